From an optimization exercise on the open Yosys and OpenROAD flow, aimed at small area; shortcuts taken in it are not production practice.
RTL that was checked went through simulation tests only; none was proved equivalent to the original.
The runs stand in the order in which they began. Some may have run side by side, so a run need not build on the results above it, and the first need not be the original design.
Some runs may be left out. An edit can pass the tests and still lose a function that they never use.
Only the layout flow was run in runs 4, 5 and 9; the RTL was not checked for function there.
No driver is modelled on the clock port, so clocking that relies on it looks cheaper here than on a real chip.

<file path="design.v">
module Mono_Pong(input clk, input rst, input start, input stop, input push_1, input push_2, 
					output [13:0] disp_score, output reg LED_r, output reg LED_g, 
					output reg [9:0] LED, output [6:0] disp_level, output [1:0] blue,
					output [3:0] zybo_LED);
	reg [7:0] score;	 
	reg dir;			 
	wire tick;			 
	reg [3:0] level;	 
	wire push;			 
	clock_generator gen(clk,rst,level,dir,push_1,push_2,tick,push);
	hex_to_sev_seg 	sev_seg_LSB(score[3:0],disp_score[6:0]);
	hex_to_sev_seg 	sev_seg_MSB(score[7:4],disp_score[13:7]);
	hex_to_sev_seg 	sev_seg_level(level[3:0],disp_level[6:0]);
	assign blue[1] = push_2;		 
	assign blue[0] = push_1;		 
	assign zybo_LED[3] = stop;		 
	assign zybo_LED[2] = start;		 
	assign zybo_LED[1] = push;		 
	assign zybo_LED[0] = push;		 
	always @(posedge clk)
		begin
			if(rst)
				begin
					LED_r <= 1'b1;
					LED_g <= 1'b0;
					score <= 8'd0;
					dir <= 1'b0;
					level <= 4'b0;
					LED <= 10'b0;
				end
			else if(tick)
			begin
			if(level==4'd0) 
				begin
					if(start==1'b1)
						begin
							LED_r <= 1'b0;
							LED_g <= 1'b1;
							level <= 4'd1;
							LED <= 10'b0000010000;
							score <= 8'd0;
							dir <= 1'b0;
						end
					else
						begin
							LED <= 10'b0000000000;
							LED_r <= 1'b1;
							LED_g <= 1'b0;
						end
				end
			else
				begin
					if(stop==1'b1)
						begin
							level <= 4'd0;
						end
					else
						begin
							if(dir==1'b0)
								begin
									LED <= LED<<1;
									if(LED == 10'b0100000000)
										dir <= 1'b1;
									if(LED == 10'b0000000001)
										begin
											if(push == 1'b1)
												begin
													if(score[3:0]==4'b1001)
														begin
 															score[7:4] <= score[7:4]+4'b1;
															score[3:0] <= 4'b0;
															if(level != 4'b1111)
																level <= level+4'b1;
														end
													else
														score <= score+8'b1;
												end
											else
												level <= 4'b0;
										end
								end
							if(dir==1'b1)
								begin
									LED <= LED>>1;
									if(LED == 10'b0000000010)
										dir <= 1'b0;
									if(LED == 10'b1000000000)
										begin
											if(push == 1'b1)
												score <= score+8'b1;
											else
												level <= 4'b0;
										end
								end	
						end
				end
			end
		end
endmodule
module clock_generator(input ck, input rst, input [3:0] level, input drctn, input push_a, input push_b,
						output tick, output reg push);
	localparam [30:0] TOT_LEVEL1 = 31'd400;
	localparam [30:0] TOT_STEP   = 31'd25;
	reg clck;				 
	reg [30:0] tot;			 
	reg [30:0] count;		 
	reg [3:0] push_count;	 
	reg [3:0] prev_level;	 
	reg check_cont_push;	 
	wire [3:0] next_push_count = (push_count==4'd9) ? 4'd1 : push_count+4'd1;
	assign tick = (level == prev_level) && (count >= tot) && (clck == 1'b0);
	always @(posedge ck)
		begin
			if(rst)
				begin
					tot <= 31'd0;
					count <= 31'd0;
					clck <= 1'b0;
					push <= 1'b0;
					prev_level <= 4'd0;
					push_count <= 4'd0;
					check_cont_push <= 1'b0;
				end
			else if(level != prev_level)
				begin
					prev_level <= level;
					if(level == 4'd0)
						begin
							tot <= 31'd0;
						end
					else
						begin	
							if(level == 4'd1)
								begin
									tot <= TOT_LEVEL1;	
									push_count <= 4'd5;		 
									check_cont_push <= 1'b0;
									push <= 1'd0;
								end
							else	
								tot <= tot-TOT_STEP;
						end
				end
			else
				begin
					if(count>=tot)
						begin
							clck <= ~clck;
							count <= 31'd0;
							push <= 1'b0;
							if(clck==0)
								begin
									push_count <= next_push_count;
									if(next_push_count!=4'd1)
										check_cont_push <= (next_push_count == 4'd9) &&
											(((drctn==1'b0) && (push_a==1'b1)) || ((drctn==1'b1) && (push_b==1'b1)));
								end
						end
					else
						begin
							count <= count+31'd1;
							if((push_count==4'd1) && (check_cont_push==1'b0) && (((drctn==1'b1) && 
										(push_a==1'b1)) || ((drctn==1'b0) && (push_b==1'b1))))
								push <= 1'b1;
						end
				end
		end
endmodule
module hex_to_sev_seg(input [3:0] out, output [6:0] disp); 
	assign disp[0] = (~out[2] & ~out[0]) | (~out[3] & out[1]) | (~out[3] & out[2] & out[0]) 
						| (out[2] & out[1])	| (out[3] & ~out[2] & ~out[1]) | (out[3] & ~out[0]);
	assign disp[1] = (out[0] & (out[3] ^ out[1])) | (~out[2] & ~out[0]) | (~out[2] & ~out[3])
						| (~out[3] & ~out[1] & ~out[0]);
    assign disp[2] = ~(out[3] | out[1]) | (~(out[3] & out[1]) & out[0]) | (out[3] ^ out[2]);
    assign disp[3] = (~out[3] & ~out[2] & ~out[0]) | (~out[2] & out[1] & out[0])
						| (out[2] & ~out[1] & out[0]) | (out[2] & out[1] & ~out[0]) 
						| (out[3] & ~out[1] & ~out[0]);
    assign disp[4] = (~out[0] & (~out[2] | out[1])) | (out[3] & (out[1] | out[2]));     
    assign disp[5] = (~out[3] & out[2] & ~out[1])  | (~out[1] & ~out[0])  | (out[2] & ~out[0])
						| (out[3] & ~out[2])  | (out[3] & out[1]);
    assign disp[6] = (~out[2] & out[1])  | (out[1] & ~out[0])  | (out[3] & ~out[2])  
						| (out[3] &out[0])	| (~out[3] & out[2] & ~out[1]);
endmodule
</file>
<file path="run.sh">
#!/bin/bash
# synth_recipe.tcl (not shown) runs the flow's synth.tcl, then flattens the netlist and writes it again
# the make line also repeats each setting of config.mk as NAME=value (left out here)
make -C /OpenROAD-flow-scripts/flow DESIGN_CONFIG=/design/flow/config.mk WORK_HOME=/design/flow/orfs CLKGATE_MAP_FILE= SYNTH_SCRIPT=/design/flow/synth_recipe.tcl finish
</file>
<file path="config.mk">
export PLATFORM = sky130hd
export DESIGN_NAME = Mono_Pong
export DESIGN_NICKNAME = Mono_Pong
export VERILOG_FILES = /design/flow/design.v
export SDC_FILE = /design/flow/constraint.sdc
export NUM_CORES = 4
export LEC_CHECK = 0
export CAP_MARGIN = 20
export CORE_MARGIN = 2
export CORE_UTILIZATION = 40
export SLEW_MARGIN = 20
</file>
<file path="constraint.sdc">
create_clock -name core_clock -period 10.0 [get_ports {clk}]
set_input_delay 2.0000 -clock core_clock [delete_from_list [all_inputs] [get_ports {clk}]]
set_output_delay 2.0000 -clock core_clock [all_outputs]
set_load 0.01 [all_outputs]
</file>
==> run notes, run 1 <==
- The worst clock skew is 11.0 ps.
- The peak per-stage delay on the critical path is 640 ps.
- The type of the worst setup path is input pin to primary output.
- The number of max-slew violations in the final report is 0.
- The maximum clock path buffer count is 2.
- The distinct cell type count after synthesis is 70.
- The clock buffer count from CTS is 9.
- The total area of multi-input combinational cells is 0.00425 mm^2.
- The congestion estimate from routability-driven global placement came to 0.859.
- The via count of the first global-routing pass is 5640.
- The clock reaches the later pin of the worst-skew pair after 360 ps.
- The worst hold path endpoint is gen.tot[26]$_SDFFE_PP0N_.
- The number of clock sinks seen by CTS is 98.
- The total instance count after detailed placement is 1059.
- The number of buffers and inverters on the critical path is 2.
- The run finished with no timing, DRC or antenna violations.
- The number of warnings printed during yosys synthesis is 2.
- The number of antenna violations at the first check in global routing is 0.
- Entering global routing, the biggest net connects 67 pins.
- After clock tree synthesis, the setup repair step added 0 buffers.
- Summed over all failing endpoints, the final setup total negative slack is 0 ps.
- The diode insertion count for antenna repair is 0.
- The shortest period the worst path allows is 5240 ps.
- Data arrives at the worst endpoint at 3240 ps.
- The die covers 0.0175 mm^2.
- The post-detailed-routing wire length is 16.7 mm.
- The floorplan die width is 132 um.
- The kind of start point of the critical path is an input pin.
- The timing-limited maximum frequency is 191 MHz.
- The final-report hold violation count is 0.
- 45 I/O pins were placed.
- The initial standard-cell utilization of the core is 0.412.
- The most numerous cell in the Yosys netlist is nor2_1.
- After clock tree synthesis, the repair step resized 0 gates.
- The fraction of registers with async set/reset is 0.
- STA classifies the critical path endpoint as a primary output.
- Dividing the synthesized area by the synthesized cell count gives 7.87 um^2.
- The share of synthesized area in the top cell type comes to 0.297.
- The cell repeated most along the worst path is clkdlybuf4s50_1.
- The worst register-to-register path begins at level[0]$_SDFFE_PP0P_.
- The number of DRC violations after detailed-routing iteration 0 is 447.
- The reg2reg setup slack is 6330 ps.
- The endpoint required time on the critical path is 8000 ps.
- The count of max-cap constraint violations is 0.
- The cell at the root of the clock tree is clkbuf_16.
- The number of cells in the finished layout apart from fillers is 1075.
- The number of H-tree levels is 3.
- The source of the worst hold timing path is gen.tot[26]$_SDFFE_PP0N_.
- Summing all flip-flop and latch instances after layout gives 0.00196 mm^2.
- The biggest area consumer among synthesized cells is dfxtp_1.
- The endpoint identified for the worst register-to-register timing path is gen.tot[10]$_SDFFE_PP0N_.
- The share of synthesized area occupied by flip-flops and latches is 0.297.
- In the global route stage, overall resource usage came out at 0.196.
- The layout net count is 927.
- Of all nets on the critical path, the largest fanout is 6.
- The routed via count divided by cell count is 5.64.
- Counting the fill cells in the layout gives 1640.
- In this run the tightest slew margin relative to its limit is 0.276.
- The layout overhead on the synthesized area is 12.8%.
- Of the cells placed in the final design, the portion with a size suffix greater than 1 is 0.0547.
- The register bit total from synthesis is 98.
- The die boundary height is 132 um.
- The count of antenna-violating nets left after detailed routing is 0.
- After clock tree synthesis, the clock-pin slew on the worst setup and hold paths is 70 ps.
- The HPWL after detailed placement is 11.8 mm.
- The floorplan has 46 rows.
- In this run the tool buffered the top-level ports with 44 buffer cells.
- Setup violations remaining at the end of the flow were counted as 0.
- Setup repair after global routing left no endpoint under its margin.
- For the pin with the worst max-slew slack, the measured transition is 1090 ps.
- The core utilization of the finished layout is 0.465.
- The CTS tree is done.
- The count of unresolved DRC violations after routing is 0.
- In this run, synthesis inferred 0 flip-flops with an integrated enable.
- Dividing the final minimum period by the clock period gives 0.524.
- The count of mapped cells out of synthesis is 838.
- The total via count after detailed routing is 6062.
- The cell area after synthesis is 0.00660 mm^2.
- Ranked by instance count, the synthesized netlist is headed by 106 x nor2_1, 98 x dfxtp_1, 67 x ha_1, 64 x a21oi_1, 56 x nand2_1.
- The path class of the lowest-slack min-delay path is flip-flop to flip-flop.
- The cell with the largest stage delay on the worst path is clkdlybuf4s50_1.
- The wire length of the first global-routing pass is 28.7 mm.
- Buffers inserted to repair hold after CTS numbered 0.
- Sorting the synthesized cells by area gives the leading types as dfxtp_1 30%, ha_1 13%, nor2_1 6.0%.
- The dominant synthesized flop cell is dfxtp_1.
- The worst register-to-register path has a depth of 7.
- The net count after synthesis is 911.
- The cell family contributing the most delay on the critical path is buffers and inverters.
- The length of the first detailed-routing pass in iterations is 5.
- Dividing the detail-routed wire length by the instance count gives 15.6 um.
- The final hold slack is 480 ps.
- The placeable core region is 0.0160 mm^2.
- The total overflow left after global routing is 0.
- The depth of the worst hold-timing path is 2.
- The critical path goes through clkdlybuf4s50_1 > clkdlybuf4s50_1.
## final cells by class
| class | instances | share of cell area |
|---|---|---|
| Multi-Input combinational cell | 643 | 0.571 |
| Sequential cell | 98 | 0.264 |
| Timing Repair Buffer | 50 | 0.0645 |
| Tap cell | 216 | 0.0363 |
| Clock buffer | 11 | 0.0313 |
| Inverter | 52 | 0.0262 |
| Clock inverter | 5 | 0.00740 |
## flip-flops by register name, summed over array words and instances, names as in the netlist
register,cells
gen.count,31
gen.tot,31
LED,10
score,8
gen.prev_level,4
gen.push_count,4
level,4
LED_g,1
LED_r,1
dir,1
gen.check_cont_push,1
gen.clck,1
gen.push,1
## worst max path at each step
stage	start	to	slack [ps]	cells past startpoint
final	stop	zybo_LED[3]	4760	2
after global routing	stop	zybo_LED[3]	4740	2
after CTS	stop	zybo_LED[3]	4770	2
after detailed placement	start	zybo_LED[2]	4770	2
after global placement	stop	zybo_LED[3]	4790	2
after floorplan	push_1	blue[0]	5880	1
## logic make-up (layout without fill, tap and decap cells)
group | after synthesis | count (layout) | synth area share
flip-flops | 98 | 98 | 0.297
AO/OA/AOI/OAI | 194 | 194 | 0.192
XOR/XNOR | 40 | 40 | 0.0531
buffers and inverters | 97 | 118 | 0.0597
multiplexers | 14 | 14 | 0.0218
adder cells (fa/ha/maj) | 67 | 67 | 0.127
AND/OR/NAND/NOR | 328 | 328 | 0.249
## per-stage QoR
| stage | instance area [um^2] | setup slack, ps |
|---|---|---|
| 5_1_grt | 7440 | 4740 |
| 3_5_place_dp | 7150 | 4770 |
| 2_1_floorplan | 6600 | 5880 |
| 3_3_place_gp | 7150 | 4790 |
| 4_1_cts | 7440 | 4770 |
| 6_report | 7440 | 4760 |
## cells in the final DEF, fill, tap and decap left out, drive strengths merged, types with 4 or more instances in the layout
master         instances
or4                    8
a31o                   7
or3                    9
a22oi                  5
and3                  12
nand4                 20
a21oi                 64
mux2i                 11
a221oi                 6
a211oi                 9
nor4                  16
dfxtp                 98
o32ai                  4
nand3b                 5
clkinv                 5
nand3                 44
clkbuf                11
xnor2                 27
and4                   5
nor2                 106
nand2b                 7
o211ai                 4
o21ai                 39
o31ai                  8
xor2                  13
buf                    7
a311oi                10
clkdlybuf4s50         43
nor3                  27
inv                   49
nand2                 56
ha                    67
a31oi                  6
o22ai                  5
## per-layer routing
metal,GRT usage,vias to the layer above,wire [um]
met1,0.288,2836,8410
met3,0.0341,25,808
met5,0,-,0
met4,0.0568,0,309
met2,0.294,136,7190
li1,-,3065,-
Power of run 1 is not shown: the default activity estimate is doubtful for this run.
==> inputs of run 2 (changes only) <==
==> design.v (replaced) <==
module Mono_Pong(input clk, input rst, input start, input stop, input push_1, input push_2,
					output [13:0] disp_score, output LED_r, output LED_g,
					output [9:0] LED, output [6:0] disp_level, output [1:0] blue,
					output [3:0] zybo_LED);
	reg [7:0] score;	 
	reg [3:0] level;	 
	reg [3:0] pos;		 
	reg       dir;		 
	reg       on;		 
	reg       clck;		 
	reg [3:0] m;		 
	reg [4:0] p;		 
	reg       push;		 
	reg       cc;		 
	localparam [4:0] P0 = 5'd0, PM1 = 5'd16, P24 = 5'd20, P25 = 5'd9;
	wire [4:0] p_step = {p[3:0], ~(p[4] ^ p[2])};
	wire half = (m == 4'd0) & (p == P25);
	wire tick = half & ~clck;
	wire at_end = (pos == 4'd0) | (pos == 4'd9);
	wire running = (level != 4'd0);
	wire bcd = ~dir;
	wire low_wrap = (score[3:0] == 4'd15) | (bcd & (score[3:0] == 4'd9));
	wire [7:0] score_inc = low_wrap ? {score[7:4] + 4'd1, 4'd0} : {score[7:4], score[3:0] + 4'd1};
	reg [7:0] score_n;
	reg [3:0] level_n;
	reg [3:0] pos_n;
	reg dir_n, on_n;
	always @* begin
		score_n = score; level_n = level; pos_n = pos; dir_n = dir; on_n = on;
		if (!running) begin
			if (start) begin
				on_n = 1'b1; level_n = 4'd1; pos_n = 4'd4; score_n = 8'd0; dir_n = 1'b0;
			end else
				on_n = 1'b0;
		end else if (stop)
			level_n = 4'd0;
		else begin
			if (!dir) begin
				pos_n = pos + 4'd1;
				if (pos == 4'd8) dir_n = 1'b1;
			end else begin
				pos_n = pos - 4'd1;
				if (pos == 4'd1) dir_n = 1'b0;
			end
			if ((!dir && pos == 4'd0) || (dir && pos == 4'd9)) begin
				if (push) begin
					score_n = score_inc;
					if (bcd && score[3:0] == 4'd9 && level != 4'd15)
						level_n = level + 4'd1;
				end else
					level_n = 4'd0;
			end
		end
	end
	always @(posedge clk) begin
		if (rst) begin
			score <= 8'd0;
			level <= 4'd0;
			on <= 1'b0;
			clck <= 1'b0;
			m <= 4'd0;
			p <= P25;
			push <= 1'b0;
		end else if (half) begin
			clck <= ~clck;
			push <= 1'b0;
			m <= level;
			p <= running ? P0 : P25;
			if (tick) begin
				score <= score_n;
				level <= level_n;
				pos <= pos_n;
				dir <= dir_n;
				on <= on_n;
				m <= level_n;
				if (level_n != level)
					p <= (level_n != 4'd0) ? PM1 : P24;
				else
					p <= (level_n != 4'd0) ? P0 : P25;
				if (!(pos_n == 4'd0 || pos_n == 4'd9))
					cc <= dir ? push_2 : push_1;
			end
		end else begin
			if (p == P24 && m != 4'd0) begin
				m <= m + 4'd1;
				p <= P0;
			end else
				p <= p_step;
			if (running && at_end && !cc && (dir ? push_1 : push_2))
				push <= 1'b1;
		end
	end
	assign LED_g = on;
	assign LED_r = ~on;
	genvar i;
	generate for (i = 0; i < 10; i = i + 1) begin : g_led
		assign LED[i] = on & (pos == i);
	end endgenerate
	assign blue = {push_2, push_1};
	assign zybo_LED = {stop, start, push, push};
	hex_to_sev_seg sev_seg_LSB(score[3:0], disp_score[6:0]);
	hex_to_sev_seg sev_seg_MSB(score[7:4], disp_score[13:7]);
	hex_to_sev_seg sev_seg_level(level, disp_level);
endmodule
module hex_to_sev_seg(input [3:0] out, output [6:0] disp);
	assign disp[0] = (~out[2] & ~out[0]) | (~out[3] & out[1]) | (~out[3] & out[2] & out[0])
						| (out[2] & out[1])	| (out[3] & ~out[2] & ~out[1]) | (out[3] & ~out[0]);
	assign disp[1] = (out[0] & (out[3] ^ out[1])) | (~out[2] & ~out[0]) | (~out[2] & ~out[3])
						| (~out[3] & ~out[1] & ~out[0]);
	assign disp[2] = ~(out[3] | out[1]) | (~(out[3] & out[1]) & out[0]) | (out[3] ^ out[2]);
	assign disp[3] = (~out[3] & ~out[2] & ~out[0]) | (~out[2] & out[1] & out[0])
						| (out[2] & ~out[1] & out[0]) | (out[2] & out[1] & ~out[0])
						| (out[3] & ~out[1] & ~out[0]);
	assign disp[4] = (~out[0] & (~out[2] | out[1])) | (out[3] & (out[1] | out[2]));
	assign disp[5] = (~out[3] & out[2] & ~out[1])  | (~out[1] & ~out[0])  | (out[2] & ~out[0])
						| (out[3] & ~out[2])  | (out[3] & out[1]);
	assign disp[6] = (~out[2] & out[1])  | (out[1] & ~out[0])  | (out[3] & ~out[2])
						| (out[3] &out[0])	| (~out[3] & out[2] & ~out[1]);
endmodule
--- a/config.mk
+++ b/config.mk
@@ -5,6 +5,7 @@
 export SDC_FILE = /design/flow/constraint.sdc
 export NUM_CORES = 4
 export LEC_CHECK = 0
+export ABC_AREA = 1
 export CAP_MARGIN = 20
 export CORE_MARGIN = 2
 export CORE_UTILIZATION = 40
==> run 2 against run 1 <==
Area after synthesis shrank 57%. Critical path depth did not move. Still clean. Non-clock buffer count fell by 6. Worst setup slack gained 170 ps. Synthesized cell count is 51% lower. Flip-flop and latch count fell by 68. Maximum frequency grew 3.3%. Core utilization is 3.3 points higher. Global-route usage fell by 1.4 points. Clock skew rose by 1.3 ps. Count of clock-buffer cells in the layout fell by 4.
==> run notes, run 2 <==
- The number of buffers and inverters on the critical path came to 2 (unchanged).
- The total via count after detailed routing is 2769 (-54%).
- On the critical path the largest part of the delay comes from buffers and inverters.
- The count of max-cap constraint violations is 0 (unchanged).
- The total instance count after detailed placement is 538 (-49%).
- The top-level port count is 45 (unchanged).
- The length of the first detailed-routing pass in iterations is 4 (-1).
- The number of DRC violations after detailed-routing iteration 0 is 120 (-73%).
- The post-route fraction of the period consumed by the critical path is 0.507 (-0.0169).
- The largest registers in the layout are score (8), p (5).
- The area of the die is 0.00775 mm^2 (-56%).
- The peak per-stage delay on the critical path is 550 ps (-90 ps).
- The reg-to-reg critical path endpoint is cc$_DFFE_PP_.
- The final-layout setup total negative slack is 0 ps (unchanged).
- The reg2reg setup slack is 7320 ps (+990 ps).
- The number of H-tree levels came to 2 (-1).
- STA classifies the critical path startpoint as an input pin.
- The clock buffer count from CTS is 5 (-4).
- The main combinational cell family by area after synthesis is simple AND/OR/NAND/NOR gates.
- score holds more flip-flops than any other register.
- The signal on the critical path passes through clkdlybuf4s50_1 > clkdlybuf4s50_1.
- The worst hold path belongs to the class flip-flop to flip-flop.
- The total number of placement rows is 30 (-35%).
- The share of synthesized area spent on multiplexers came to 0.00354 (-0.0183).
- The timing-limited maximum frequency is 197 MHz (+3.3%).
- The layout net count was 495 (-47%).
- The biggest area contributor in the post-synthesis netlist is ha_1.
- The number of hold-repair buffers added at the cts stage is 0 (unchanged).
- The simple-gate portion of the synthesized area is 0.286 (+0.0374).
- The worst clock skew was 12.3 ps (+1.34 ps).
- The via count of the first global-routing pass is 2494 (-56%).
- The global placement routability congestion was 0.860 (+0.10%).
- The source of the worst hold timing path is p[0]$_SDFF_PP1_.
- Clock tree synthesis selected as its root buffer the cell clkbuf_8.
- The maximum number of pins on one net before global-route repair was 14 (-79%).
- For this design, the slowest cell found on the critical path is clkdlybuf4s50_1.
- The cell repeated most along the worst path is clkdlybuf4s50_1.
- The endpoint required time on the critical path came to 8000 ps (about the same).
- The number of buffers added for setup after CTS is 0 (unchanged).
- The most numerous cell in the Yosys netlist is nand2_1.
- The dominant synthesized flop cell is dfxtp_1.
- The type of the worst setup path is input pin to primary output.
- The distinct cell type count after synthesis was 45 (-36%).
- The net count after synthesis came to 455 (-50%).
- The number of buffers inserted by port buffering came to 44 (unchanged).
- The number of cells in the finished layout apart from fillers is 546 (-49%).
- The clock latency of the later-clocked register in the worst-skew pair was 280 ps (-80 ps).
- The number of antenna violations at the first check in global routing is 0 (unchanged).
- The wire length of the first global-routing pass was 11.3 mm (-61%).
- The floorplan die width was 88.1 um (-34%).
- The diode insertion count for antenna repair is 0 (unchanged).
- The fraction of layout instances using a drive strength above 1 is 0.0800 (+0.0253).
- The fraction of post-synthesis cell area in the top cell type by area came to 0.177 (-0.120).
- The maximum clock path buffer count was 2 (unchanged).
- The cell area after synthesis is 0.00283 mm^2 (-57%).
- The biggest fanout along the worst timing path was 4 (-2).
- The depth of the worst hold-timing path is 2 (unchanged).
- The routed via count divided by cell count is 5.07 (-10%).
- The share of synthesized cell area in full adder, half adder and majority cells is 0.177 (+0.0500).
- The HPWL after detailed placement is 5.28 mm (-55%).
- The worst-case reg-to-reg path depth is 11 (+4).
- In the layout the commonest cells are 82 x nand2_1, 51 x inv_1, 45 x nor2_1.
- After synthesis, the cell types taking the most area are ha_1 18%, dfxtp_1 17%, nand2_1 11%.
- The flow ran to the end and the layout has no timing, DRC or antenna violations.
- The total global-route track usage was 0.183 (-0.0138).
- The shortest period the worst path allows is 5070 ps (-169 ps).
- The area share of xor/xnor cells in the synthesized design is 0.0124 (-0.0407).
- Setup repair after global routing left no endpoint under its margin.
- The final-report hold violation count is 0 (unchanged).
- The category of the worst setup path capture point is a primary output.
- The total of cells resized after clock tree synthesis came to 0 (unchanged).
- The final routed wire length divided by cell count is 12.3 um (-21%).
- The initial standard-cell utilization of the core was 0.414 (+0.00140).
- The slew at the pin closest to its max-slew limit was 542 ps (-545 ps).
- By count the netlist is led by 82 x nand2_1, 51 x inv_1, 45 x nor2_1, 40 x ha_1, 29 x o21ai_0.
- The placeable core region is 0.00683 mm^2 (-57%).
- The post-synthesis compound-gate area fraction is 0.179 (-0.0131).
- The number of warnings printed during yosys synthesis is 1 (-1).
- The layout overhead on the synthesized area is 20.4%.
- The commonest non-fill, non-tap cell in the layout is nand2_1.
- The clock slew seen by the registers of the worst setup and hold paths is 50 ps (-20 ps).
- The remaining global-route overflow was 0 (unchanged).
- The flip-flop count of the largest register, all copies and words added is 8.
- The count of flip-flops with a built-in enable after synthesis is 6 (+6).
- The die boundary height was 88.1 um (-34%).
- The share of synthesized area occupied by flip-flops and latches is 0.234 (-0.0636).
- The reg-to-reg critical path startpoint is level[1]$_SDFFE_PP0P_.
- The core utilization of the finished layout is 0.498 (+0.0328).
- The count of antenna-violating nets left after detailed routing is 0 (unchanged).
- The post-detailed-routing wire length was 6.69 mm (-60%).
- The arrival time at the worst endpoint is 3070 ps (-170 ps).
- The max-slew headroom at the worst pin is 0.636 (+0.360).
- The number of clock sinks seen by CTS is 30 (-69%).
- The number of max-slew violations in the final report is 0 (unchanged).
- TritonCTS built the clock tree.
- The count of unresolved DRC violations after routing came to 0 (unchanged).
- The worst hold path terminates at p[1]$_SDFF_PP0_.
- The count of mapped cells out of synthesis came to 409 (-51%).
- The fraction of registers with async set/reset is 0 (unchanged).
- Tracing the worst setup path back leads to its startpoint at start.
- The register bit total from synthesis came to 30 (-69%).
- The post-synthesis average cell area is 6.91 um^2 (-12%).
- The number of endpoints failing setup at the final stage was 0 (unchanged).
[run 2: area by class of cell]
cell class                      instances  area (um^2)
Timing Repair Buffer                   44          440
Tap cell                               96          120
Multi-Input combinational cell        307         1860
Clock buffer                            7         86.3
Fill cell                             727         3430
Sequential cell                        30          661
Inverter                               61          229
Clock inverter                          1         5.00
[run 2: worst register-to-register path, stage by stage, from the launching register on]
cell and delay, ps:
dfxtp_1 600, inv_1 250, ha_1 280, nand2_2 180
nand2_2 120, inv_1 180, nand3_1 120, o21ai_1 90
o21a_2 170, inv_2 40, or2_1 200, a31oi_1 160
[run 2: layer usage]
layer / global-route usage / part of all wire / vias up
met5: 0 / 0 / -
li1: - / - / 1429
met2: 0.293 / 0.46 / 67
met1: 0.251 / 0.49 / 1267
met4: 0.0551 / 0.011 / 0
met3: 0.0339 / 0.039 / 6
[run 2: how the worst max path moves through the flow]
stage                             end  slack [ps]  depth (start not counted)
after CTS                 zybo_LED[2]        4920                          2
after floorplan               blue[0]        5880                          1
after global placement    zybo_LED[2]        4950                          2
after detailed placement  zybo_LED[2]        4920                          2
after global routing      zybo_LED[2]        4880                          2
final                     zybo_LED[2]        4930                          2
[run 2: cells by family (layout without fill, tap and decap cells)]
logic type | after synthesis | in the layout
simple gates | 179 | 179
compound gates | 83 | 83
xor+xnor | 4 | 4
buf+inv | 72 | 113
mux | 1 | 1
flops | 30 | 30
fa+ha+maj | 40 | 40
[run 2: stage by stage]
step	worst slack, ps	instance area [um^2]	hold slack (ps)
after detailed placement	4920	3310	450
after CTS	4920	3400	458
after floorplan	5880	2830	430
after global routing	4880	3400	471
final	4930	3400	456
after global placement	4950	3310	444
Power of run 2 is not shown: the default activity estimate is doubtful for this run.
==> inputs of run 3 (changes only) <==
==> flow/run.sh (new file) <==
#!/bin/bash
# Own layout flow: the standard synthesis, then the combinational logic between the
# standard synthesis's flip-flops is re-mapped by ABC for area (flip-flops, their names and
# cell types are kept as the standard synthesis made them), then the standard layout.
# Each tool's output goes to a log file of its own in the work folder.
set -euo pipefail
W=$(pwd)
R=$W/orfs/results/${FLOW_PLATFORM}/Mono_Pong/base
LIB=$FLOW_HOME/platforms/${FLOW_PLATFORM}/lib/sky130_fd_sc_hd__tt_025C_1v80.lib
YOSYS=$(command -v yosys || echo "$FLOW_HOME/../tools/install/yosys/bin/yosys")

bash standard.sh synth > "$W/synth.log" 2>&1
cp "$R/1_2_yosys.v" "$W/standard_synth.v"

SEQ=$(grep -oE "sky130_fd_sc_hd__[a-z0-9_]+" "$W/standard_synth.v" | sort -u | grep -E "__(e?df|sdf|dl|conb)" | tr '\n' ' ')
sed -e "s|@LIB@|$LIB|g" -e "s|@SEQ@|$SEQ|g" -e "s|@IN@|$W/standard_synth.v|g" \
    -e "s|@OUT@|$W/resynth.v|g" -e "s|@ABC@|$W/flow/area.abc|g" -e "s|@TOP@|$FLOW_TOP|g" \
    "$W/flow/resynth.ys" > "$W/resynth_run.ys"
"$YOSYS" -s "$W/resynth_run.ys" > "$W/resynth.log" 2>&1

grep -E "sky130_fd_sc_hd__(e?df|sdf|dl)[a-z0-9_]* " "$W/standard_synth.v" | sort > "$W/ff_standard.txt"
grep -E "sky130_fd_sc_hd__(e?df|sdf|dl)[a-z0-9_]* " "$W/resynth.v" | sort > "$W/ff_resynth.txt"
if cmp -s "$W/ff_standard.txt" "$W/ff_resynth.txt"; then
  cp "$W/resynth.v" "$R/1_2_yosys.v"
else
  echo "flip-flops differ after re-mapping; keeping the standard netlist" >> "$W/resynth.log"
fi
touch "$R/1_2_yosys.v"

bash standard.sh finish > "$W/layout.log" 2>&1
==> flow/area.abc (new file) <==
strash
&get -n
&deepsyn -T 60
&put
strash
dch -f
map -a
topo
==> flow/resynth.ys (new file) <==
# re-map the combinational logic of the standard synthesis netlist; flip-flops stay as they are
read_liberty -ignore_miss_func @LIB@
blackbox @SEQ@
read_verilog @IN@
hierarchy -top @TOP@
flatten
rename -hide w:*.*
opt -purge
abc -liberty @LIB@ -dont_use *probe* -dont_use *lpflow* -dont_use *clkbuf* -dont_use *clkinv* -script @ABC@
opt_clean -purge
setundef -zero
splitnets
opt_clean -purge
hilomap -singleton -hicell sky130_fd_sc_hd__conb_1 HI -locell sky130_fd_sc_hd__conb_1 LO
insbuf -buf sky130_fd_sc_hd__buf_1 A X
opt_clean -purge
stat -liberty @LIB@
write_verilog -noattr -nohex -nodec @OUT@
==> standard.sh (new file) <==
#!/bin/bash
# synth_recipe.tcl (not shown) runs the flow's synth.tcl, then flattens the netlist and writes it again
# the make line also repeats each setting of config.mk as NAME=value (left out here)
make -C /OpenROAD-flow-scripts/flow DESIGN_CONFIG=/design/flow/config.mk WORK_HOME=/design/flow/orfs CLKGATE_MAP_FILE= SYNTH_SCRIPT=/design/flow/synth_recipe.tcl "${@:-finish}"
removed: run.sh
==> run 3 against run 2 <==
Clock skew shrank 1.3 ps. Non-clock buffer count is the same. Wire length shrank 30%. Global-route usage is 1.2 points higher.
==> run notes, run 3 <==
- The flow ran to the end and the layout has no timing, DRC or antenna violations.
- The count of max-cap constraint violations was 0 (unchanged).
- The clock slew seen by the registers of the worst setup and hold paths is 70 ps (+20 ps).
- The length of the first detailed-routing pass in iterations is 4 (unchanged).
- The most crowded layer after global routing is met2.
- The shortest period the worst path allows is 5100 ps (+30.4 ps).
- The met3 routing resource usage after global routing is 0.0389 (+0.00496).
- The total number of placement rows is 24 (-20%).
- The routed via count divided by cell count came to 5.06 (-0.30%).
- The source of the worst hold timing path is p[0]$_SDFF_PP1_.
- The flip-flop count of the largest register, all copies and words added is 8 (unchanged).
- The worst clock skew is 11.0 ps (-1.32 ps).
- The number of buffers and inverters on the critical path came to 2 (unchanged).
- The number of DRC violations after detailed-routing iteration 0 was 157 (+31%).
- The type of the worst setup path is input pin to primary output.
- The area of the die is 0.00520 mm^2 (-33%).
- The final hold slack is 443 ps (-13.6 ps).
- The endpoint required time on the critical path is 8000 ps (about the same).
- The worst setup path is launched from an input pin.
- The critical path goes through clkdlybuf4s50_1 > clkdlybuf4s50_1.
- The biggest fanout along the worst timing path is 3 (-1).
- The largest registers in the layout are score (8), p (5).
- The cell at the root of the clock tree is clkbuf_8.
- The count of antenna-violating nets left after detailed routing was 0 (unchanged).
- The depth of the worst hold-timing path is 2 (unchanged).
- TritonCTS built the clock tree.
- The post-detailed-routing wire length was 4.65 mm (-30%).
- The number of warnings printed during yosys synthesis was 1 (unchanged).
- The number of hold-repair buffers added at the cts stage was 0 (unchanged).
- The cell area after synthesis is 0.00186 mm^2 (-34%).
- The max-slew headroom at the worst pin is 0.714 (+0.0781).
- The met2 track utilization from global routing is 0.316 (+0.0233).
- Counting stages on the worst path, the most repeated cell is clkdlybuf4s50_1.
- The floorplan die width is 72.1 um (-18%).
- The maximum number of pins on one net before global-route repair is 11 (-3).
- The final routed wire length divided by cell count was 11.9 um (-3.1%).
- The number of antenna violations at the first check in global routing was 0 (unchanged).
- The HPWL after detailed placement is 3.72 mm (-30%).
- The count of unresolved DRC violations after routing is 0 (unchanged).
- The placeable core region is 0.00441 mm^2 (-35%).
- The number of buffers added for setup after CTS is 0 (unchanged).
- The library cells used most frequently in the layout, excluding fill and tap cells, are 60 x nor2_1, 56 x inv_1, 44 x nand2_1, 44 x clkdlybuf4s50_1.
- The final-layout setup total negative slack is 0 ps (unchanged).
- The timing-limited maximum frequency was 196 MHz (-0.60%).
- The final-report hold violation count is 0 (unchanged).
- The maximum clock path buffer count is 2 (unchanged).
- Broken down by cell family, the worst path's largest delay share belongs to buffers and inverters.
- The net count after synthesis is 300 (-34%).
- The count of mapped cells out of synthesis is 294 (-28%).
- The wire length of the first global-routing pass was 8.17 mm (-27%).
- The reg-to-reg critical path startpoint is pos[0]$_DFFE_PP_.
- The number of endpoints failing setup at the final stage was 0 (unchanged).
- The met1 capacity usage during global routing is 0.263 (+0.0125).
- The total global-route track usage is 0.195 (+0.0123).
- The clock latency of the later-clocked register in the worst-skew pair is 280 ps (about the same).
- Relative to the synthesized area, the layout overhead comes to 31.2%.
- The reg-to-reg critical path endpoint is score[7]$_SDFFE_PP0P_.
- The top-level port count is 45 (unchanged).
- The total instance count after detailed placement is 384 (-29%).
- The commonest non-fill, non-tap cell in the layout is nor2_1.
- The register name with the most flops is score.
- The total of cells resized after clock tree synthesis is 0 (unchanged).
- The category of the worst setup path capture point is a primary output.
- The number of cells in the finished layout apart from fillers came to 392 (-28%).
- The worst hold path endpoint is p[1]$_SDFF_PP0_.
- The clock buffer count from CTS is 5 (unchanged).
- The number of clock sinks seen by CTS came to 30 (unchanged).
- Setup repair after global routing left no endpoint under its margin.
- The arrival time at the worst endpoint is 3100 ps (+30 ps).
- The slew at the pin closest to its max-slew limit is 427 ps (-114 ps).
- The fraction of layout instances using a drive strength above 1 came to 0.0324 (-0.0476).
- The post-synthesis average cell area is 6.31 um^2 (-8.7%).
- The number of max-slew violations in the final report is 0 (unchanged).
- The global placement routability congestion is 0.902 (+4.9%).
- The number of H-tree levels is 2 (unchanged).
- The via count of the first global-routing pass was 1891 (-24%).
- The reg2reg setup slack is 7170 ps (-150 ps).
- The post-route fraction of the period consumed by the critical path came to 0.510 (+0.00304).
- The peak per-stage delay on the critical path was 560 ps (about the same).
- The cell with the largest stage delay on the worst path is clkdlybuf4s50_1.
- The diode insertion count for antenna repair came to 0 (unchanged).
- The initial standard-cell utilization of the core is 0.420 (+0.00662).
- The worst-case reg-to-reg path depth is 17 (+6).
- The remaining global-route overflow was 0 (unchanged).
- The path class of the lowest-slack min-delay path is flip-flop to flip-flop.
- The total via count after detailed routing was 1982 (-28%).
- The number of buffers inserted by port buffering was 44 (unchanged).
- The layout net count is 345 (-30%).
- The die boundary height came to 72.1 um (-18%).
==> run 3: worst max-delay path by stage <==
stage                     startpoint          end  slack [ps]  depth (start not counted)
final                           stop  zybo_LED[3]        4900                          2
after global routing            stop  zybo_LED[3]        4880                          2
after CTS                       stop  zybo_LED[3]        4900                          2
after detailed placement        stop  zybo_LED[3]        4900                          2
after global placement          stop  zybo_LED[3]        4900                          2
after floorplan               push_1      blue[0]        5880                          1
==> run 3: final cells by class <==
type	count	area, um^2
clock inverters	2	12.5
well taps	52	65.1
fillers	483	1980
multi-input cells	202	962
repair buffers	44	440
inverters	56	210
clock buffers	6	82.6
flip-flops and latches	30	661
==> run 3: through the flow <==
step | util | setup slack [ps] | area (um^2)
after floorplan | - | 5880 | 1860
after global placement | 0.530 | 4900 | 2340
after detailed placement | 0.530 | 4900 | 2340
after CTS | 0.551 | 4900 | 2430
after global routing | 0.551 | 4880 | 2430
final | 0.551 | 4900 | 2430
==> run 3: per-layer routing <==
| layer | share of wire | routed length (um) |
|---|---|---|
| met1 | 0.49 | 2300 |
| met2 | 0.45 | 2100 |
| met3 | 0.046 | 215 |
| met4 | 0.0073 | 34 |
| met5 | 0 | 0 |
Power of run 3 is not shown: the default activity estimate is doubtful for this run.
==> inputs of run 4 (changes only) <==
==> design.v (replaced) <==
module Mono_Pong(input clk, input rst, input start, input stop, input push_1, input push_2,
					output [13:0] disp_score, output LED_r, output LED_g,
					output [9:0] LED, output [6:0] disp_level, output [1:0] blue,
					output [3:0] zybo_LED);
	reg [7:0] score;	 
	reg [3:0] level;	 
	reg [3:0] pos;		 
	reg       dir;		 
	reg       on;		 
	reg       clck;		 
	reg [3:0] m;		 
	reg [4:0] p;		 
	reg       push;		 
	reg       cc;		 
	localparam [4:0] P0 = 5'd0, PM1 = 5'd16, P24 = 5'd20, P25 = 5'd9;
	wire running = |level;
	wire half = (m == 4'd0) & (p == P25);
	wire tick = half & ~clck;
	wire at0 = ~pos[3] & ~pos[2] & ~pos[1] & ~pos[0];
	wire at9 = pos[3] & pos[0];
	wire at_end = at0 | at9;
	wire at1 = ~pos[3] & ~pos[2] & ~pos[1] & pos[0];
	wire at8 = pos[3] & ~pos[0];
	wire turn = dir ? at1 : at8;		 
	wire hit_pos = dir ? at9 : at0;		 
	wire btn_end = dir ? push_1 : push_2;	 
	wire btn_next = dir ? push_2 : push_1;	 
	wire bcd = ~dir;
	wire nine = (score[3:0] == 4'd9);
	wire low_wrap = (&score[3:0]) | (bcd & nine);
	wire [7:0] score_inc = low_wrap ? {score[7:4] + 4'd1, 4'd0} : {score[7:4], score[3:0] + 4'd1};
	wire play = running & ~stop;			 
	wire new_game = ~running & start;
	wire hit = play & hit_pos & push;
	wire miss = play & hit_pos & ~push;
	wire up = hit & bcd & nine & ~(&level);
	wire [3:0] level_step = new_game ? 4'd1 : (stop | miss) ? 4'd0 : up ? level + 4'd1 : level;
	wire level_chg = new_game | (running & stop) | miss | up;
	wire [3:0] level_n = rst ? 4'd0 : tick ? level_step : level;
	wire chg = tick & level_chg & ~rst;
	wire reload = rst | half;
	wire run_n = |level_n;
	always @(posedge clk) begin
		level <= level_n;
		if (rst | (tick & new_game))
			score <= 8'd0;
		else if (tick & hit)
			score <= score_inc;
		if (rst)
			on <= 1'b0;
		else if (tick & ~running)
			on <= start;
		if (tick & new_game) begin
			pos <= 4'd4;
			dir <= 1'b0;
		end else if (tick & play) begin
			pos <= dir ? pos - 4'd1 : pos + 4'd1;
			if (turn) dir <= ~dir;
		end
		if (tick & ~turn)
			cc <= btn_next;
		if (reload) begin
			m <= level_n;
			p <= chg ? (run_n ? PM1 : P24) : (run_n ? P0 : P25);
		end else if (p == P24 && m != 4'd0) begin
			m <= m + 4'd1;
			p <= P0;
		end else
			p <= {p[3:0], ~(p[4] ^ p[2])};
		if (rst)
			clck <= 1'b0;
		else if (half)
			clck <= ~clck;
		if (reload)
			push <= 1'b0;
		else if (running & at_end & ~cc & btn_end)
			push <= 1'b1;
	end
	assign LED_g = on;
	assign LED_r = ~on;
	assign LED[0] = on & at0;
	assign LED[1] = on & at1;
	assign LED[2] = on & ~pos[3] & ~pos[2] & pos[1] & ~pos[0];
	assign LED[3] = on & ~pos[3] & ~pos[2] & pos[1] & pos[0];
	assign LED[4] = on & ~pos[3] & pos[2] & ~pos[1] & ~pos[0];
	assign LED[5] = on & ~pos[3] & pos[2] & ~pos[1] & pos[0];
	assign LED[6] = on & ~pos[3] & pos[2] & pos[1] & ~pos[0];
	assign LED[7] = on & ~pos[3] & pos[2] & pos[1] & pos[0];
	assign LED[8] = on & at8;
	assign LED[9] = on & at9;
	assign blue = {push_2, push_1};
	assign zybo_LED = {stop, start, push, push};
	hex_to_sev_seg sev_seg_LSB(score[3:0], disp_score[6:0]);
	hex_to_sev_seg sev_seg_MSB(score[7:4], disp_score[13:7]);
	hex_to_sev_seg sev_seg_level(level, disp_level);
endmodule
module hex_to_sev_seg(input [3:0] out, output [6:0] disp);
	assign disp[0] = (~out[2] & ~out[0]) | (~out[3] & out[1]) | (~out[3] & out[2] & out[0])
						| (out[2] & out[1])	| (out[3] & ~out[2] & ~out[1]) | (out[3] & ~out[0]);
	assign disp[1] = (out[0] & (out[3] ^ out[1])) | (~out[2] & ~out[0]) | (~out[2] & ~out[3])
						| (~out[3] & ~out[1] & ~out[0]);
	assign disp[2] = ~(out[3] | out[1]) | (~(out[3] & out[1]) & out[0]) | (out[3] ^ out[2]);
	assign disp[3] = (~out[3] & ~out[2] & ~out[0]) | (~out[2] & out[1] & out[0])
						| (out[2] & ~out[1] & out[0]) | (out[2] & out[1] & ~out[0])
						| (out[3] & ~out[1] & ~out[0]);
	assign disp[4] = (~out[0] & (~out[2] | out[1])) | (out[3] & (out[1] | out[2]));
	assign disp[5] = (~out[3] & out[2] & ~out[1])  | (~out[1] & ~out[0])  | (out[2] & ~out[0])
						| (out[3] & ~out[2])  | (out[3] & out[1]);
	assign disp[6] = (~out[2] & out[1])  | (out[1] & ~out[0])  | (out[3] & ~out[2])
						| (out[3] &out[0])	| (~out[3] & out[2] & ~out[1]);
endmodule
--- a/flow/run.sh
+++ b/flow/run.sh
@@ -27,4 +27,6 @@
 fi
 touch "$R/1_2_yosys.v"
 
+# ports get the smallest plain buffer instead of the delay buffer buffer_ports picks itself
+export BUFFER_PORTS_ARGS="-buffer_cell sky130_fd_sc_hd__buf_1"
 bash standard.sh finish > "$W/layout.log" 2>&1
--- a/config.mk
+++ b/config.mk
@@ -8,5 +8,5 @@
 export ABC_AREA = 1
 export CAP_MARGIN = 20
 export CORE_MARGIN = 2
-export CORE_UTILIZATION = 40
+export CORE_UTILIZATION = 70
 export SLEW_MARGIN = 20
==> run 4 against run 3 <==
Maximum frequency rose by 20%. Worst setup slack better by 840 ps. Die area fell by 43%. Clock skew fell by 3.1 ps. Hold slack improved by 22 ps. Critical path depth unchanged. Core utilization increased by 28 points. Global-route usage increased by 8.9 points. Sequential share of layout area increased by 4.9 points.
==> run notes, run 4 <==
- The path class of the lowest-slack min-delay path is flip-flop to flip-flop.
- The number of antenna violations at the first check in global routing is 0 (unchanged).
- The HPWL after detailed placement is 3.03 mm (-19%).
- The worst clock skew is 7.84 ps (-3.13 ps).
- The clock slew seen by the registers of the worst setup and hold paths is 90 ps (+20 ps).
- The cell area after placement is 0.00195 mm^2 (-16%).
- The biggest fanout along the worst timing path is 3 (unchanged).
- The maximum number of pins on one net before global-route repair was 11 (unchanged).
- The number of max-slew violations in the final report is 0 (unchanged).
- The peak per-stage delay on the critical path was 160 ps (-400 ps).
- The post-detailed-routing wire length is 4.08 mm (-12%).
- The final design instance area without fill is 0.00203 mm^2 (-17%).
- The total number of placement rows came to 18 (-25%).
- The diode insertion count for antenna repair was 0 (unchanged).
- The clock buffer count from CTS is 5 (unchanged).
- The layout overhead on the synthesized area is 14.5%.
- The number of hold-repair buffers added at the cts stage was 0 (unchanged).
- The die boundary height was 54.3 um (-25%).
- The wire length of the first global-routing pass came to 6.14 mm (-25%).
- The number of buffers added for setup after CTS is 0 (unchanged).
- The count of antenna-violating nets left after detailed routing is 0 (unchanged).
- The initial standard-cell utilization of the core is 0.729 (+0.309).
- The number of endpoints failing setup at the final stage is 0 (unchanged).
- The CTS tree is done.
- The number of fillers in the final layout is 178 (-63%).
- The number of warnings printed during yosys synthesis is 1 (unchanged).
- The final-report hold violation count is 0 (unchanged).
- The cell at the root of the clock tree is clkbuf_4.
- The maximum clock path buffer count is 2 (unchanged).
- The length of the first detailed-routing pass in iterations is 5 (+1).
- The register name with the most flops is score.
- The met3 routing resource usage after global routing is 0.0519 (+0.0130).
- The slew at the pin closest to its max-slew limit is 468 ps (+41.1 ps).
- The flip-flop count of the largest register, all copies and words added is 8 (unchanged).
- The count of unresolved DRC violations after routing is 0 (unchanged).
- The post-route fraction of the period consumed by the critical path is 0.426 (-0.0840).
- The number of buffers inserted by port buffering came to 44 (unchanged).
- The timing-limited maximum frequency is 235 MHz (+20%).
- The total global-route track usage is 0.284 (+0.0895).
- The largest registers in the layout are score (8), p (5).
- Setup repair after global routing left no endpoint under its margin.
- The top-level port count was 45 (unchanged).
- The fraction of layout instances using a drive strength above 1 is 0.0307 (-0.00168).
- The total via count after detailed routing is 1918 (-3.2%).
- The type of the worst setup path is input pin to primary output.
- The cell repeated most along the worst path is buf_1.
- The global placement routability congestion came to 0.873 (-3.1%).
- The run finished with no timing, DRC or antenna violations.
- The max-slew headroom at the worst pin is 0.685 (-0.0287).
- The total area of sequential cells is 651 um^2 (-1.5%).
- The met2 track utilization from global routing is 0.510 (+0.194).
- The slowest stage of the critical path is the buf_1 cell.
- Traced cell by cell, the critical path runs through buf_1 > buf_1.
- The cell area after synthesis is 0.00177 mm^2 (-4.5%).
- The via count of the first global-routing pass was 1555 (-18%).
- The floorplan die width was 54.3 um (-25%).
- The clock latency of the later-clocked register in the worst-skew pair came to 330 ps (+50 ps).
- The area of the die was 0.00295 mm^2 (-43%).
- The met1 capacity usage during global routing is 0.340 (+0.0770).
- The total of cells resized after clock tree synthesis came to 0 (unchanged).
- The number of clock sinks seen by CTS is 30 (unchanged).
- Leaving out fill and tap cells, the most frequent cells in the layout are 67 x nor2_1, 52 x inv_1, 44 x buf_1.
- The shortest period the worst path allows is 4260 ps (-840 ps).
- The total area of multi-input combinational cells was 905 um^2 (-6.0%).
- The commonest non-fill, non-tap cell in the layout is nor2_1.
- The endpoint required time on the critical path is 8000 ps (about the same).
- The post-synthesis average cell area was 6.33 um^2 (+0.33%).
- The arrival time at the worst endpoint is 2260 ps (-840 ps).
- The core utilization of the finished layout is 0.835 (+0.284).
- STA classifies the critical path startpoint as an input pin.
- The remaining global-route overflow is 0 (unchanged).
- The number of H-tree levels was 2 (unchanged).
- The cell family contributing the most delay on the critical path is buffers and inverters.
- The final routed wire length divided by cell count is 11.5 um (-3.4%).
- The count of mapped cells out of synthesis was 280 (-4.8%).
- The number of DRC violations after detailed-routing iteration 0 is 90 (-43%).
- The layout net count is 331 (-4.1%).
- The final-layout setup total negative slack is 0 ps (unchanged).
- The routed via count divided by cell count is 5.39 (+6.6%).
- The placeable core region is 0.00243 mm^2 (-45%).
- STA classifies the critical path endpoint as a primary output.
- The net count after synthesis is 286 (-4.7%).
- The most crowded layer after global routing is met2.
- The number of buffers and inverters on the critical path was 2 (unchanged).
- The count of max-cap constraint violations came to 0 (unchanged).
## run 4: final timing paths
kind	startpoint	endpoint	slack, ps	depth (start not counted)
hold reg to reg	p[0]$_DFF_P_	p[1]$_SDFF_PP0_	460	2
hold / removal	p[0]$_DFF_P_	p[1]$_SDFF_PP0_	460	2
setup reg to reg	m[0]$_DFFE_PP_	m[2]$_DFFE_PP_	7280	13
setup / recovery	stop	zybo_LED[3]	5740	2
## run 4: metal layers
| layer | vias to the layer above | part of all wire | wire [um] |
|---|---|---|---|
| met5 | - | 0 | 0 |
| met4 | 0 | 0.016 | 65 |
| met3 | 7 | 0.058 | 237 |
| met2 | 70 | 0.50 | 2030 |
| met1 | 848 | 0.43 | 1740 |
| li1 | 993 | - | - |
## run 4: worst reg2reg max path, stage by stage (launching register included)
cell and delay (ps):
edfxtp_1 410, nor2_1 150, nand2_1 90, nor2_1 140
inv_1 90, nor2_1 250, nand2_1 140, nor3_1 260
inv_1 100, nor3_1 380, o21ai_0 190, a31oi_1 220
nand2_1 70, o31ai_1 70
## run 4: final cells by class
class / count / area share
multi-input combinational: 192 / 0.445
sequential: 30 / 0.320
inverter: 52 / 0.0961
timing repair buffer: 44 / 0.0813
clock inverter: 3 / 0.0197
clock buffer: 5 / 0.0185
tap: 30 / 0.0185
## run 4: per-stage QoR
stage,hold slack [ps],std cells,setup WS (ps)
after floorplan,423,280,5880
after global placement,435,348,5740
after detailed placement,447,348,5730
after CTS,463,356,5730
after global routing,495,356,5620
final,465,356,5740
Power of run 4 is not shown: the default activity estimate is doubtful for this run.
==> inputs of run 5 (changes only) <==
--- a/config.mk
+++ b/config.mk
@@ -9,4 +9,6 @@
 export CAP_MARGIN = 20
 export CORE_MARGIN = 2
 export CORE_UTILIZATION = 70
+export CTS_BUF_LIST = sky130_fd_sc_hd__clkbuf_4
+export CTS_CLUSTER_SIZE = 30
 export SLEW_MARGIN = 20
==> run 5 against run 4 <==
Still clean. Count of clock-buffer cells in the layout stayed put. Global-route usage stayed put. Wire length is the same. Worst setup slack is the same. Synthesized cell count is the same. First-iteration DRC count did not move. Core utilization unchanged. Register-to-register slack about the same. Sequential share of layout area unchanged. Largest cell class unchanged.
==> run notes, run 5 <==
- The run finished with no timing, DRC or antenna violations.
- The routed via count divided by cell count was 5.39 (unchanged).
- The die boundary height is 54.3 um (unchanged).
- The core utilization of the finished layout was 0.835 (unchanged).
- The reg-to-reg critical path endpoint is m[2]$_DFFE_PP_.
- The total area of sequential cells was 651 um^2 (unchanged).
- The cell at the root of the clock tree is clkbuf_4.
- The number of buffers inserted by port buffering is 44 (unchanged).
- The cell with the largest stage delay on the worst path is buf_1.
- The clock slew seen by the registers of the worst setup and hold paths is 90 ps (about the same).
- The CTS tree is done.
- The number of cells in the finished layout apart from fillers was 356 (unchanged).
- The number of H-tree levels is 2 (unchanged).
- The worst hold path begins at p[0]$_DFF_P_.
- Counting flops per register, the top entry is score.
- The area of the die is 0.00295 mm^2 (unchanged).
- The top-level port count is 45 (unchanged).
- The length of the first detailed-routing pass in iterations is 5 (unchanged).
- The maximum number of pins on one net before global-route repair was 11 (unchanged).
- The arrival time at the worst endpoint was 2260 ps (about the same).
- The via count of the first global-routing pass is 1555 (unchanged).
- The library cells used most frequently in the layout, excluding fill and tap cells, are 67 x nor2_1, 52 x inv_1, 44 x buf_1.
- The startpoint identified for the worst register-to-register timing path is m[0]$_DFFE_PP_.
- The slew at the pin closest to its max-slew limit was 468 ps (unchanged).
- The floorplan die width is 54.3 um (unchanged).
- The count of max-cap constraint violations is 0 (unchanged).
- The largest registers in the layout are score (8), p (5).
- The layout overhead on the synthesized area is 14.5% (unchanged).
- The count of antenna-violating nets left after detailed routing is 0 (unchanged).
- The shortest period the worst path allows came to 4260 ps (unchanged).
- The cell area after synthesis is 0.00177 mm^2 (unchanged).
- The final-report hold violation count is 0 (unchanged).
- The depth of the worst hold-timing path is 2 (unchanged).
- The final routed wire length divided by cell count is 11.5 um (unchanged).
- The number of warnings printed during yosys synthesis was 1 (unchanged).
- The timing-limited maximum frequency is 235 MHz (unchanged).
- The number of fillers in the final layout is 178 (unchanged).
- For hold timing, the worst endpoint is p[1]$_SDFF_PP0_.
- The met3 routing resource usage after global routing is 0.0519 (unchanged).
- The most crowded layer after global routing is met2.
- The number of endpoints failing setup at the final stage came to 0 (unchanged).
- The HPWL after detailed placement came to 3.03 mm (unchanged).
- The worst-case reg-to-reg path depth was 13 (unchanged).
- Grouping stages by cell kind, the critical path spends the most delay in buffers and inverters.
- The diode insertion count for antenna repair is 0 (unchanged).
- The final design instance area without fill is 0.00203 mm^2 (unchanged).
- The wire length of the first global-routing pass is 6.14 mm (unchanged).
- The met2 track utilization from global routing is 0.510 (unchanged).
- The fraction of layout instances using a drive strength above 1 was 0.0307 (unchanged).
- The worst clock skew is 7.84 ps (unchanged).
- The count of unresolved DRC violations after routing is 0 (unchanged).
- The initial standard-cell utilization of the core is 0.729 (unchanged).
- The category of the worst setup path capture point is a primary output.
- The cell area after placement is 0.00195 mm^2 (unchanged).
- The number of DRC violations after detailed-routing iteration 0 came to 90 (unchanged).
- The total area of multi-input combinational cells was 905 um^2 (unchanged).
- Setup repair after global routing left no endpoint under its margin.
- The total via count after detailed routing is 1918 (unchanged).
- The total of cells resized after clock tree synthesis came to 0 (unchanged).
- The number of buffers and inverters on the critical path was 2 (unchanged).
- The total global-route track usage was 0.284 (unchanged).
- The clock buffer count from CTS came to 5 (unchanged).
- The number of buffers added for setup after CTS was 0 (unchanged).
- The path class of the tightest hold or removal check is flip-flop to flip-flop.
- STA classifies the critical path startpoint as an input pin.
- The number of clock sinks seen by CTS is 30 (unchanged).
- Walking the worst path, the cells encountered are buf_1 > buf_1.
- The net count after synthesis is 286 (unchanged).
- The final-layout setup total negative slack came to 0 ps (unchanged).
- The layout net count is 331 (unchanged).
- The flip-flop count of the largest register, all copies and words added is 8 (unchanged).
- The number of antenna violations at the first check in global routing is 0 (unchanged).
- The reg2reg setup slack is 7280 ps (about the same).
- The post-route fraction of the period consumed by the critical path was 0.426 (unchanged).
- The type of the worst setup path is input pin to primary output.
- Leaving out fill and tap cells, the most frequent cell in the layout is nor2_1.
- The max-slew headroom at the worst pin came to 0.685 (unchanged).
- The number of max-slew violations in the final report is 0 (unchanged).
- The biggest fanout along the worst timing path is 3 (unchanged).
- The global placement routability congestion is 0.873 (unchanged).
- The cell depth of the worst setup path was 2 (unchanged).
- The post-detailed-routing wire length is 4.08 mm (unchanged).
- The peak per-stage delay on the critical path is 160 ps (about the same).
- The remaining global-route overflow is 0 (unchanged).
- The total number of placement rows was 18 (unchanged).
- The placeable core region was 0.00243 mm^2 (unchanged).
- The total instance count after detailed placement is 348 (unchanged).
- The post-synthesis average cell area is 6.33 um^2 (unchanged).
- The number of hold-repair buffers added at the cts stage is 0 (unchanged).
- The clock latency of the later-clocked register in the worst-skew pair is 330 ps (about the same).
- The met1 capacity usage during global routing is 0.340 (unchanged).
- The maximum clock path buffer count is 2 (unchanged).
- The count of mapped cells out of synthesis is 280 (unchanged).
- The endpoint required time on the critical path is 8000 ps (about the same).
- The cell that appears most often on the critical path is buf_1.
-- run 5: layer usage --
layer / wire (um) / part of all wire / vias up
li1: - / - / 993
met1: 1740 / 0.43 / 848
met2: 2030 / 0.50 / 70
met3: 237 / 0.058 / 7
met4: 65 / 0.016 / 0
met5: 0 / 0 / -
-- run 5: final cells by class --
cell class                      count  area share
Clock buffer                        5      0.0185
Clock inverter                      3      0.0197
Inverter                           52      0.0961
Multi-Input combinational cell    192       0.445
Sequential cell                    30       0.320
Tap cell                           30      0.0185
Timing Repair Buffer               44      0.0813
-- run 5: stage by stage --
| stage | setup WS [ps] | hold slack (ps) |
|---|---|---|
| floorplan | 5880 | 423 |
| global placement | 5740 | 435 |
| detailed placement | 5730 | 447 |
| CTS | 5730 | 463 |
| global route | 5620 | 495 |
| finish | 5740 | 465 |
-- run 5: how the worst max path moves through the flow --
| stage | from | endpoint | slack [ps] |
|---|---|---|---|
| 4_1_cts | stop | zybo_LED[3] | 5730 |
| 3_3_place_gp | stop | zybo_LED[3] | 5740 |
| 5_1_grt | score[2]$_SDFFE_PP0P_ | disp_score[0] | 5620 |
| 3_5_place_dp | stop | zybo_LED[3] | 5730 |
| 6_report | stop | zybo_LED[3] | 5740 |
| 2_1_floorplan | push_1 | blue[0] | 5880 |
-- run 5: worst reg2reg max path: stages, from the launching register on --
cell,delay (ps)
edfxtp_1,410
nor2_1,150
nand2_1,90
nor2_1,140
inv_1,90
nor2_1,250
nand2_1,140
nor3_1,260
inv_1,100
nor3_1,380
o21ai_0,190
a31oi_1,220
nand2_1,70
o31ai_1,70
Power of run 5 is not shown: the default activity estimate is doubtful for this run.
==> inputs of run 6 (changes only) <==
--- a/design.v
+++ b/design.v
@@ -6,7 +6,6 @@
 	reg [3:0] level;	 
 	reg [3:0] pos;		 
 	reg       dir;		 
-	reg       on;		 
 	reg       clck;		 
 	reg [3:0] m;		 
 	reg [4:0] p;		 
@@ -16,8 +15,9 @@
 	wire running = |level;
 	wire half = (m == 4'd0) & (p == P25);
 	wire tick = half & ~clck;
+	wire off = pos[3] & pos[1];
 	wire at0 = ~pos[3] & ~pos[2] & ~pos[1] & ~pos[0];
-	wire at9 = pos[3] & pos[0];
+	wire at9 = pos[3] & ~pos[1] & pos[0];
 	wire at_end = at0 | at9;
 	wire at1 = ~pos[3] & ~pos[2] & ~pos[1] & pos[0];
 	wire at8 = pos[3] & ~pos[0];
@@ -46,11 +46,9 @@
 			score <= 8'd0;
 		else if (tick & hit)
 			score <= score_inc;
-		if (rst)
-			on <= 1'b0;
-		else if (tick & ~running)
-			on <= start;
-		if (tick & new_game) begin
+		if (rst | (tick & ~running & ~start))
+			pos <= 4'd15;
+		else if (tick & new_game) begin
 			pos <= 4'd4;
 			dir <= 1'b0;
 		end else if (tick & play) begin
@@ -76,18 +74,18 @@
 		else if (running & at_end & ~cc & btn_end)
 			push <= 1'b1;
 	end
-	assign LED_g = on;
-	assign LED_r = ~on;
-	assign LED[0] = on & at0;
-	assign LED[1] = on & at1;
-	assign LED[2] = on & ~pos[3] & ~pos[2] & pos[1] & ~pos[0];
-	assign LED[3] = on & ~pos[3] & ~pos[2] & pos[1] & pos[0];
-	assign LED[4] = on & ~pos[3] & pos[2] & ~pos[1] & ~pos[0];
-	assign LED[5] = on & ~pos[3] & pos[2] & ~pos[1] & pos[0];
-	assign LED[6] = on & ~pos[3] & pos[2] & pos[1] & ~pos[0];
-	assign LED[7] = on & ~pos[3] & pos[2] & pos[1] & pos[0];
-	assign LED[8] = on & at8;
-	assign LED[9] = on & at9;
+	assign LED_g = ~off;
+	assign LED_r = off;
+	assign LED[0] = at0;
+	assign LED[1] = at1;
+	assign LED[2] = ~pos[3] & ~pos[2] & pos[1] & ~pos[0];
+	assign LED[3] = ~pos[3] & ~pos[2] & pos[1] & pos[0];
+	assign LED[4] = ~pos[3] & pos[2] & ~pos[1] & ~pos[0];
+	assign LED[5] = ~pos[3] & pos[2] & ~pos[1] & pos[0];
+	assign LED[6] = ~pos[3] & pos[2] & pos[1] & ~pos[0];
+	assign LED[7] = ~pos[3] & pos[2] & pos[1] & pos[0];
+	assign LED[8] = at8;
+	assign LED[9] = at9;
 	assign blue = {push_2, push_1};
 	assign zybo_LED = {stop, start, push, push};
 	hex_to_sev_seg sev_seg_LSB(score[3:0], disp_score[6:0]);
--- a/config.mk
+++ b/config.mk
@@ -8,7 +8,8 @@
 export ABC_AREA = 1
 export CAP_MARGIN = 20
 export CORE_MARGIN = 2
-export CORE_UTILIZATION = 70
+export CORE_UTILIZATION = 75
 export CTS_BUF_LIST = sky130_fd_sc_hd__clkbuf_4
+export CTS_CLUSTER_DIAMETER = 100
 export CTS_CLUSTER_SIZE = 30
 export SLEW_MARGIN = 20
==> run 6 against run 5 <==
Area after synthesis down 0.42%. Synthesized cell count up 0.71%. The run now fails in global placement (3_3_place_gp).
==> run notes, run 6 <==
- The flow did not finish.
- The stage where the run came to a stop is global placement (3_3_place_gp).
- The first error in the log reads "[ERROR GPL-0301] Utilization 101.230 % exceeds 100%".
- The number of warnings printed during yosys synthesis came to 1 (unchanged).
- The total number of placement rows was 17 (-1).
- The cell area after synthesis is 0.00177 mm^2 (-0.42%).
- The number of buffers inserted by port buffering is 44 (unchanged).
- The post-synthesis average cell area was 6.26 um^2 (-1.1%).
- The net count after synthesis is 288 (+0.70%).
- The floorplan die width is 52.5 um (-3.3%).
- The die boundary height is 52.5 um (-3.3%).
- The top-level port count was 45 (unchanged).
- The initial standard-cell utilization of the core is 0.798 (+0.0692).
- The count of mapped cells out of synthesis is 282 (+0.71%).
==> inputs of run 7 (changes only) <==
--- a/design.v
+++ b/design.v
@@ -39,6 +39,7 @@
 	wire [3:0] level_n = rst ? 4'd0 : tick ? level_step : level;
 	wire chg = tick & level_chg & ~rst;
 	wire reload = rst | half;
+	wire wrap = (p == P24) & (m != 4'd0);
 	wire run_n = |level_n;
 	always @(posedge clk) begin
 		level <= level_n;
@@ -50,21 +51,19 @@
 			pos <= 4'd15;
 		else if (tick & new_game) begin
 			pos <= 4'd4;
-			dir <= 1'b0;
 		end else if (tick & play) begin
 			pos <= dir ? pos - 4'd1 : pos + 4'd1;
-			if (turn) dir <= ~dir;
 		end
+		dir <= ~(tick & new_game) & (dir ^ (tick & play & turn));
 		if (tick & ~turn)
 			cc <= btn_next;
 		if (reload) begin
 			m <= level_n;
 			p <= chg ? (run_n ? PM1 : P24) : (run_n ? P0 : P25);
-		end else if (p == P24 && m != 4'd0) begin
-			m <= m + 4'd1;
-			p <= P0;
-		end else
-			p <= {p[3:0], ~(p[4] ^ p[2])};
+		end else begin
+			m <= m + {3'd0, wrap};
+			p <= wrap ? P0 : {p[3:0], ~(p[4] ^ p[2])};
+		end
 		if (rst)
 			clck <= 1'b0;
 		else if (half)
==> flow/area.abc (replaced) <==
strash
&get -n
&deepsyn -T 30
&put
strash
dch -f
amap
topo
--- a/config.mk
+++ b/config.mk
@@ -7,9 +7,9 @@
 export LEC_CHECK = 0
 export ABC_AREA = 1
 export CAP_MARGIN = 20
-export CORE_MARGIN = 2
-export CORE_UTILIZATION = 75
+export CORE_AREA = 2.3 2.72 59.8 59.84
 export CTS_BUF_LIST = sky130_fd_sc_hd__clkbuf_4
 export CTS_CLUSTER_DIAMETER = 100
 export CTS_CLUSTER_SIZE = 30
+export DIE_AREA = 0 0 62 62
 export SLEW_MARGIN = 20
==> run 7 against run 6 <==
The run now finishes clean. Area after synthesis shrank 5.5%. Synthesized cell count shrank 9.9%.
==> run notes, run 7 <==
- The floorplan step defined a die boundary enclosing 0.00384 mm^2.
- For the pin with the worst max-slew slack, the measured transition is 596 ps.
- The number of hold buffers added after CTS was 0.
- The cell at the root of the clock tree is clkbuf_4.
- The count of mapped cells out of synthesis was 254 (-9.9%).
- Counting stages on the worst path, the most repeated cell is buf_1.
- For the worst setup path, the data arrival time is 2320 ps.
- The cell area after synthesis is 0.00167 mm^2 (-5.5%).
- In this run the worst path has a maximum fanout of 3.
- The number of buffers inserted by port buffering came to 44 (unchanged).
- CTS built an H-tree with a depth of 2.
- The first detailed-routing pass took 4 iterations.
- For the final routed database, the setup TNS stands at 0 ps.
- The worst setup path startpoint is stop.
- The total number of placement rows is 21 (+4).
- The number of antenna violations at the first check in global routing came to 0.
- The number of clock sinks seen by CTS is 29.
- The commonest non-fill, non-tap cell in the layout is nor2_1.
- The post-synthesis average cell area came to 6.57 um^2 (+4.9%).
- The met2 track utilization from global routing is 0.335.
- The count of nets left with antenna violations once routing finished came out at 0.
- Max-cap violations in this run came to 0.
- For this block, the routed nets add up to 3.86 mm of wire.
- The die boundary height came to 62 um (+18%).
- The number of max-slew violations in the final report is 0.
- Clock-pin slew was measured on the worst setup and hold paths at 90 ps.
- The register with the most flip-flops in the layout has 8 of them.
- In this run, the number of DRC markers left after iteration 0 of detailed routing was 115.
- The CTS tree is done.
- The source of the worst hold timing path is clck$_SDFFE_PP0P_.
- In this run the worst hold path is classified as flip-flop to flip-flop.
- The number of endpoints failing setup at the final stage is 0.
- The repair_antennas step left the layout with diodes totalling 0.
- Derived from the worst setup path, the maximum achievable clock frequency is 231 MHz.
- For met1 alone, demand over resource in global routing was 0.270.
- The first global-routing pass estimated 5.95 mm of wire.
- The number of fillers in the final layout is 329.
- The floorplan die width is 62 um (+18%).
- The worst hold path passes through 2 cells.
- Of the available clock period, the critical path in the final layout requires 0.432.
- Traced cell by cell, the critical path runs through buf_1 > buf_1.
- The clock latency of the later-clocked register in the worst-skew pair is 320 ps.
- Setup repair after global routing left no endpoint under its margin.
- Together, buffers and inverters on the worst path number 2.
- For this run, the slowest stage of the critical path takes 190 ps.
- The number of cells on the worst reg-to-reg path is 14.
- The worst clock skew is 7.21 ps.
- The layout overhead on the synthesized area is 15.0%.
- The library cells used most frequently in the layout, excluding fill and tap cells, are 65 x nor2_1, 44 x buf_1, 35 x inv_1.
- The fraction of layout instances using a drive strength above 1 is 0.0200.
- The initial standard-cell utilization of the core is 0.508 (-0.290).
- Dividing the detail-routed via count by the number of cells gives 5.23.
- The kind of cell adding the most delay to the critical path is buffers and inverters.
- The run finished with no timing, DRC or antenna violations.
- In the global route stage, met3 resource usage came out at 0.0683.
- The placeable core region is 0.00328 mm^2.
- In this run the post-CTS setup repair buffer count came out at 0.
- After global routing, the most crowded layer is met2.
- The max-slew headroom at the worst pin is 0.599.
- The top-level port count was 45 (unchanged).
- The type of the worst setup path is input pin to primary output.
- The number of warnings printed during yosys synthesis is 1 (unchanged).
- The register name with the most flops is score.
- The maximum number of pins on one net before global-route repair is 10.
- In the final layout, the registers with the most flip-flops are score (8), p (5).
- For this run the aggregate overflow at the end of global routing stands at 0.
- The total of cells resized after clock tree synthesis is 0.
- The count of unresolved DRC violations after routing is 0.
- Across every metal layer, demand over resource in global routing totals 0.212.
- The final route contains 1809 vias.
- The longest clock path from root to sink contains 2 buffers.
- The endpoint required time on the critical path is 8000 ps.
- Detailed placement ended at an HPWL of 3.01 mm.
- The via count of the first global-routing pass is 1407.
- Among all stages on the critical path, the largest delay is contributed by buf_1.
- The final-report hold violation count is 0.
- The net count of the finished layout is 305.
- The net count after synthesis is 260 (-9.7%).
- The cell depth of the worst setup path is 2.
- The congestion estimate from routability-driven global placement came to 0.806.
- The final routed wire length divided by cell count is 11.2 um.
- Buffers inserted during clock tree synthesis total 5.
- The smallest clock period supported by the final layout is computed as 4320 ps.
- The kind of start point of the critical path is an input pin.
- In this run the critical register-to-register path is launched from m[0]$_DFF_P_.
- The category of the worst setup path capture point is a primary output.
==> run 7: path summary, 6_finish.rpt <==
kind	end	slack, ps
hold / removal	clck$_SDFFE_PP0P_	470
hold reg to reg	clck$_SDFFE_PP0P_	470
setup reg to reg	score[7]$_SDFFE_PP0P_	6360
setup / recovery	zybo_LED[3]	5680
==> run 7: layout make-up <==
class,instances,area [um^2],share of cell area
multi-input cells,184,923,0.481
flip-flops and latches,29,591,0.308
repair buffers,44,165,0.0861
inverters,35,131,0.0685
well taps,46,57.6,0.0300
clock buffers,5,37.5,0.0196
clock inverters,3,12.5,0.00652
==> run 7: layer usage <==
metal,vias up,share of wire
li1,958,-
met1,804,0.47
met2,43,0.47
met3,4,0.051
met4,0,0.012
met5,-,0
==> run 7: stage by stage <==
step / cell area, um^2 / setup WS (ps) / utilization / std cells / hold WS (ps)
finish: 1920 / 5680 / 0.584 / 346 / 468
global route: 1920 / 5630 / 0.584 / 346 / 511
CTS: 1920 / 5670 / 0.584 / 346 / 476
detailed placement: 1870 / 5670 / 0.569 / 338 / 464
global placement: 1870 / 5670 / 0.569 / 338 / 440
floorplan: 1670 / 5880 / - / 254 / 426
Power of run 7 is not shown: the default activity estimate is doubtful for this run.
==> inputs of run 8 (changes only) <==
--- a/config.mk
+++ b/config.mk
@@ -8,8 +8,8 @@
 export ABC_AREA = 1
 export CAP_MARGIN = 20
 export CORE_AREA = 2.3 2.72 59.8 59.84
-export CTS_BUF_LIST = sky130_fd_sc_hd__clkbuf_4
-export CTS_CLUSTER_DIAMETER = 100
-export CTS_CLUSTER_SIZE = 30
+export CTS_BUF_LIST = sky130_fd_sc_hd__clkbuf_8
+export CTS_CLUSTER_DIAMETER = 300
+export CTS_CLUSTER_SIZE = 50
 export DIE_AREA = 0 0 62 62
 export SLEW_MARGIN = 20
==> run 8 against run 7 <==
Cell count did not move. Critical path depth is the same. Worst setup slack about the same. Non-clock buffer count stayed put. Area after synthesis unchanged. Die area unchanged. Maximum frequency about the same. Register-to-register slack about the same. Via count grew 0.17%.
==> run notes, run 8 <==
- The total via count after detailed routing is 1812 (+0.17%).
- The biggest fanout along the worst timing path was 3 (unchanged).
- The number of hold-repair buffers added at the cts stage is 0 (unchanged).
- The floorplan die width was 62 um (unchanged).
- The number of antenna violations at the first check in global routing is 0 (unchanged).
- The wire length of the first global-routing pass is 5.95 mm (unchanged).
- The final critical-path setup slack is 5680 ps (-0.180 ps).
- The final-layout setup total negative slack was 0 ps (unchanged).
- The maximum clock path buffer count was 2 (unchanged).
- The number of buffers inserted by port buffering is 44 (unchanged).
- The run finished with no timing, DRC or antenna violations.
- The final-report hold violation count is 0 (unchanged).
- The die boundary height is 62 um (unchanged).
- The top-level port count is 45 (unchanged).
- The root buffer cell chosen for the clock tree is clkbuf_8.
- The slew at the pin closest to its max-slew limit is 596 ps (+0.604 ps).
- The count of mapped cells out of synthesis was 254 (unchanged).
- The category of the worst setup path capture point is a primary output.
- The kind of cell adding the most delay to the critical path is buffers and inverters.
- The maximum number of pins on one net before global-route repair is 10 (unchanged).
- The depth of the worst hold-timing path is 2 (unchanged).
- The number of cells in the finished layout apart from fillers is 346 (unchanged).
- The arrival time at the worst endpoint was 2320 ps (about the same).
- The startpoint identified for the worst hold timing path is clck$_SDFFE_PP0P_.
- The timing-limited maximum frequency is 231 MHz (about the same).
- The layout net count is 305 (unchanged).
- The worst-case reg-to-reg path depth was 14 (unchanged).
- The clock latency of the later-clocked register in the worst-skew pair is 270 ps (-50 ps).
- The post-route fraction of the period consumed by the critical path is 0.432 (about the same).
- The fraction of layout instances using a drive strength above 1 is 0.0267 (+0.00667).
- The net count after synthesis came to 260 (unchanged).
- The reg-to-reg critical path startpoint is m[0]$_DFF_P_.
- The cell area after synthesis is 0.00167 mm^2 (unchanged).
- The worst clock skew is 6.48 ps (-0.736 ps).
- The via count of the first global-routing pass is 1410 (+0.21%).
- Setup repair after global routing left no endpoint under its margin.
- The total of cells resized after clock tree synthesis was 0 (unchanged).
- The length of the first detailed-routing pass in iterations is 4 (unchanged).
- The type of the worst setup path is input pin to primary output.
- The number of clock sinks seen by CTS was 29 (unchanged).
- The count of antenna-violating nets left after detailed routing came to 0 (unchanged).
- The placeable core region came to 0.00328 mm^2 (unchanged).
- Counting flops per register, the top entry is score.
- The diode insertion count for antenna repair is 0 (unchanged).
- The signal on the critical path passes through buf_1 > buf_1.
- The HPWL after detailed placement is 3.01 mm (unchanged).
- The area of the die is 0.00384 mm^2 (unchanged).
- The number of endpoints failing setup at the final stage is 0 (unchanged).
- The layout overhead on the synthesized area is 18.1%.
- The endpoint required time on the critical path is 8000 ps (about the same).
- The number of max-slew violations in the final report was 0 (unchanged).
- The worst hold path endpoint is clck$_SDFFE_PP0P_.
- The routed via count divided by cell count is 5.24 (+0.17%).
- The number of buffers added for setup after CTS is 0 (unchanged).
- The count of max-cap constraint violations was 0 (unchanged).
- The shortest period the worst path allows is 4320 ps (+0.180 ps).
- The clock buffer count from CTS is 5 (unchanged).
- The count of unresolved DRC violations after routing is 0 (unchanged).
- The max-slew headroom at the worst pin was 0.599 (about the same).
- The total number of placement rows is 21 (unchanged).
- The library cells used most frequently in the layout, excluding fill and tap cells, are 65 x nor2_1, 44 x buf_1, 35 x inv_1.
- TritonCTS built the clock tree.
- The post-placement setup slack is 5670 ps (unchanged).
- The total global-route track usage is 0.212 (unchanged).
- The worst register-to-register path ends at score[7]$_SDFFE_PP0P_.
- The peak per-stage delay on the critical path is 190 ps (about the same).
- The number of fillers in the final layout was 322 (-2.1%).
- The global placement routability congestion was 0.806 (unchanged).
- The number of H-tree levels came to 2 (unchanged).
- The number of DRC violations after detailed-routing iteration 0 came to 118 (+2.6%).
- The number of warnings printed during yosys synthesis came to 1 (unchanged).
- The initial standard-cell utilization of the core is 0.508 (unchanged).
- Among all stages on the critical path, the largest delay is contributed by buf_1.
- The number of buffers and inverters on the critical path is 2 (unchanged).
- The final routed wire length divided by cell count was 11.1 um (-0.36%).
- The remaining global-route overflow is 0 (unchanged).
- The cell repeated most along the worst path is buf_1.
- The final hold slack was 464 ps (-3.88 ps).
- The post-detailed-routing wire length is 3.84 mm (-0.36%).
- The post-synthesis average cell area is 6.57 um^2 (unchanged).
- The total instance count after detailed placement is 338 (unchanged).
- The flip-flop count of the largest register, all copies and words added is 8 (unchanged).
- In the final layout, the registers with the most flip-flops are score (8), p (5).
- The kind of start point of the critical path is an input pin.
- The reg2reg setup slack is 6360 ps (about the same).
- The clock slew seen by the registers of the worst setup and hold paths is 60 ps (-30 ps).
- The library cell used most frequently in the layout, excluding fill and tap cells, is nor2_1.
- The path class of the lowest-slack min-delay path is flip-flop to flip-flop.
==> run 8: routing by layer <==
metal | track usage | routed length (um) | vias up
met5 | 0 | 0 | -
met4 | 0.0760 | 46 | 0
met3 | 0.0683 | 190 | 4
met2 | 0.335 | 1810 | 48
met1 | 0.270 | 1800 | 794
li1 | - | - | 966
==> run 8: area by class of cell <==
class | count | area, um^2 | area share
tap | 46 | 57.6 | 0.0292
inverter | 35 | 131 | 0.0667
sequential | 29 | 591 | 0.300
clock buffer | 7 | 96.3 | 0.0489
clock inverter | 1 | 5.00 | 0.00254
multi-input combinational | 184 | 923 | 0.469
timing repair buffer | 44 | 165 | 0.0839
==> run 8: worst max-delay path by stage <==
stage / slack, ps / cells after the start / from / end
3_3_place_gp: 5670 / 2 / stop / zybo_LED[3]
4_1_cts: 5670 / 2 / stop / zybo_LED[3]
6_report: 5680 / 2 / stop / zybo_LED[3]
3_5_place_dp: 5670 / 2 / stop / zybo_LED[3]
2_1_floorplan: 5880 / 1 / push_1 / blue[0]
5_1_grt: 5630 / 2 / stop / zybo_LED[3]
==> run 8: per-stage QoR <==
stage               instance area [um^2]  utilization
global route                        1970        0.600
floorplan                           1670            -
finish                              1970        0.600
detailed placement                  1870        0.569
global placement                    1870        0.569
CTS                                 1970        0.600
Power of run 8 is not shown: the default activity estimate is doubtful for this run.
==> inputs of run 9 (changes only) <==
--- a/design.v
+++ b/design.v
@@ -26,15 +26,19 @@
 	wire btn_end = dir ? push_1 : push_2;	 
 	wire btn_next = dir ? push_2 : push_1;	 
 	wire bcd = ~dir;
-	wire nine = (score[3:0] == 4'd9);
-	wire low_wrap = (&score[3:0]) | (bcd & nine);
-	wire [7:0] score_inc = low_wrap ? {score[7:4] + 4'd1, 4'd0} : {score[7:4], score[3:0] + 4'd1};
+	wire nine = (score[3:0] == 4'd8);
+	wire low_wrap = (score[3:0] == 4'd14) | (bcd & nine);
+	wire [3:0] low_step = {score[3:0][2:0], ((score[3:0] == 4'd0) | (score[3:0] == 4'd1) | (score[3:0] == 4'd2) | (score[3:0] == 4'd3) | (score[3:0] == 4'd7) | (score[3:0] == 4'd12) | (score[3:0] == 4'd13) | (score[3:0] == 4'd14))};
+	wire [3:0] high_step = {score[7:4][2:0], ((score[7:4] == 4'd0) | (score[7:4] == 4'd4) | (score[7:4] == 4'd5) | (score[7:4] == 4'd6) | (score[7:4] == 4'd7) | (score[7:4] == 4'd9) | (score[7:4] == 4'd10) | (score[7:4] == 4'd11))};
+	wire [7:0] score_inc = low_wrap ? {high_step, 4'd13} : {score[7:4], low_step};
+	wire [3:0] level_inc = {level[2:0], ((level == 4'd0) | (level == 4'd4) | (level == 4'd5) | (level == 4'd6) | (level == 4'd7) | (level == 4'd9) | (level == 4'd10) | (level == 4'd11))};
+	wire [3:0] m_inc = {m[2:0], ((m == 4'd0) | (m == 4'd4) | (m == 4'd5) | (m == 4'd6) | (m == 4'd7) | (m == 4'd9) | (m == 4'd10) | (m == 4'd11))};
 	wire play = running & ~stop;			 
 	wire new_game = ~running & start;
 	wire hit = play & hit_pos & push;
 	wire miss = play & hit_pos & ~push;
-	wire up = hit & bcd & nine & ~(&level);
-	wire [3:0] level_step = new_game ? 4'd1 : (stop | miss) ? 4'd0 : up ? level + 4'd1 : level;
+	wire up = hit & bcd & nine & (level != 4'd8);
+	wire [3:0] level_step = new_game ? 4'd1 : (stop | miss) ? 4'd0 : up ? level_inc : level;
 	wire level_chg = new_game | (running & stop) | miss | up;
 	wire [3:0] level_n = rst ? 4'd0 : tick ? level_step : level;
 	wire chg = tick & level_chg & ~rst;
@@ -44,7 +48,7 @@
 	always @(posedge clk) begin
 		level <= level_n;
 		if (rst | (tick & new_game))
-			score <= 8'd0;
+			score <= {4'd9, 4'd13};
 		else if (tick & hit)
 			score <= score_inc;
 		if (rst | (tick & ~running & ~start))
@@ -61,7 +65,7 @@
 			m <= level_n;
 			p <= chg ? (run_n ? PM1 : P24) : (run_n ? P0 : P25);
 		end else begin
-			m <= m + {3'd0, wrap};
+			if (wrap) m <= m_inc;
 			p <= wrap ? P0 : {p[3:0], ~(p[4] ^ p[2])};
 		end
 		if (rst)
@@ -87,22 +91,25 @@
 	assign LED[9] = at9;
 	assign blue = {push_2, push_1};
 	assign zybo_LED = {stop, start, push, push};
-	hex_to_sev_seg sev_seg_LSB(score[3:0], disp_score[6:0]);
-	hex_to_sev_seg sev_seg_MSB(score[7:4], disp_score[13:7]);
-	hex_to_sev_seg sev_seg_level(level, disp_level);
+	assign disp_score[6:0] = {((score[3:0] == 4'd0) | (score[3:0] == 4'd1) | (score[3:0] == 4'd2) | (score[3:0] == 4'd4) | (score[3:0] == 4'd5) | (score[3:0] == 4'd6) | (score[3:0] == 4'd7) | (score[3:0] == 4'd8) | (score[3:0] == 4'd9) | (score[3:0] == 4'd12) | (score[3:0] == 4'd14) | (score[3:0] == 4'd15)),
+		((score[3:0] == 4'd0) | (score[3:0] == 4'd1) | (score[3:0] == 4'd2) | (score[3:0] == 4'd3) | (score[3:0] == 4'd4) | (score[3:0] == 4'd5) | (score[3:0] == 4'd8) | (score[3:0] == 4'd9) | (score[3:0] == 4'd13) | (score[3:0] == 4'd14) | (score[3:0] == 4'd15)),
+		((score[3:0] == 4'd0) | (score[3:0] == 4'd1) | (score[3:0] == 4'd3) | (score[3:0] == 4'd4) | (score[3:0] == 4'd5) | (score[3:0] == 4'd6) | (score[3:0] == 4'd7) | (score[3:0] == 4'd13) | (score[3:0] == 4'd14) | (score[3:0] == 4'd15)),
+		((score[3:0] == 4'd1) | (score[3:0] == 4'd2) | (score[3:0] == 4'd3) | (score[3:0] == 4'd4) | (score[3:0] == 4'd5) | (score[3:0] == 4'd6) | (score[3:0] == 4'd7) | (score[3:0] == 4'd12) | (score[3:0] == 4'd13) | (score[3:0] == 4'd15)),
+		((score[3:0] == 4'd0) | (score[3:0] == 4'd1) | (score[3:0] == 4'd2) | (score[3:0] == 4'd4) | (score[3:0] == 4'd5) | (score[3:0] == 4'd7) | (score[3:0] == 4'd8) | (score[3:0] == 4'd9) | (score[3:0] == 4'd10) | (score[3:0] == 4'd11) | (score[3:0] == 4'd12) | (score[3:0] == 4'd13)),
+		((score[3:0] == 4'd0) | (score[3:0] == 4'd4) | (score[3:0] == 4'd6) | (score[3:0] == 4'd7) | (score[3:0] == 4'd8) | (score[3:0] == 4'd9) | (score[3:0] == 4'd10) | (score[3:0] == 4'd11) | (score[3:0] == 4'd12) | (score[3:0] == 4'd13)),
+		((score[3:0] == 4'd0) | (score[3:0] == 4'd2) | (score[3:0] == 4'd3) | (score[3:0] == 4'd4) | (score[3:0] == 4'd5) | (score[3:0] == 4'd6) | (score[3:0] == 4'd8) | (score[3:0] == 4'd10) | (score[3:0] == 4'd12) | (score[3:0] == 4'd13) | (score[3:0] == 4'd14) | (score[3:0] == 4'd15))};
+	assign disp_score[13:7] = {((score[7:4] == 4'd1) | (score[7:4] == 4'd2) | (score[7:4] == 4'd4) | (score[7:4] == 4'd5) | (score[7:4] == 4'd6) | (score[7:4] == 4'd8) | (score[7:4] == 4'd10) | (score[7:4] == 4'd11) | (score[7:4] == 4'd12) | (score[7:4] == 4'd13) | (score[7:4] == 4'd14) | (score[7:4] == 4'd15)),
+		((score[7:4] == 4'd0) | (score[7:4] == 4'd2) | (score[7:4] == 4'd4) | (score[7:4] == 4'd5) | (score[7:4] == 4'd8) | (score[7:4] == 4'd9) | (score[7:4] == 4'd10) | (score[7:4] == 4'd11) | (score[7:4] == 4'd12) | (score[7:4] == 4'd14) | (score[7:4] == 4'd15)),
+		((score[7:4] == 4'd0) | (score[7:4] == 4'd1) | (score[7:4] == 4'd2) | (score[7:4] == 4'd4) | (score[7:4] == 4'd6) | (score[7:4] == 4'd8) | (score[7:4] == 4'd9) | (score[7:4] == 4'd11) | (score[7:4] == 4'd12) | (score[7:4] == 4'd15)),
+		((score[7:4] == 4'd0) | (score[7:4] == 4'd1) | (score[7:4] == 4'd2) | (score[7:4] == 4'd5) | (score[7:4] == 4'd6) | (score[7:4] == 4'd8) | (score[7:4] == 4'd9) | (score[7:4] == 4'd11) | (score[7:4] == 4'd13) | (score[7:4] == 4'd15)),
+		((score[7:4] == 4'd1) | (score[7:4] == 4'd3) | (score[7:4] == 4'd5) | (score[7:4] == 4'd7) | (score[7:4] == 4'd8) | (score[7:4] == 4'd9) | (score[7:4] == 4'd10) | (score[7:4] == 4'd11) | (score[7:4] == 4'd12) | (score[7:4] == 4'd13) | (score[7:4] == 4'd14) | (score[7:4] == 4'd15)),
+		((score[7:4] == 4'd1) | (score[7:4] == 4'd3) | (score[7:4] == 4'd6) | (score[7:4] == 4'd7) | (score[7:4] == 4'd9) | (score[7:4] == 4'd10) | (score[7:4] == 4'd12) | (score[7:4] == 4'd13) | (score[7:4] == 4'd14) | (score[7:4] == 4'd15)),
+		((score[7:4] == 4'd0) | (score[7:4] == 4'd2) | (score[7:4] == 4'd4) | (score[7:4] == 4'd5) | (score[7:4] == 4'd6) | (score[7:4] == 4'd7) | (score[7:4] == 4'd9) | (score[7:4] == 4'd11) | (score[7:4] == 4'd12) | (score[7:4] == 4'd13) | (score[7:4] == 4'd14) | (score[7:4] == 4'd15))};
+	assign disp_level = {((level == 4'd2) | (level == 4'd3) | (level == 4'd4) | (level == 4'd5) | (level == 4'd6) | (level == 4'd7) | (level == 4'd8) | (level == 4'd9) | (level == 4'd10) | (level == 4'd11) | (level == 4'd12) | (level == 4'd14)),
+		((level == 4'd0) | (level == 4'd3) | (level == 4'd5) | (level == 4'd6) | (level == 4'd7) | (level == 4'd8) | (level == 4'd9) | (level == 4'd10) | (level == 4'd11) | (level == 4'd12) | (level == 4'd15)),
+		((level == 4'd0) | (level == 4'd2) | (level == 4'd6) | (level == 4'd7) | (level == 4'd8) | (level == 4'd10) | (level == 4'd11) | (level == 4'd12) | (level == 4'd14) | (level == 4'd15)),
+		((level == 4'd0) | (level == 4'd2) | (level == 4'd3) | (level == 4'd4) | (level == 4'd6) | (level == 4'd7) | (level == 4'd10) | (level == 4'd12) | (level == 4'd14) | (level == 4'd15)),
+		((level == 4'd0) | (level == 4'd1) | (level == 4'd3) | (level == 4'd4) | (level == 4'd5) | (level == 4'd6) | (level == 4'd7) | (level == 4'd9) | (level == 4'd10) | (level == 4'd11) | (level == 4'd13) | (level == 4'd14)),
+		((level == 4'd0) | (level == 4'd1) | (level == 4'd2) | (level == 4'd4) | (level == 4'd5) | (level == 4'd9) | (level == 4'd10) | (level == 4'd11) | (level == 4'd13) | (level == 4'd14)),
+		((level == 4'd0) | (level == 4'd2) | (level == 4'd3) | (level == 4'd4) | (level == 4'd5) | (level == 4'd6) | (level == 4'd8) | (level == 4'd10) | (level == 4'd11) | (level == 4'd12) | (level == 4'd13) | (level == 4'd15))};
 endmodule
-module hex_to_sev_seg(input [3:0] out, output [6:0] disp);
-	assign disp[0] = (~out[2] & ~out[0]) | (~out[3] & out[1]) | (~out[3] & out[2] & out[0])
-						| (out[2] & out[1])	| (out[3] & ~out[2] & ~out[1]) | (out[3] & ~out[0]);
-	assign disp[1] = (out[0] & (out[3] ^ out[1])) | (~out[2] & ~out[0]) | (~out[2] & ~out[3])
-						| (~out[3] & ~out[1] & ~out[0]);
-	assign disp[2] = ~(out[3] | out[1]) | (~(out[3] & out[1]) & out[0]) | (out[3] ^ out[2]);
-	assign disp[3] = (~out[3] & ~out[2] & ~out[0]) | (~out[2] & out[1] & out[0])
-						| (out[2] & ~out[1] & out[0]) | (out[2] & out[1] & ~out[0])
-						| (out[3] & ~out[1] & ~out[0]);
-	assign disp[4] = (~out[0] & (~out[2] | out[1])) | (out[3] & (out[1] | out[2]));
-	assign disp[5] = (~out[3] & out[2] & ~out[1])  | (~out[1] & ~out[0])  | (out[2] & ~out[0])
-						| (out[3] & ~out[2])  | (out[3] & out[1]);
-	assign disp[6] = (~out[2] & out[1])  | (out[1] & ~out[0])  | (out[3] & ~out[2])
-						| (out[3] &out[0])	| (~out[3] & out[2] & ~out[1]);
-endmodule
==> flow/run.sh (replaced) <==
#!/bin/bash
# Own layout flow: the standard synthesis, then the combinational logic between the
# standard synthesis's flip-flops is re-mapped by ABC for area (flip-flops, their names and
# cell types are kept as the standard synthesis made them), then the standard layout
# with plain buf_1 port buffers. The re-mapping is tried with several ABC seeds in two
# rounds (the second starts from the first round's smallest netlist); the smallest is kept.
# Each tool's output goes to a log file of its own in the work folder.
set -euo pipefail
W=$(pwd)
R=$W/orfs/results/${FLOW_PLATFORM}/Mono_Pong/base
LIB=$FLOW_HOME/platforms/${FLOW_PLATFORM}/lib/sky130_fd_sc_hd__tt_025C_1v80.lib
YOSYS=$(command -v yosys || echo "$FLOW_HOME/../tools/install/yosys/bin/yosys")

bash standard.sh synth > "$W/synth.log" 2>&1
cp "$R/1_2_yosys.v" "$W/standard_synth.v"
SEQ=$(grep -oE "sky130_fd_sc_hd__[a-z0-9_]+" "$W/standard_synth.v" | sort -u | grep -E "__(e?df|sdf|dl|conb)" | tr '\n' ' ')
ffs() { grep -E "sky130_fd_sc_hd__(e?df|sdf|dl)[a-z0-9_]* " "$1" | sort; }
ffs "$W/standard_synth.v" > "$W/ff_standard.txt"

resynth() { # input netlist, seed -> resynth_<seed>.v, resynth_<seed>.log
  local in=$1 s=$2
  sed "s|@SEED@|$s|" "$W/flow/area.abc" > "$W/area_$s.abc"
  sed -e "s|@LIB@|$LIB|g" -e "s|@SEQ@|$SEQ|g" -e "s|@IN@|$in|g" \
      -e "s|@OUT@|$W/resynth_$s.v|g" -e "s|@ABC@|$W/area_$s.abc|g" -e "s|@TOP@|$FLOW_TOP|g" \
      "$W/flow/resynth.ys" > "$W/resynth_$s.ys"
  "$YOSYS" -s "$W/resynth_$s.ys" > "$W/resynth_$s.log" 2>&1 || true
}
best="$W/standard_synth.v"; best_area=1e12
pick() { # keep the smallest valid netlist among the given seeds
  for s in "$@"; do
    [[ -s "$W/resynth_$s.v" ]] || continue
    ffs "$W/resynth_$s.v" > "$W/ff_$s.txt"
    cmp -s "$W/ff_standard.txt" "$W/ff_$s.txt" || continue
    a=$(grep -a "Chip area" "$W/resynth_$s.log" | tail -1 | awk '{print $NF}')
    if awk -v a="$a" -v b="$best_area" 'BEGIN{exit !(a<b)}'; then best="$W/resynth_$s.v"; best_area=$a; fi
  done
}
for s in 1 2 3 4; do resynth "$W/standard_synth.v" $s & done; wait
pick 1 2 3 4
cp "$best" "$W/round1.v"
for s in 5 6 7 8; do resynth "$W/round1.v" $s & done; wait
pick 5 6 7 8
echo "kept $best ($best_area um2)" > "$W/resynth_choice.log"
cp "$best" "$W/resynth.v"
cp "$best" "$R/1_2_yosys.v"
touch "$R/1_2_yosys.v"

# ports get the smallest plain buffer instead of the delay buffer buffer_ports picks itself
export BUFFER_PORTS_ARGS="-buffer_cell sky130_fd_sc_hd__buf_1"
bash standard.sh finish > "$W/layout.log" 2>&1
==> flow/area.abc (replaced) <==
strash
&get -n
&deepsyn -T 30 -S @SEED@
&put
strash
dch -f
amap
topo
--- a/config.mk
+++ b/config.mk
@@ -8,8 +8,8 @@
 export ABC_AREA = 1
 export CAP_MARGIN = 20
 export CORE_AREA = 2.3 2.72 59.8 59.84
-export CTS_BUF_LIST = sky130_fd_sc_hd__clkbuf_8
-export CTS_CLUSTER_DIAMETER = 300
-export CTS_CLUSTER_SIZE = 50
+export CTS_BUF_LIST = sky130_fd_sc_hd__clkbuf_4
+export CTS_CLUSTER_DIAMETER = 100
+export CTS_CLUSTER_SIZE = 30
 export DIE_AREA = 0 0 62 62
 export SLEW_MARGIN = 20
==> run 9 against run 8 <==
Still clean on timing, DRC and antenna. Area after synthesis shrank 2.7%. First-iteration DRC count shrank 4.2%. Worst setup slack gained 27 ps. Critical path depth is the same. Global-route usage shrank 0.57 points. Clock skew grew 0.80 ps. Non-clock buffer count is the same. Count of clock-buffer cells in the layout shrank 2.
==> run notes, run 9 <==
- The run finished with no timing, DRC or antenna violations.
- The number of warnings printed during yosys synthesis was 1 (unchanged).
- The routed via count divided by cell count is 5.09 (-2.9%).
- The number of clock sinks seen by CTS came to 29 (unchanged).
- The worst-case reg-to-reg path depth is 16 (+2).
- The length of the first detailed-routing pass in iterations is 4 (unchanged).
- The clock slew seen by the registers of the worst setup and hold paths is 90 ps (+30 ps).
- The floorplan die width was 62 um (unchanged).
- The HPWL after detailed placement is 2.81 mm (-6.6%).
- The peak per-stage delay on the critical path is 170 ps (-20 ps).
- The worst clock skew is 7.27 ps (+0.800 ps).
- Traced cell by cell, the critical path runs through buf_1 > buf_1.
- The area of the die is 0.00384 mm^2 (unchanged).
- The number of buffers inserted by port buffering came to 44 (unchanged).
- The arrival time at the worst endpoint was 2300 ps (-20 ps).
- The register name with the most flops is score.
- The post-route fraction of the period consumed by the critical path is 0.430 (-0.00273).
- The path class of the lowest-slack min-delay path is flip-flop to flip-flop.
- The maximum clock path buffer count was 2 (unchanged).
- The die boundary height is 62 um (unchanged).
- STA classifies the critical path endpoint as a primary output.
- The number of endpoints failing setup at the final stage was 0 (unchanged).
- The top-level port count is 45 (unchanged).
- The cell area after placement came to 0.00182 mm^2 (-2.4%).
- The total number of placement rows was 21 (unchanged).
- The total of cells resized after clock tree synthesis came to 0 (unchanged).
- The cell with the largest stage delay on the worst path is buf_1.
- Setup repair after global routing left no endpoint under its margin.
- Tracing the worst setup path back leads to its startpoint at stop.
- The count of max-cap constraint violations came to 0 (unchanged).
- The count of mapped cells out of synthesis came to 240 (-5.5%).
- The remaining global-route overflow is 0 (unchanged).
- The number of DRC violations after detailed-routing iteration 0 came to 113 (-4.2%).
- The final design instance area without fill came to 0.00190 mm^2 (-3.4%).
- The placeable core region was 0.00328 mm^2 (unchanged).
- The critical path in this run is classified as input pin to primary output.
- The diode insertion count for antenna repair was 0 (unchanged).
- The initial standard-cell utilization of the core is 0.494 (-0.0137).
- The cell depth of the worst setup path is 2 (unchanged).
- The count of antenna-violating nets left after detailed routing is 0 (unchanged).
- The cell at the root of the clock tree is clkbuf_4.
- The largest registers in the layout are score (8), p (5).
- The core utilization of the finished layout is 0.579 (-0.0206).
- The reg2reg setup slack is 6640 ps (+280 ps).
- The number of buffers added for setup after CTS came to 0 (unchanged).
- The global placement routability congestion is 0.825 (+2.4%).
- The final routed wire length divided by cell count is 10.9 um (-1.6%).
- Leaving out fill and tap cells, the most frequent cell in the layout is nor2_1.
- The kind of cell adding the most delay to the critical path is buffers and inverters.
- The count of unresolved DRC violations after routing was 0 (unchanged).
- The reg-to-reg critical path startpoint is m[0]$_DFFE_PP_.
- The max-slew headroom at the worst pin is 0.540 (-0.0593).
- TritonCTS built the clock tree.
- The number of H-tree levels is 2 (unchanged).
- The number of buffers and inverters on the critical path is 2 (unchanged).
- The layout net count is 291 (-4.6%).
- The slew at the pin closest to its max-slew limit was 683 ps (+87.2 ps).
- The post-detailed-routing wire length is 3.63 mm (-5.6%).
- The total via count after detailed routing is 1689 (-6.8%).
- The maximum number of pins on one net before global-route repair came to 12 (+2).
- The depth of the worst hold-timing path is 2 (unchanged).
- The shortest period the worst path allows was 4300 ps (-27.3 ps).
- The via count of the first global-routing pass is 1351 (-4.2%).
- The clock latency of the later-clocked register in the worst-skew pair came to 340 ps (+70 ps).
- Counting stages on the worst path, the most repeated cell is buf_1.
- The clock buffer count from CTS is 5 (unchanged).
- The final-report hold violation count was 0 (unchanged).
- The net count after synthesis is 246 (-5.4%).
- The total instance count after detailed placement is 324 (-4.1%).
- The cell area after synthesis is 0.00162 mm^2 (-2.7%).
- The total global-route track usage is 0.206 (-0.00568).
- The final-layout setup total negative slack was 0 ps (unchanged).
- The biggest fanout along the worst timing path is 3 (unchanged).
- The fraction of layout instances using a drive strength above 1 is 0.0245 (-0.00219).
- In this run the most critical hold path is launched from p[0]$_DFF_P_.
- The flip-flop count of the largest register, all copies and words added was 8 (unchanged).
- The number of hold-repair buffers added at the cts stage is 0 (unchanged).
- The worst setup path is launched from an input pin.
- The endpoint required time on the critical path is 8000 ps (about the same).
- The number of max-slew violations in the final report is 0 (unchanged).
- The number of antenna violations at the first check in global routing is 0 (unchanged).
- The timing-limited maximum frequency is 233 MHz (+0.64%).
- The wire length of the first global-routing pass is 5.72 mm (-3.8%).
- In the layout the commonest cells are 65 x nor2_1, 44 x buf_1, 35 x inv_1.
- The post-synthesis average cell area is 6.76 um^2 (+3.0%).
- The number of cells in the finished layout apart from fillers is 332 (-4.0%).
- The area growth from synthesis to layout is 17.2%.
-- run 9: metal layers --
layer,track usage,wire length [um],vias up
met5,0,0,-
met4,0.109,77,0
met3,0.0435,111,8
met2,0.332,1690,34
met1,0.258,1750,738
li1,-,-,909
-- run 9: metrics by stage --
stage	setup slack [ps]	hold slack (ps)
floorplan	5880	431
global placement	5720	448
detailed placement	5710	447
CTS	5710	460
global route	5660	507
finish	5700	458
-- run 9: final cells by class --
cell class	instances	area [um^2]
clock inverters	3	41.3
repair buffers	44	165
inverters	35	131
flip-flops and latches	29	631
well taps	46	57.6
multi-input cells	170	838
fillers	341	1380
clock buffers	5	37.5
-- run 9: final timing paths --
path | endpoint
worst min register to register | p[1]$_SDFF_PP0_
worst max-delay path | zybo_LED[3]
worst max register to register | m[3]$_DFFE_PP_
worst min-delay path | p[1]$_SDFF_PP0_
Power of run 9 is not shown: the default activity estimate is doubtful for this run.
==> inputs of run 10 (changes only) <==
--- a/design.v
+++ b/design.v
@@ -28,8 +28,10 @@
 	wire bcd = ~dir;
 	wire nine = (score[3:0] == 4'd8);
 	wire low_wrap = (score[3:0] == 4'd14) | (bcd & nine);
-	wire [3:0] low_step = {score[3:0][2:0], ((score[3:0] == 4'd0) | (score[3:0] == 4'd1) | (score[3:0] == 4'd2) | (score[3:0] == 4'd3) | (score[3:0] == 4'd7) | (score[3:0] == 4'd12) | (score[3:0] == 4'd13) | (score[3:0] == 4'd14))};
-	wire [3:0] high_step = {score[7:4][2:0], ((score[7:4] == 4'd0) | (score[7:4] == 4'd4) | (score[7:4] == 4'd5) | (score[7:4] == 4'd6) | (score[7:4] == 4'd7) | (score[7:4] == 4'd9) | (score[7:4] == 4'd10) | (score[7:4] == 4'd11))};
+	wire [3:0] sl = score[3:0];
+	wire [3:0] sh = score[7:4];
+	wire [3:0] low_step = {sl[2:0], ((sl == 4'd0) | (sl == 4'd1) | (sl == 4'd2) | (sl == 4'd3) | (sl == 4'd7) | (sl == 4'd12) | (sl == 4'd13) | (sl == 4'd14))};
+	wire [3:0] high_step = {sh[2:0], ((sh == 4'd0) | (sh == 4'd4) | (sh == 4'd5) | (sh == 4'd6) | (sh == 4'd7) | (sh == 4'd9) | (sh == 4'd10) | (sh == 4'd11))};
 	wire [7:0] score_inc = low_wrap ? {high_step, 4'd13} : {score[7:4], low_step};
 	wire [3:0] level_inc = {level[2:0], ((level == 4'd0) | (level == 4'd4) | (level == 4'd5) | (level == 4'd6) | (level == 4'd7) | (level == 4'd9) | (level == 4'd10) | (level == 4'd11))};
 	wire [3:0] m_inc = {m[2:0], ((m == 4'd0) | (m == 4'd4) | (m == 4'd5) | (m == 4'd6) | (m == 4'd7) | (m == 4'd9) | (m == 4'd10) | (m == 4'd11))};
--- a/flow/run.sh
+++ b/flow/run.sh
@@ -2,8 +2,8 @@
 # Own layout flow: the standard synthesis, then the combinational logic between the
 # standard synthesis's flip-flops is re-mapped by ABC for area (flip-flops, their names and
 # cell types are kept as the standard synthesis made them), then the standard layout
-# with plain buf_1 port buffers. The re-mapping is tried with several ABC seeds in two
-# rounds (the second starts from the first round's smallest netlist); the smallest is kept.
+# with plain buf_1 port buffers. The re-mapping is tried with eight ABC seeds; the smallest
+# netlist is kept.
 # Each tool's output goes to a log file of its own in the work folder.
 set -euo pipefail
 W=$(pwd)
@@ -37,8 +37,7 @@
 }
 for s in 1 2 3 4; do resynth "$W/standard_synth.v" $s & done; wait
 pick 1 2 3 4
-cp "$best" "$W/round1.v"
-for s in 5 6 7 8; do resynth "$W/round1.v" $s & done; wait
+for s in 5 6 7 8; do resynth "$W/standard_synth.v" $s & done; wait
 pick 5 6 7 8
 echo "kept $best ($best_area um2)" > "$W/resynth_choice.log"
 cp "$best" "$W/resynth.v"
==> run 10 against run 9 <==
Critical path type unchanged. Worst setup slack improved by 8.7 ps. First-iteration DRC count decreased by 31%. Highest routed layer unchanged. Maximum frequency increased by 0.20%. Cell count decreased by 3.0%. Register-to-register slack got worse by 220 ps. Still clean. Global-route usage increased by 0.19 points. Count of clock-buffer cells in the layout increased by 2.
==> run notes, run 10 <==
- The flow ran to the end and the layout has no timing, DRC or antenna violations.
- The count of mapped cells out of synthesis is 230 (-4.2%).
- The post-route fraction of the period consumed by the critical path is 0.429 (-0.000875).
- The worst hold path endpoint is p[1]$_SDFF_PP0_.
- Among cell families on the critical path, the largest total delay comes from buffers and inverters.
- The initial standard-cell utilization of the core is 0.487 (-0.00724).
- The number of buffers and inverters on the critical path is 2 (unchanged).
- The final-report hold violation count is 0 (unchanged).
- The wire length of the first global-routing pass is 5.85 mm (+2.3%).
- The flip-flop count of the largest register, all copies and words added was 8 (unchanged).
- STA classifies the critical path startpoint as an input pin.
- In this design, the critical path's most frequently occurring cell is buf_1.
- The die boundary height is 62 um (unchanged).
- The HPWL after detailed placement is 2.87 mm (+2.0%).
- The arrival time at the worst endpoint is 2290 ps (about the same).
- The slew at the pin closest to its max-slew limit is 682 ps (-1.73 ps).
- The count of max-cap constraint violations is 0 (unchanged).
- The clock latency of the later-clocked register in the worst-skew pair is 320 ps (-20 ps).
- The critical path goes through buf_1 > buf_1.
- The fraction of layout instances using a drive strength above 1 is 0.0254 (+0.000887).
- The worst clock skew is 5.71 ps (-1.57 ps).
- The post-synthesis average cell area is 6.95 um^2 (+2.8%).
- The count of antenna-violating nets left after detailed routing is 0 (unchanged).
- The shortest period the worst path allows is 4290 ps (-8.75 ps).
- The post-detailed-routing wire length is 3.70 mm (+2.1%).
- The net count after synthesis is 236 (-4.1%).
- The top-level port count is 45 (unchanged).
- The via count of the first global-routing pass is 1369 (+1.3%).
- The number of fillers in the final layout is 332 (-2.6%).
- The routed via count divided by cell count came to 5.25 (+3.1%).
- The area of the die came to 0.00384 mm^2 (unchanged).
- The total via count after detailed routing is 1689 (unchanged).
- The number of antenna violations at the first check in global routing came to 0 (unchanged).
- The maximum number of pins on one net before global-route repair is 10 (-2).
- The peak per-stage delay on the critical path is 160 ps (about the same).
- The number of hold-repair buffers added at the cts stage is 0 (unchanged).
- The endpoint required time on the critical path came to 8000 ps (about the same).
- The count of unresolved DRC violations after routing is 0 (unchanged).
- The final-layout setup total negative slack is 0 ps (unchanged).
- The clock buffer count from CTS was 5 (unchanged).
- TritonCTS built the clock tree.
- The number of buffers added for setup after CTS was 0 (unchanged).
- The maximum clock path buffer count is 2 (unchanged).
- After global routing, the most crowded layer is met2.
- The timing-limited maximum frequency came to 233 MHz (+0.20%).
- The met1 capacity usage during global routing came to 0.266 (+0.00788).
- The global placement routability congestion is 0.812 (-1.7%).
- The reg2reg setup slack is 6420 ps (-220 ps).
- The worst hold path begins at p[0]$_DFF_P_.
- The commonest non-fill, non-tap cell in the layout is nor2_1.
- The number of clock sinks seen by CTS is 29 (unchanged).
- The length of the first detailed-routing pass in iterations came to 5 (+1).
- The total of cells resized after clock tree synthesis is 0 (unchanged).
- The placeable core region is 0.00328 mm^2 (unchanged).
- The clock slew seen by the registers of the worst setup and hold paths is 80 ps (about the same).
- score holds more flip-flops than any other register.
- The cell area after synthesis is 0.00160 mm^2 (-1.5%).
- The final routed wire length divided by cell count came to 11.5 um (+5.3%).
- The number of max-slew violations in the final report was 0 (unchanged).
- The depth of the worst hold-timing path came to 2 (unchanged).
- The total global-route track usage is 0.208 (+0.00195).
- The number of buffers inserted by port buffering was 44 (unchanged).
- The biggest fanout along the worst timing path came to 3 (unchanged).
- Setup repair after global routing left no endpoint under its margin.
- The number of DRC violations after detailed-routing iteration 0 came to 78 (-31%).
- The number of warnings printed during yosys synthesis is 1 (unchanged).
- The layout net count came to 281 (-3.4%).
- The remaining global-route overflow came to 0 (unchanged).
- The reg-to-reg critical path endpoint is m[0]$_DFFE_PP_.
- The worst setup path is of the input pin to primary output kind.
- The reg-to-reg critical path startpoint is m[0]$_DFFE_PP_.
- The worst setup path is captured at a primary output.
- The total number of placement rows is 21 (unchanged).
- The root buffer cell chosen for the clock tree is clkbuf_4.
- The worst-case reg-to-reg path depth is 16 (unchanged).
- The largest registers in the layout are score (8), p (5).
- The min-delay analysis places its worst path in the category flip-flop to flip-flop.
- The number of endpoints failing setup at the final stage is 0 (unchanged).
- The met3 routing resource usage after global routing is 0.0683 (+0.0248).
- The diode insertion count for antenna repair is 0 (unchanged).
- The layout overhead on the synthesized area is 16.0%.
- The met2 track utilization from global routing is 0.329 (-0.00298).
- The floorplan die width was 62 um (unchanged).
- The max-slew headroom at the worst pin came to 0.541 (+0.00117).
- The number of H-tree levels was 2 (unchanged).
- The top cell types in the final layout, fill and taps aside, are 64 x nor2_1, 44 x buf_1, 33 x inv_1.
- The cell with the largest stage delay on the worst path is buf_1.
-- run 10: final cells by class --
class	count	area (um^2)	area share
Clock inverter	1	3.75	0.00202
Tap cell	46	57.6	0.0310
Sequential cell	29	631	0.340
Clock buffer	7	52.6	0.0283
Multi-Input combinational cell	162	822	0.443
Inverter	33	124	0.0668
Timing Repair Buffer	44	165	0.0890
-- run 10: how the worst max path moves through the flow --
stage / start / to / slack [ps] / cells past startpoint
after global routing: stop / zybo_LED[3] / 5650 / 2
after global placement: stop / zybo_LED[3] / 5710 / 2
after detailed placement: stop / zybo_LED[3] / 5710 / 2
after floorplan: push_1 / blue[0] / 5880 / 1
final: stop / zybo_LED[3] / 5710 / 2
after CTS: stop / zybo_LED[3] / 5710 / 2
-- run 10: metrics by stage --
step	util	hold slack [ps]	cells	area [um^2]	setup slack (ps)
after global placement	0.548	464	314	1800	5710
final	0.565	468	322	1860	5710
after detailed placement	0.548	456	314	1800	5710
after global routing	0.565	486	322	1860	5650
after CTS	0.565	469	322	1860	5710
after floorplan	-	431	230	1600	5880
-- run 10: per-layer routing --
layer,part of all wire,up-vias
li1,-,888
met1,0.47,762
met2,0.47,34
met3,0.044,5
met4,0.011,0
met5,0,-
Power of run 10 is not shown: the default activity estimate is doubtful for this run.
==> inputs of run 11 (changes only) <==
--- a/flow/run.sh
+++ b/flow/run.sh
@@ -2,7 +2,7 @@
 # Own layout flow: the standard synthesis, then the combinational logic between the
 # standard synthesis's flip-flops is re-mapped by ABC for area (flip-flops, their names and
 # cell types are kept as the standard synthesis made them), then the standard layout
-# with plain buf_1 port buffers. The re-mapping is tried with eight ABC seeds; the smallest
+# with plain buf_1 port buffers and a one-buffer clock tree. The re-mapping is tried with eight ABC seeds; the smallest
 # netlist is kept.
 # Each tool's output goes to a log file of its own in the work folder.
 set -euo pipefail
@@ -46,4 +46,7 @@
 
 # ports get the smallest plain buffer instead of the delay buffer buffer_ports picks itself
 export BUFFER_PORTS_ARGS="-buffer_cell sky130_fd_sc_hd__buf_1"
+# after CTS, one clock buffer drives all flip-flops (see post_cts.tcl)
+export POST_CTS_TCL="$W/flow/post_cts.tcl"
+export POST_CTS_ROOT_BUF=sky130_fd_sc_hd__clkbuf_8
 bash standard.sh finish > "$W/layout.log" 2>&1
==> flow/post_cts.tcl (new file) <==
# Run by ORFS's cts step after its clock tree (POST_CTS_TCL): the tree TritonCTS built for this
# small design (a root buffer and four leaf buffers) is replaced by its root buffer alone,
# sized up, driving every flip-flop clock pin. All flip-flops keep a common clock arrival.
# Nothing changes unless the tree is made only of clkbuf cells and flip-flop clock pins.
set block [ord::get_db_block]
set db [ord::get_db]
set port_net [[$block findBTerm clk] getNet]
set root ""
foreach it [$port_net getITerms] {
  set inst [$it getInst]
  if {[string match "sky130_fd_sc_hd__clkbuf_*" [[$inst getMaster] getName]]} { lappend root $inst }
}
if {[llength $root] != 1} {
  puts "post_cts: [llength $root] buffers on the clock port, tree kept"
  return
}
set root_out [[$root findITerm X] getNet]
set bufs {}
set sinks {}
set ok 1
set queue [list $root_out]
while {[llength $queue]} {
  set n [lindex $queue 0]
  set queue [lrange $queue 1 end]
  foreach it [$n getITerms] {
    set inst [$it getInst]
    if {$inst eq $root} continue
    set m [[$inst getMaster] getName]
    set pin [[$it getMTerm] getName]
    if {[string match "sky130_fd_sc_hd__clkbuf_*" $m] && $pin eq "A"} {
      lappend bufs $inst
      lappend queue [[$inst findITerm X] getNet]
    } elseif {[string match "sky130_fd_sc_hd__*df*" $m] && $pin eq "CLK"} {
      lappend sinks $it
    } else {
      puts "post_cts: unexpected clock load $m/$pin, tree kept"
      set ok 0
    }
  }
}
if {!$ok} { return }
puts "post_cts: replacing [llength $bufs] leaf buffers, [llength $sinks] flip-flop clock pins"
foreach it $sinks {
  $it disconnect
  $it connect $root_out
}
foreach b $bufs {
  set n [[$b findITerm X] getNet]
  odb::dbInst_destroy $b
  if {$n ne "NULL" && [llength [$n getITerms]] == 0} { odb::dbNet_destroy $n }
}
$root swapMaster [$db findMaster $::env(POST_CTS_ROOT_BUF)]
detailed_placement
check_placement -verbose
estimate_parasitics -placement
report_clock_skew
==> run 11 against run 10 <==
Synthesized cell count is the same. Area after synthesis unchanged. The run now fails in clock tree synthesis (4_1_cts).
==> run notes, run 11 <==
- The number of buffers inserted by port buffering is 44 (unchanged).
- The cell area after synthesis was 0.00160 mm^2 (unchanged).
- The die boundary height is 62 um (unchanged).
- The cell area after placement is 0.00180 mm^2 (unchanged).
- The number of warnings printed during yosys synthesis was 1 (unchanged).
- The global placement routability congestion is 0.812 (unchanged).
- The initial standard-cell utilization of the core is 0.487 (unchanged).
- The last stage reached is clock tree synthesis (4_1_cts).
- The post-synthesis average cell area is 6.95 um^2 (unchanged).
- The flow did not finish.
- The net count after synthesis is 236 (unchanged).
- The first error in the log reads "Error: cts.tcl, 90 invalid command name ”NULL”".
- The top-level port count came to 45 (unchanged).
- The HPWL after detailed placement was 2.87 mm (unchanged).
- The floorplan die width is 62 um (unchanged).
- The total number of placement rows is 21 (unchanged).
- The count of mapped cells out of synthesis came to 230 (unchanged).
[run 11: worst max-delay path by stage]
stage | slack (ps) | start | end
detailed placement | 5710 | stop | zybo_LED[3]
global placement | 5710 | stop | zybo_LED[3]
floorplan | 5880 | push_1 | blue[0]
[run 11: metrics by stage]
step	worst slack, ps	std cells	utilization
floorplan	5880	230	-
global placement	5710	314	0.548
detailed placement	5710	314	0.548
==> inputs of run 12 (changes only) <==
--- a/flow/run.sh
+++ b/flow/run.sh
@@ -2,8 +2,8 @@
 # Own layout flow: the standard synthesis, then the combinational logic between the
 # standard synthesis's flip-flops is re-mapped by ABC for area (flip-flops, their names and
 # cell types are kept as the standard synthesis made them), then the standard layout
-# with plain buf_1 port buffers and a one-buffer clock tree. The re-mapping is tried with eight ABC seeds; the smallest
-# netlist is kept.
+# with plain buf_1 port buffers and without CTS's dummy clock loads. The re-mapping is tried
+# with twelve ABC seeds; the smallest netlist is kept.
 # Each tool's output goes to a log file of its own in the work folder.
 set -euo pipefail
 W=$(pwd)
@@ -39,6 +39,8 @@
 pick 1 2 3 4
 for s in 5 6 7 8; do resynth "$W/standard_synth.v" $s & done; wait
 pick 5 6 7 8
+for s in 9 10 11 12; do resynth "$W/standard_synth.v" $s & done; wait
+pick 9 10 11 12
 echo "kept $best ($best_area um2)" > "$W/resynth_choice.log"
 cp "$best" "$W/resynth.v"
 cp "$best" "$R/1_2_yosys.v"
@@ -46,7 +48,5 @@
 
 # ports get the smallest plain buffer instead of the delay buffer buffer_ports picks itself
 export BUFFER_PORTS_ARGS="-buffer_cell sky130_fd_sc_hd__buf_1"
-# after CTS, one clock buffer drives all flip-flops (see post_cts.tcl)
-export POST_CTS_TCL="$W/flow/post_cts.tcl"
-export POST_CTS_ROOT_BUF=sky130_fd_sc_hd__clkbuf_8
+export CTS_ARGS="-sink_clustering_enable -repair_clock_nets -sink_clustering_size 30 -sink_clustering_max_diameter 100 -buf_list sky130_fd_sc_hd__clkbuf_4 -dont_use_dummy_load"
 bash standard.sh finish > "$W/layout.log" 2>&1
removed: flow/post_cts.tcl
==> run 12 against run 11 <==
The run now finishes clean. Area after synthesis is the same. Synthesized cell count unchanged.
==> run notes, run 12 <==
- The flow ran to the end and the layout has no timing, DRC or antenna violations.
- The top-level port count is 45 (unchanged).
- In the layout the commonest cells are 64 x nor2_1, 44 x buf_1, 33 x inv_1.
- In this run the tightest slew margin relative to its limit is 0.541.
- At the pin with the least slew margin, the transition time is 682 ps.
- The kind of cell adding the most delay to the critical path is buffers and inverters.
- The register with the most flip-flops in the layout has 8 of them.
- The number of buffers and inverters on the critical path is 2.
- The number of warnings printed during yosys synthesis is 1 (unchanged).
- The post-synthesis average cell area is 6.95 um^2 (unchanged).
- Once the clock tree was built, the resizer swapped 0 gates to a different size.
- The layout overhead on the synthesized area is 14.9%.
- Once the clock tree was built, the setup fixing pass inserted 0 buffers.
- The clock buffer count from CTS is 5.
- Among the stages of the critical path, the cell type that occurs most often is buf_1.
- The detailed router placed 1683 vias in this run.
- The layout has 331 filler cells.
- The final-report hold violation count was 0.
- The count of antenna-violating nets left after detailed routing is 0.
- The floorplan die width is 62 um (unchanged).
- Dividing the detail-routed wire length by the instance count gives 11.6 um.
- The die boundary height is 62 um (unchanged).
- The net count after synthesis is 236 (unchanged).
- Data on the critical path is required at its endpoint by 8000 ps.
- Clock-pin slew was measured on the worst setup and hold paths at 80 ps.
- The pre-antenna-repair detailed-routing pass consisted of 4 iterations.
- The arrival time at the worst endpoint is 2290 ps.
- The count of max-cap constraint violations is 0.
- The category of the worst setup path capture point is a primary output.
- The worst-case reg-to-reg path depth is 16.
- The CTS tree is done.
- The via count of the first global-routing pass is 1365.
- The floorplan step defined a die boundary enclosing 0.00384 mm^2.
- The routed via count divided by cell count is 5.28.
- The path class of the lowest-slack min-delay path is flip-flop to flip-flop.
- At the end of the flow, the number of nets in the layout was 281.
- The cell area after synthesis is 0.00160 mm^2 (unchanged).
- The cell depth of the worst setup path is 2.
- The cell with the largest stage delay on the worst path is buf_1.
- The maximum clock path buffer count is 2.
- The signal on the critical path passes through buf_1 > buf_1.
- The final hold slack is 468 ps.
- The first global-routing pass estimated 5.80 mm of wire.
- The number of DRC violations after detailed-routing iteration 0 is 64.
- The initial standard-cell utilization of the core is 0.487 (unchanged).
- The number of buffers inserted by port buffering came to 44 (unchanged).
- Summed over all layers, the routed wires come to 3.69 mm.
- The fraction of layout instances using a drive strength above 1 is 0.0183.
- The placeable core region is 0.00328 mm^2.
- The shortest period the worst path allows is 4290 ps.
- Setup violations remaining at the end of the flow were counted as 0.
- The depth of the worst hold-timing path is 2.
- For this run, design rule violations remaining after detail routing come to 0.
- The post-route fraction of the period consumed by the critical path is 0.429.
- The kind of start point of the critical path is an input pin.
- The tree is rooted in a clkbuf_4.
- The clock latency of the later-clocked register in the worst-skew pair is 320 ps.
- The total number of placement rows is 21 (unchanged).
- The worst clock skew is 4.55 ps.
- Clock tree synthesis found a total of 29 sinks.
- Leaving out fill and tap cells, the most frequent cell in the layout is nor2_1.
- The number of antenna diodes in the final layout is 0.
- The type of the worst setup path is input pin to primary output.
- The largest registers in the layout are score (8), p (5).
- The number of max-slew violations in the final report is 0.
- For this run, the slowest stage of the critical path takes 160 ps.
- The final-layout setup total negative slack is 0 ps.
- Entering global routing, the biggest net connects 9 pins.
- The count of mapped cells out of synthesis is 230 (unchanged).
- The number of hold-repair buffers added at the cts stage is 0.
- For this run, the total global-route usage over all layers was measured as 0.206.
- The number of antenna violations at the first check in global routing is 0.
- Measured on the finished design, the core utilization comes to 0.559.
- Setup repair after global routing left no endpoint under its margin.
- The biggest fanout along the worst timing path is 3.
- The HPWL after detailed placement is 2.87 mm (unchanged).
- The number of H-tree levels is 2.
- Counting flops per register, the top entry is score.
- The global placement routability congestion is 0.812 (unchanged).
- After global routing the overflow that remains totals 0.
- The timing-limited maximum frequency is 233 MHz.
run 12: cell type report:
class	instances	area, um^2	share of cell area
Timing Repair Buffer	44	165	0.0899
Multi-Input combinational cell	162	822	0.448
Sequential cell	29	631	0.343
Inverter	33	124	0.0674
Clock buffer	5	37.5	0.0204
Tap cell	46	57.6	0.0313
run 12: metrics by stage:
stage | area, um^2 | worst slack, ps | instances
2_1_floorplan | 1600 | 5880 | 230
4_1_cts | 1840 | 5710 | 319
3_3_place_gp | 1800 | 5710 | 314
6_report | 1840 | 5710 | 319
3_5_place_dp | 1800 | 5710 | 314
5_1_grt | 1840 | 5650 | 319
run 12: worst register-to-register path: cells and delay by family (launching register included):
family	cells	cell delay, ps
DFF	1	400
and+or+nand+nor	11	1910
buffers and inverters	2	360
AOI/OAI and AO/OA	3	760
run 12: final timing paths:
| kind | from | to | slack, ps |
|---|---|---|---|
| max | stop | zybo_LED[3] | 5710 |
| min | p[0]$_DFF_P_ | p[1]$_SDFF_PP0_ | 470 |
| max reg2reg | m[0]$_DFFE_PP_ | m[0]$_DFFE_PP_ | 6420 |
| min reg2reg | p[0]$_DFF_P_ | p[1]$_SDFF_PP0_ | 470 |
run 12: routing by layer:
layer	track usage	part of all wire	vias up	wire length, um
met5	0	0	-	0
met4	0.0729	0.011	0	42
met3	0.0683	0.044	5	162
met2	0.326	0.47	34	1750
met1	0.263	0.47	760	1740
li1	-	-	884	-
Power of run 12 is not shown: the default activity estimate is doubtful for this run.
==> inputs of run 13 (changes only) <==
--- a/design.v
+++ b/design.v
@@ -40,9 +40,9 @@
 	wire hit = play & hit_pos & push;
 	wire miss = play & hit_pos & ~push;
 	wire up = hit & bcd & nine & (level != 4'd8);
-	wire [3:0] level_step = new_game ? 4'd1 : (stop | miss) ? 4'd0 : up ? level_inc : level;
 	wire level_chg = new_game | (running & stop) | miss | up;
-	wire [3:0] level_n = rst ? 4'd0 : tick ? level_step : level;
+	wire kill = rst | (tick & running & (stop | miss));
+	wire [3:0] level_n = kill ? 4'd0 : (tick & (new_game | up)) ? level_inc : level;
 	wire chg = tick & level_chg & ~rst;
 	wire reload = rst | half;
 	wire wrap = (p == P24) & (m != 4'd0);
==> run 13 against run 12 <==
Sequential share of layout area rose by 0.38 points. Non-clock buffer count did not move. Critical path type unchanged. Critical path depth did not move. Cell count fell by 0.94%. Maximum frequency rose by 0.17%. Still clean. Worst setup slack improved by 7.2 ps. Count of clock-buffer cells in the layout did not move. Register-to-register slack improved by 330 ps. Largest cell class unchanged. First-iteration DRC count rose by 53%. Area after synthesis fell by 1.3%.
==> run notes, run 13 <==
- The flow ran to the end and the layout has no timing, DRC or antenna violations.
- The post-detailed-routing wire length was 3.67 mm (-0.60%).
- The clock latency of the later-clocked register in the worst-skew pair came to 320 ps (about the same).
- The initial standard-cell utilization of the core is 0.481 (-0.00610).
- The remaining global-route overflow is 0 (unchanged).
- The type of the worst setup path is input pin to primary output.
- The count of antenna-violating nets left after detailed routing is 0 (unchanged).
- The count of max-cap constraint violations is 0 (unchanged).
- The top-level port count is 45 (unchanged).
- The layout net count was 278 (-1.1%).
- The global placement routability congestion was 0.918 (+13%).
- The total of cells resized after clock tree synthesis came to 0 (unchanged).
- The count of mapped cells out of synthesis came to 227 (-1.3%).
- The final-layout setup total negative slack is 0 ps (unchanged).
- The flip-flop count of the largest register, all copies and words added was 8 (unchanged).
- The worst setup path is captured at a primary output.
- In the layout the commonest cells are 58 x nor2_1, 44 x buf_1, 32 x inv_1.
- The fraction of layout instances using a drive strength above 1 is 0.0185 (+0.000204).
- The number of clock sinks seen by CTS came to 29 (unchanged).
- The path with the worst hold slack has its endpoint at pos[3]$_SDFFE_PP1P_.
- The shortest period the worst path allows came to 4280 ps (-7.23 ps).
- The total global-route track usage came to 0.196 (-0.0107).
- The max-slew headroom at the worst pin was 0.515 (-0.0260).
- The path class of the lowest-slack min-delay path is flip-flop to flip-flop.
- The wire length of the first global-routing pass is 5.58 mm (-3.8%).
- The biggest fanout along the worst timing path is 3 (unchanged).
- The number of DRC violations after detailed-routing iteration 0 is 98 (+53%).
- The worst clock skew is 12.1 ps (+7.59 ps).
- The HPWL after detailed placement is 2.89 mm (+0.70%).
- The number of hold-repair buffers added at the cts stage is 0 (unchanged).
- The post-synthesis average cell area is 6.96 um^2 (about the same).
- The kind of cell adding the most delay to the critical path is buffers and inverters.
- The timing-limited maximum frequency was 234 MHz (+0.17%).
- The library cell used most frequently in the layout, excluding fill and tap cells, is nor2_1.
- The length of the first detailed-routing pass in iterations is 4 (unchanged).
- The clock buffer count from CTS is 5 (unchanged).
- The depth of the worst hold-timing path was 1 (-1).
- The area of the die is 0.00384 mm^2 (unchanged).
- The via count of the first global-routing pass is 1306 (-4.3%).
- The cell at the root of the clock tree is clkbuf_4.
- The number of buffers and inverters on the critical path is 2 (unchanged).
- The number of warnings printed during yosys synthesis is 1 (unchanged).
- The final routed wire length divided by cell count is 11.6 um (+0.35%).
- The number of buffers added for setup after CTS is 0 (unchanged).
- The number of antenna violations at the first check in global routing is 0 (unchanged).
- The number of fillers in the final layout is 362 (+9.4%).
- The final-report hold violation count came to 0 (unchanged).
- The maximum clock path buffer count is 2 (unchanged).
- The maximum number of pins on one net before global-route repair came to 9 (unchanged).
- The worst register-to-register path begins at m[0]$_DFFE_PP_.
- The arrival time at the worst endpoint is 2280 ps (about the same).
- The endpoint required time on the critical path came to 8000 ps (about the same).
- The source of the worst hold timing path is pos[3]$_SDFFE_PP1P_.
- The reg-to-reg critical path endpoint is score[0]$_SDFFE_PP1P_.
- The critical path goes through buf_1 > buf_1.
- The placeable core region is 0.00328 mm^2 (unchanged).
- The kind of start point of the critical path is an input pin.
- The reg2reg setup slack is 6750 ps (+330 ps).
- The diode insertion count for antenna repair is 0 (unchanged).
- The number of endpoints failing setup at the final stage is 0 (unchanged).
- The layout overhead on the synthesized area is 15.1%.
- The die boundary height is 62 um (unchanged).
- The total via count after detailed routing is 1653 (-1.8%).
- The number of H-tree levels was 2 (unchanged).
- The net count after synthesis is 233 (-1.3%).
- The cell repeated most along the worst path is buf_1.
- Among all stages on the critical path, the largest delay is contributed by buf_1.
- The register name with the most flops is score.
- The count of unresolved DRC violations after routing is 0 (unchanged).
- The clock slew seen by the registers of the worst setup and hold paths was 70 ps (about the same).
- The number of buffers inserted by port buffering is 44 (unchanged).
- The floorplan die width is 62 um (unchanged).
- The post-route fraction of the period consumed by the critical path is 0.428 (-0.000723).
- The worst-case reg-to-reg path depth was 13 (-3).
- The peak per-stage delay on the critical path is 160 ps (about the same).
- The CTS tree is done.
- The number of max-slew violations in the final report is 0 (unchanged).
- In the final layout, the registers with the most flip-flops are score (8), p (5).
- The total number of placement rows came to 21 (unchanged).
- The slew at the pin closest to its max-slew limit was 720 ps (+38.6 ps).
- Setup repair after global routing left no endpoint under its margin.
- The routed via count divided by cell count was 5.23 (-0.85%).
- The cell area after synthesis is 0.00158 mm^2 (-1.3%).
-- run 13: worst reg2reg max path: stages (launching register included) --
cell	delay (ps)
edfxtp_1	400
nor2_1	120
nor2_1	70
nor3_1	240
nand4_1	240
nor2_1	300
nand2_1	120
nor2_1	170
inv_1	110
nor3b_1	610
o211ai_1	330
nand2_1	200
inv_1	120
o311ai_0	110
-- run 13: area by class of cell --
type | instances | area, um^2 | area share
Tap cell | 46 | 57.6 | 0.0317
Inverter | 32 | 120 | 0.0661
Clock buffer | 5 | 37.5 | 0.0207
Sequential cell | 29 | 631 | 0.347
Timing Repair Buffer | 44 | 165 | 0.0909
Multi-Input combinational cell | 160 | 806 | 0.444
-- run 13: worst max-delay path by stage --
stage	start	end	slack, ps	depth (start not counted)
floorplan	push_1	blue[0]	5880	1
global placement	stop	zybo_LED[3]	5730	2
detailed placement	push_1	blue[0]	5710	2
CTS	push_1	blue[0]	5710	2
global route	start	zybo_LED[2]	5700	2
finish	push_1	blue[0]	5720	2
-- run 13: layer usage --
layer / part of all wire / global-route usage / up-vias
li1: - / - / 871
met1: 0.47 / 0.258 / 733
met2: 0.46 / 0.304 / 41
met3: 0.052 / 0.0704 / 8
met4: 0.013 / 0.0517 / 0
met5: 0 / 0 / -
-- run 13: through the flow --
stage | hold slack [ps] | area, um^2 | worst slack, ps | std cells | util
finish | 483 | 1820 | 5720 | 316 | 0.553
global route | 513 | 1820 | 5700 | 316 | 0.553
CTS | 488 | 1820 | 5710 | 316 | 0.553
detailed placement | 474 | 1780 | 5710 | 311 | 0.542
global placement | 467 | 1780 | 5730 | 311 | 0.542
floorplan | 445 | 1580 | 5880 | 227 | -
Power of run 13 is not shown: the default activity estimate is doubtful for this run.

-- re-timing with driven ports --
Ports are ideal in the flow. The routed layouts listed here were re-timed in OpenROAD.
Step 1: set_driving_cell puts a clkbuf_16 on clk and a buf_2 on each other input, an assumption about the parent block.
Step 2 times the ports against the registers' clock, not the clock port: input delays grow and output delays shrink by t, the midpoint of the rising clock arrivals with the driver on.
a / b / c = ideal / step 1 / step 2; a / b = the first two.
run	t (ns)	setup WS [ns]	slew at the worst register clock pin (ns)
run 1	0.394	4.757 / 4.732 / 4.732	0.07 / 0.07
run 2	0.304	4.926 / 4.904 / 4.904	0.07 / 0.07
run 3	0.300	4.896 / 4.869 / 4.869	0.07 / 0.07
run 4	0.349	5.736 / 5.713 / 5.713	0.10 / 0.10
run 5	0.349	5.736 / 5.713 / 5.713	0.10 / 0.10
run 7	0.341	5.675 / 5.652 / 5.649	0.10 / 0.10
run 8	0.297	5.675 / 5.652 / 5.631	0.07 / 0.07
run 9	0.356	5.702 / 5.681 / 5.681	0.10 / 0.10
run 10	0.342	5.711 / 5.687 / 5.687	0.09 / 0.09
run 12	0.337	5.711 / 5.687 / 5.687	0.08 / 0.08
run 13	0.337	5.718 / 5.696 / 5.696	0.09 / 0.09
After both steps setup and hold are still met in every run listed. The setup slack of run 8, which loses most, moves by -0.023 ns with the drivers and by -0.044 ns with both steps.
